Background: an optimization exercise with open tools, aiming at small area. Do not read the settings as production practice.
Only simulation tests tie the RTL to the original design; equivalence was not proved.
Order is by start time. A run may have started before the one above it ended, and the first run may already hold edits.
Not every run is shown, and edits may drop behaviour that the tests do not exercise.
Power and IR drop assume default switching activity. The clock port is modelled as an ideal driver; clocking choices that lean on that would not hold on a real chip.

File: flow/config.mk
export PLATFORM = sky130hd
export DESIGN_NAME = ram
export DESIGN_NICKNAME = ram
export VERILOG_FILES = /design/flow/design.v
export SDC_FILE = /design/flow/constraint.sdc
export NUM_CORES = 4
export LEC_CHECK = 0
export CAP_MARGIN = 20
export CORE_MARGIN = 2
export CORE_UTILIZATION = 50
export SLEW_MARGIN = 20
File: flow/constraint.sdc
create_clock -name core_clock -period 10.0 [get_ports {clock}]
set_input_delay 2.0000 -clock core_clock [delete_from_list [all_inputs] [get_ports {clock}]]
set_output_delay 2.0000 -clock core_clock [all_outputs]
set_load 0.01 [all_outputs]
File: flow/design.v
module ram
#(parameter logHeight = 5)  
(bytein, byteout, adr, rwn, clock);
    input logic [7:0] bytein;
    input logic [logHeight+1:0] adr;
    input logic rwn, clock;
    output logic [7:0] byteout;
    localparam N = 2**(logHeight+2);
    logic [7:0] mem [N-1:0];
    logic                 pend_we;
    logic [logHeight+1:0] pend_adr;
    logic [7:0]           pend_data;
    always_ff @(posedge clock) begin
        pend_we   <= ~rwn;
        pend_adr  <= adr;
        pend_data <= bytein;
        if (pend_we)
            mem[pend_adr] <= pend_data;
        if (rwn)
            byteout <= mem[adr];
    end
endmodule
File: flow/run.sh
#!/bin/bash
# synth_recipe.tcl (not shown) runs the flow's synth.tcl, then flattens the netlist and writes it again
# the make line also repeats each setting of config.mk as NAME=value (left out here)
make -C /OpenROAD-flow-scripts/flow DESIGN_CONFIG=/design/flow/config.mk WORK_HOME=/design/flow/orfs CLKGATE_MAP_FILE= SYNTH_SCRIPT=/design/flow/synth_recipe.tcl finish
==> impl_metrics.ini, run 1 <==
[worst_setup_path]
slowest_delay_ns = 0.60
endpoint_kind = flip-flop
worstPathRequired_ns = 10.40
crit_fanout = 71
cp-start-kind = primary input
cp.arrival_ns = 5.63
cp_common_cell = mux4_2
path_class = primary input to flip-flop
cp_slowest_cell = mux4_2
path_cells = buf_8 -> buf_12 -> buf_16 -> mux4_2 -> mux4_2 -> mux4_2 -> mux2_2

[timing]
setup_viol = 0
period_needed_ns = 5.23
tns_ns = 0
slew_headroom_pct = 22.7
skew_ns = 0.0239
maxSlewViolCount = 0
tightest_slew_ns = 1.16
fmax_mhz = 191
rsz0062_at_grt = false
setup_ws_ns = 4.77
hold_violations = 0
fin_crit_sh_pct = 52.3

[synth]
synthFlopType = edfxtp_1
yosys_warnings = 1
synth_cell_types = 18
syn_inst = 1652
synthesis.area_um2 = 40100
synth.avg_cell_area_um2 = 24.3
yosys.area.top_type = edfxtp_1
ys_seq_area_share_pct = 78.1
synth_fp_nets = 1669
ys_ff_latch = 1048
netlist.area_leader.share_pct = 77.3
synth_commonest_cells = edfxtp_1, mux4_2, nor2_1
ys_async_sr_fraction_pct = 0
synth_area_leaders = edfxtp_1, mux4_2, nor2_1, dfxtp_1, clkbuf_1
synth_most_common_cell = edfxtp_1
synth_edf_count = 1032

[route]
via_per_inst = 6.11
firstDrtPassIters = 5
drtIter0Drc = 2050
drc = 0
antenna_left = 0
wire_per_inst_um = 31.2
routed_wl_mm = 89.2
vias = 17400

[floorplanning]
dieArea_um2 = 82400
rows = 103
die_y_um = 287
chipWidth_um = 287
design.core.area_um2 = 79100
io_pins = 25
initial_core_util_pct = 50.6

[place]
dp_hpwl_mm = 51.7
io_buffers = 24
post-place-ws_ns = 4.04
gp_congestion = 0.760

[outcome]
status = no timing/DRC/antenna violations

[global_routing]
overflow = 0
grt_max_degree = 112
antenna_found_initial = 10
grt_pass1_vias = 17800
grt_pass1_wl_mm = 129
track_usage_pct = 22.3

[power_and_ir_drop]
vdd_drop_max_uv = 205
p_leak_nw = 13.6
power_density_nw_per_um2 = 203

[clock_network]
cts.clk_slew.worst_paths_ns = 0.06
ctsHoldBuffers = 0
cts_sinks = 1048
cts_buffers = 104
cts_resized = 0
cts_tree = yes
h-tree-depth = 3
clock_latency_ns = 0.66
root_buffer = clkbuf_16
cts_setup_buffers = 0
clock_path_buffers = 3

[layout]
drive_gt1_share_pct = 29.8
final_nets = 1737
syn_to_final_growth_pct = 12.1
post-route-util_pct = 56.8
diodes = 0

[worst_hold_path]
hold_class = flip-flop to flip-flop

[job]
maxCapViolCount = 0
## registers in the layout (all words and copies together), names as in the netlist
name       flops
byteout        8
pend_we        1
mem         1024
pend_adr       7
pend_data      8
## power breakdown
part / switching [mW] / internal, mW / total, mW
Clock: 1.60 / 2.25 / 3.84
Combinational: 0.232 / 0.177 / 0.408
Sequential: 0.0380 / 4.85 / 4.89
## layout by cell type, fill, tap and decap left out, types with 10 or more instances in the layout
cell and instances:
edfxtp_1 1032, mux4_2 336, nor2_1 120, clkbuf_16 109, clkbuf_1 26, buf_4 24, clkinv_1 20, clkinv_2 19
clkdlybuf4s50_1 19, nand2_1 14, nand3_1 10, bufinv_16 10
## worst max-delay path: cells and delay by family
| family | cells | cell delay, ns |
|---|---|---|
| buffers and inverters | 3 | 1.43 |
| multiplexers | 4 | 1.90 |
## layout make-up
class	instances	area, um2
well taps	1050	1310
fillers	5803	34200
multi-input cells	514	8390
clock inverters	57	544
clock buffers	135	2830
inverters	1	3.75
flip-flops and latches	1048	31300
repair buffers	51	504
## layer usage
| layer | share of wire [%] | wire length [um] | up-vias | GRT usage, % |
|---|---|---|---|---|
| met4 | 2.0 | 1750 | 6 | 5.25 |
| met2 | 49 | 44000 | 576 | 35.5 |
| li1 | - | - | 7228 | - |
| met5 | 0.052 | 46 | - | 0 |
| met3 | 6.1 | 5460 | 121 | 3.92 |
| met1 | 43 | 37900 | 9517 | 32.7 |
## metrics by stage
step | hold WS (ns) | area (um2) | power [mW] | instances
final | 0.654 | 44900 | 9.14 | 2856
after global routing | 0.689 | 44900 | 9.39 | 2856
after CTS | 0.662 | 44900 | 9.21 | 2855
after detailed placement | 0.655 | 41500 | 5.40 | 2663
after global placement | 0.637 | 41500 | 5.39 | 2663
after floorplan | 0.874 | 40100 | 5.23 | 1652
## path summary, 6_finish.rpt
kind                     start     endpoint  slack [ns]  depth (start not counted)
setup / recovery        adr[0]   byteout[7]        4.77                          7
hold / removal    pend_data[6]  mem[103][6]        0.65                          0
setup reg to reg   pend_adr[0]    mem[9][0]        6.95                          2
hold reg to reg   pend_data[6]  mem[103][6]        0.65                          0
## cell families (layout without fill, tap and decap cells)
| group | count (synthesis) | count (layout) | share of synthesized area, % |
|---|---|---|---|
| buffers and inverters | 90 | 244 | 1.00 |
| flip-flops | 1048 | 1048 | 78.1 |
| multiplexers | 344 | 344 | 19.1 |
| AND/OR/NAND/NOR | 170 | 170 | 1.74 |
==> inputs of run 2 (changes only) <==
==> flow/design.v (replaced) <==
module rd_aoi3 (a, s, y);
    input  logic [2:0] a, s;
    output logic y;
    assign y = ~((a[0] & s[0]) | (a[1] & s[1]) | (a[2] & s[2]));
endmodule
module rd_aoi2 (a, s, y);
    input  logic [1:0] a, s;
    output logic y;
    assign y = ~((a[0] & s[0]) | (a[1] & s[1]));
endmodule
module ram
#(parameter logHeight = 5)  
(bytein, byteout, adr, rwn, clock);
    input logic [7:0] bytein;
    input logic [logHeight+1:0] adr;
    input logic rwn, clock;
    output logic [7:0] byteout;
    localparam N  = 2**(logHeight+2);
    localparam NG = (N + 2) / 3;    
    logic [7:0] mem [N-1:0];
    logic                 pend_we;
    logic [logHeight+1:0] pend_adr;
    logic [7:0]           pend_data;
    logic [3*NG-1:0] rsel;
    always_comb begin
        rsel = '0;
        for (int i = 0; i < N; i++)
            rsel[i] = (adr == i);
    end
    logic [7:0] rdata;
    genvar b, g;
    generate
        for (b = 0; b < 8; b++) begin : bit_g
            logic [NG-1:0] leaf_n;
            for (g = 0; g < NG; g++) begin : grp_g
                if (3*g + 2 < N) begin : full_g
                    rd_aoi3 u (
                        .a({mem[3*g+2][b], mem[3*g+1][b], mem[3*g][b]}),
                        .s(rsel[3*g+2:3*g]),
                        .y(leaf_n[g]));
                end else begin : part_g
                    rd_aoi2 u (
                        .a({mem[3*g+1][b], mem[3*g][b]}),
                        .s(rsel[3*g+1:3*g]),
                        .y(leaf_n[g]));
                end
            end
            assign rdata[b] = ~&leaf_n;
        end
    endgenerate
    always_ff @(posedge clock) begin
        pend_we   <= ~rwn;
        pend_adr  <= adr;
        pend_data <= bytein;
        if (pend_we)
            mem[pend_adr] <= pend_data;
        if (rwn)
            byteout <= rdata;
    end
endmodule
--- a/flow/config.mk
+++ b/flow/config.mk
@@ -7,5 +7,7 @@
 export LEC_CHECK = 0
 export CAP_MARGIN = 20
 export CORE_MARGIN = 2
-export CORE_UTILIZATION = 50
+export CORE_UTILIZATION = 35
 export SLEW_MARGIN = 20
+export SYNTH_HIERARCHICAL = 1
+export SYNTH_MINIMUM_KEEP_SIZE = 0
==> run 2 against run 1 <==
  * Non-clock buffer count fell by 9
  * Sequential share of layout area increased by 4.1 points
  * Sequential power barely moved
  * Cell count grew 21%
  * Critical path type unchanged
  * Critical endpoint is now byteout[1]
==> impl_metrics.ini, run 2 <==
[outcome]
status = no timing/DRC/antenna violations

[floorplanning]
dieArea_um2 = 108000
design.core.area_um2 = 105000
io_pins = 25
initial_core_util_pct = 35.2
rows = 119
die_y_um = 329
chipWidth_um = 329

[clock_network]
h-tree-depth = 3
clock_path_buffers = 3
cts_resized = 0
root_buffer = clkbuf_16
cts_tree = yes
cts_buffers = 100
ctsHoldBuffers = 0
cts_setup_buffers = 0
clock_latency_ns = 0.68
cts.clk_slew.worst_paths_ns = 0.06
cts_sinks = 1048

[worst_setup_path]
endpoint_kind = flip-flop
worstPathRequired_ns = 10.36
cp.arrival_ns = 6.24
cp-start-kind = primary input
reg2reg_slack_ns = 7.07
reg2reg_depth = 4
crit_fanout = 8
path_class = primary input to flip-flop

[layout]
syn_to_final_growth_pct = 14.7
final_cell_mix = edfxtp_1, a222oi_1, nor2_1
largest_reg_flops = 1024
drive_gt1_share_pct = 9.54
n_fill_cell = 9225
diodes = 0
final_common_cell = edfxtp_1
final_nets = 2001
top_regs = mem (1024), byteout (8), pend_data (8)
top_register = mem
postLayoutCellArea_um2 = 42400

[route]
vias = 20900
firstDrtPassIters = 15
wire_per_inst_um = 28.9
via_per_inst = 6.03
drtIter0Drc = 4209
routed_wl_mm = 99.9
drc = 0
antenna_left = 0

[place]
io_buffers = 24
dp_hpwl_mm = 63.3
gp_congestion = 0.902
place_area_um2 = 39000

[global_routing]
grt_pass1_wl_mm = 143
grt_max_degree = 90
track_usage_pct = 18.0
grt_pass1_vias = 20100
overflow = 0
antenna_found_initial = 4

[synth]
yosys.area.top_type = edfxtp_1
yosys_warnings = 7
ys_ff_latch = 1048
synth.avg_cell_area_um2 = 19.8
syn_inst = 1865
ys_async_sr_fraction_pct = 0
synth_fp_nets = 1882
synth_most_common_cell = edfxtp_1
synth_cell_types = 22
synth_edf_count = 1032
synth_commonest_cells = edfxtp_1, a222oi_1, nor2_1
ys_seq_area_share_pct = 84.6
synthFlopType = edfxtp_1
synthesis.area_um2 = 37000
synth_area_leaders = edfxtp_1, a222oi_1, nor2_1, nand4_1, dfxtp_1
netlist.area_leader.share_pct = 83.8

[timing]
tightest_slew_ns = 1.24
skew_ns = 0.0424
setup_viol = 0
tns_ns = 0
maxSlewViolCount = 0
slew_headroom_pct = 16.4
rsz0062_at_grt = false
fin_crit_sh_pct = 58.8
period_needed_ns = 5.88
fmax_mhz = 170
hold_violations = 0

[worst_hold_path]
min_path_cells = 0
hold_class = flip-flop to flip-flop

[power_and_ir_drop]
p_leak_nw = 12.7
vdd_drop_max_uv = 166
power_density_nw_per_um2 = 211

[job]
maxCapViolCount = 0
-- run 2: path summary, 6_finish.rpt --
check,start,to
worst max-delay path,adr[2],byteout[1]
worst min-delay path,pend_data[1],mem[42][1]
worst max register to register,pend_adr[0],mem[41][5]
worst min register to register,pend_data[1],mem[42][1]
-- run 2: area by class of cell --
class | instances | area, um2 | area share, %
Inverter | 1 | 3.75 | 0.00885
Timing Repair Buffer | 42 | 377 | 0.888
Clock buffer | 122 | 2660 | 6.26
Sequential cell | 1048 | 31300 | 73.9
Clock inverter | 62 | 748 | 1.76
Tap cell | 1391 | 1740 | 4.10
Multi-Input combinational cell | 791 | 5560 | 13.1
-- run 2: stage by stage --
stage	util [%]	power, mW	setup WS (ns)	cells	hold WS [ns]
6_report	40.4	8.97	4.12	3457	0.701
5_1_grt	40.4	9.19	4.27	3457	0.737
4_1_cts	40.3	9.01	4.41	3456	0.700
3_5_place_dp	37.1	5.16	3.74	3272	0.683
3_3_place_gp	37.1	5.16	3.71	3271	0.673
2_1_floorplan	-	5.05	6.17	1865	0.613
-- run 2: logic make-up (layout without fill, tap and decap cells) --
| family | Yosys count | count (layout) | synth area share [%] |
|---|---|---|---|
| AOI/OAI and AO/OA | 344 | 344 | 9.36 |
| buffers and inverters | 26 | 227 | 0.433 |
| DFF | 1048 | 1048 | 84.6 |
| and+or+nand+nor | 447 | 447 | 5.59 |
-- run 2: where the power goes --
part / leakage (nW) / internal, mW / switching (mW)
Combinational: 1.58 / 0.0375 / 0.142
Clock: 1.66 / 2.31 / 1.59
Sequential: 9.42 / 4.85 / 0.0452
Total: 12.7 / 7.19 / 1.78
-- run 2: critical path, stage by stage --
cell	delay (ns)
clkdlybuf4s50_1	0.73
and2b_1	0.28
nand3_1	0.73
nor2_1	0.37
a222oi_1	0.61
nand4_1	0.23
nor4_1	1.08
nand3_1	0.20
-- run 2: Yosys stat by module, one instance, submodules excluded --
module | cells inside | flip-flops and latches | area (um2) | times used
rd_aoi3 | 1 | 0 | 10.0 | 336
ram | 1521 | 1048 | 33500 | 1
rd_aoi2 | 1 | 0 | 12.5 | 8
-- run 2: routing by layer --
| metal | part of all wire, % | GRT usage [%] | vias up | wire length (um) |
|---|---|---|---|---|
| met2 | 47 | 28.4 | 1399 | 46600 |
| met3 | 11 | 4.27 | 184 | 11200 |
| met4 | 3.1 | 6.02 | 8 | 3080 |
| li1 | - | - | 8618 | - |
| met5 | 0.046 | 0 | - | 46 |
| met1 | 39 | 24.7 | 10700 | 38900 |
==> inputs of run 3 (changes only) <==
==> flow/flow/run.sh (new file) <==
#!/bin/bash
# Standard layout, but clock tree synthesis without dummy loads.
set -euo pipefail
export CTS_ARGS="-sink_clustering_enable -repair_clock_nets -dont_use_dummy_load"
bash standard.sh finish > standard_flow.log 2>&1
==> flow/standard.sh (new file) <==
#!/bin/bash
# synth_recipe.tcl (not shown) runs the flow's synth.tcl, then flattens the netlist and writes it again
# the make line also repeats each setting of config.mk as NAME=value (left out here)
make -C /OpenROAD-flow-scripts/flow DESIGN_CONFIG=/design/flow/config.mk WORK_HOME=/design/flow/orfs CLKGATE_MAP_FILE= SYNTH_SCRIPT=/design/flow/synth_recipe.tcl "${@:-finish}"
removed: flow/run.sh
==> run 3 against run 2 <==
  * Still clean on timing, DRC and antenna
  * Routed wire length down 0.99%
  * Sequential share of layout area up 1.6 points
  * Non-clock buffer count down 1
  * Register-to-register slack worse by 0.10 ns
  * Critical path depth unchanged
  * Maximum frequency up 3.2%
  * Sequential power about the same
  * Area after synthesis unchanged
  * Total power down 8.3%
  * Clock skew up 0.023 ns
  * Cell count down 2.5%
  * Largest power group unchanged
  * Highest routed layer unchanged
==> impl_metrics.ini, run 3 <==
[place]
post-place-ws_ns = 3.74
gp_congestion = 0.902
dp_hpwl_mm = 63.3
io_buffers = 24

[synth]
synthFlopType = edfxtp_1
synth_area_leaders = edfxtp_1, a222oi_1, nor2_1, nand4_1, dfxtp_1
synth_cell_types = 22
syn_inst = 1865
ys_seq_area_share_pct = 84.6
synth_commonest_cells = edfxtp_1, a222oi_1, nor2_1
synth.avg_cell_area_um2 = 19.8
ys_ff_latch = 1048
ys_async_sr_fraction_pct = 0
synth_fp_nets = 1882
synthesis.area_um2 = 37000
synth_edf_count = 1032
yosys.area.top_type = edfxtp_1
yosys_warnings = 7
synth_most_common_cell = edfxtp_1
netlist.area_leader.share_pct = 83.8

[worst_setup_path]
cpLargestDelayFamily = simple AND/OR/NAND/NOR gates
slowest_delay_ns = 0.98
path_class = primary input to flip-flop
reg2reg_slack_ns = 6.97
worstPathRequired_ns = 10.37
cp-start-kind = primary input
crit_fanout = 8
reg2reg_depth = 3
worst-path-buf-inv = 1
cp_slowest_cell = nor4_1
cp.arrival_ns = 6.07
endpoint_kind = flip-flop
path_cells = clkdlybuf4s50_1 -> and2b_1 -> nand3_1 -> nor2_1 -> a222oi_1 -> nand4_1 -> nor4_1 -> nand3_1
cp_common_cell = nand3_1
r2r-start = pend_adr[0]
r2r-end = mem[61][2]

[route]
vias = 20600
via_per_inst = 6.10
antenna_left = 0
drc = 0
wire_per_inst_um = 29.3
firstDrtPassIters = 17
drtIter0Drc = 4061
routed_wl_mm = 98.9

[layout]
syn_to_final_growth_pct = 12.2
regArea_um2 = 31300
multi_input_area_um2 = 5560
final_common_cell = edfxtp_1
final_cell_mix = edfxtp_1, a222oi_1, nor2_1
largest_reg_flops = 1024
top_regs = mem (1024), byteout (8), pend_data (8)
final_nets = 2000
n_fill_cell = 9296
diodes = 0
top_register = mem
drive_gt1_share_pct = 7.32

[floorplanning]
die_y_um = 329
dieArea_um2 = 108000
initial_core_util_pct = 35.2
io_pins = 25
chipWidth_um = 329
rows = 119
design.core.area_um2 = 105000

[clock_network]
h-tree-depth = 3
cts_tree = yes
cts_buffers = 100
cts_resized = 0
cts.clk_slew.worst_paths_ns = 0.06
clock_latency_ns = 0.67
cts_sinks = 1048
root_buffer = clkbuf_16
cts_setup_buffers = 0
clock_path_buffers = 3
ctsHoldBuffers = 0

[timing]
maxSlewViolCount = 0
setup_viol = 0
period_needed_ns = 5.70
tightest_slew_ns = 1.23
fin_crit_sh_pct = 57.0
fmax_mhz = 175
slew_headroom_pct = 17.9
rsz0062_at_grt = false
hold_violations = 0
skew_ns = 0.0650
tns_ns = 0
setup_ws_ns = 4.30

[power_and_ir_drop]
vdd_drop_max_uv = 153
p_leak_nw = 12.2
power_density_nw_per_um2 = 198

[global_routing]
grt_max_degree = 90
grt_pass1_vias = 20000
grt_pass1_wl_mm = 141
antenna_found_initial = 4
track_usage_pct = 17.9
overflow = 0

[worst_hold_path]
holdCritStartpoint = pend_data[1]
min_path_cells = 0
hold_class = flip-flop to flip-flop
whs_endpoint = mem[36][1]

[job]
maxCapViolCount = 0

[outcome]
status = no timing/DRC/antenna violations
-- run 3: cell counts after synthesis --
Identical to the previous run, type by type.
-- run 3: how the worst max path moves through the flow --
stage                 from          to  slack (ns)  depth (start not counted)
floorplan           adr[4]  byteout[0]        6.17                          8
global placement    adr[2]  byteout[0]        3.71                          8
detailed placement  adr[2]  byteout[0]        3.74                          8
CTS                 adr[2]  byteout[0]        4.40                          8
global route        adr[2]  byteout[2]        4.35                          8
finish              adr[2]  byteout[4]        4.30                          8
-- run 3: power breakdown --
| group | internal (mW) | total, mW | switching (mW) | leakage, nW |
|---|---|---|---|---|
| combinational | 0.0373 | 0.179 | 0.141 | 1.57 |
| clock | 1.74 | 3.15 | 1.41 | 1.23 |
| sequential | 4.85 | 4.90 | 0.0450 | 9.42 |
-- run 3: per-stage QoR --
step	utilization (%)	power, mW	instance area (um2)	instances	hold slack (ns)
finish	39.5	8.23	41500	3372	0.680
global route	39.5	8.44	41500	3372	0.717
CTS	39.5	8.27	41500	3372	0.692
detailed placement	37.1	5.16	39000	3272	0.683
global placement	37.1	5.16	39000	3271	0.673
floorplan	-	5.05	37000	1865	0.613
-- run 3: area by class of cell --
type	instances	share of cell area, %
Inverter	1	0.00904
Clock buffer	100	6.03
Sequential cell	1048	75.5
Tap cell	1391	4.19
Multi-Input combinational cell	791	13.4
Timing Repair Buffer	41	0.880
-- run 3: worst register-to-register path, stage by stage, from the launching register on --
cell	delay [ns]
dfxtp_1	0.70
nor2b_1	0.24
nand2_1	0.75
nor2_1	0.92
-- run 3: kinds of logic (layout without fill, tap and decap cells) --
group | count (synthesis) | in the layout | synth area share [%]
buf+inv | 26 | 142 | 0.433
flops | 1048 | 1048 | 84.6
compound gates | 344 | 344 | 9.36
simple gates | 447 | 447 | 5.59
-- run 3: per-layer routing --
| metal | routed length, um | track usage (%) | part of all wire (%) | vias to the layer above |
|---|---|---|---|---|
| li1 | - | - | - | 8509 |
| met1 | 38300 | 24.4 | 39 | 10400 |
| met2 | 45900 | 28.2 | 46 | 1410 |
| met3 | 11400 | 4.52 | 12 | 192 |
| met4 | 3250 | 6.23 | 3.3 | 8 |
| met5 | 50 | 0 | 0.051 | - |
-- run 3: per-module statistics from Yosys (local to each module, per instance) --
module,area [um2],flip-flops and latches
rd_aoi2,12.5,0
ram,33500,1048
rd_aoi3,10.0,0
==> inputs of run 4 (changes only) <==
==> flow/flow/run.sh (replaced) <==
#!/bin/bash
# Standard layout, but a leaner clock tree: no dummy loads, and larger sink
# clusters driven by clkbuf_16 (the flip-flop clock slew stays near 100 ps).
set -euo pipefail
export CTS_ARGS="-sink_clustering_enable -repair_clock_nets -dont_use_dummy_load -buf_list sky130_fd_sc_hd__clkbuf_16 -sink_clustering_size 30 -sink_clustering_max_diameter 100"
bash standard.sh finish > standard_flow.log 2>&1
==> run 4 against run 3 <==
  * Global-route usage decreased by 0.32 points
  * Maximum frequency shrank 0.88%
  * Clock-buffer cell count down 60
  * Synthesized cell count unchanged
  * Sequential share of layout area is 2.8 points higher
  * Area after synthesis is the same
  * Clock power shrank 39%
  * Cell area fell by 3.6%
  * Via count decreased by 1.5%
  * Sequential power about the same
  * Still clean on timing, DRC and antenna
  * Worst setup slack got worse by 0.051 ns
  * Combinational power about the same
==> impl_metrics.ini, run 4 <==
[outcome]
status = no timing/DRC/antenna violations

[route]
via_per_inst = 6.11
vias = 20200
wire_per_inst_um = 29.6
drc = 0
drtIter0Drc = 4041
antenna_left = 0
routed_wl_mm = 97.9
firstDrtPassIters = 14

[place]
gp_congestion = 0.902
place_area_um2 = 39000
post-place-ws_ns = 3.74
dp_hpwl_mm = 63.3
io_buffers = 24

[synth]
synth_edf_count = 1032
netlist.area_leader.share_pct = 83.8
synth_most_common_cell = edfxtp_1
yosys.area.top_type = edfxtp_1
synth.avg_cell_area_um2 = 19.8
synth_commonest_cells = edfxtp_1, a222oi_1, nor2_1
synth_area_leaders = edfxtp_1, a222oi_1, nor2_1, nand4_1, dfxtp_1
ys_seq_area_share_pct = 84.6
synthesis.area_um2 = 37000
syn_inst = 1865
synth_fp_nets = 1882
yosys_warnings = 7
synthFlopType = edfxtp_1
ys_async_sr_fraction_pct = 0
ys_ff_latch = 1048
synth_cell_types = 22

[power_and_ir_drop]
p_leak_nw = 11.5
p_total_mw = 6.98
vdd_drop_max_uv = 114
power_density_nw_per_um2 = 175

[clock_network]
cts_buffers = 40
h-tree-depth = 2
cts_tree = yes
ctsHoldBuffers = 0
root_buffer = clkbuf_16
cts_setup_buffers = 0
cts_resized = 0
clock_path_buffers = 3
clock_latency_ns = 0.62
cts.clk_slew.worst_paths_ns = 0.11
cts_sinks = 1048

[layout]
final_nets = 1940
diodes = 0
post-route-util_pct = 38.1
drive_gt1_share_pct = 4.42
largest_reg_flops = 1024
top_register = mem
top_regs = mem (1024), byteout (8), pend_data (8)
n_fill_cell = 9440
syn_to_final_growth_pct = 8.13
postLayoutCellArea_um2 = 40000
final_common_cell = edfxtp_1
final_cell_mix = edfxtp_1, a222oi_1, nor2_1

[floorplanning]
design.core.area_um2 = 105000
die_y_um = 329
initial_core_util_pct = 35.2
dieArea_um2 = 108000
io_pins = 25
chipWidth_um = 329
rows = 119

[job]
maxCapViolCount = 0

[timing]
fmax_mhz = 174
rsz0062_at_grt = false
slew_headroom_pct = 21.3
skew_ns = 0.0339
hold_violations = 0
tns_ns = 0
fin_crit_sh_pct = 57.5
setup_viol = 0
setup_ws_ns = 4.25
maxSlewViolCount = 0
tightest_slew_ns = 1.17
period_needed_ns = 5.75

[global_routing]
overflow = 0
grt_pass1_wl_mm = 139
grt_pass1_vias = 19500
grt_max_degree = 90
track_usage_pct = 17.6
antenna_found_initial = 3

[worst_setup_path]
crit_fanout = 8
cp-start-kind = primary input
worstPathRequired_ns = 10.32
cp.arrival_ns = 6.07
endpoint_kind = flip-flop
path_class = primary input to flip-flop

[worst_hold_path]
hold_class = flip-flop to flip-flop
-- run 4: changes by cell type in the layout (fill, tap and decap cells not counted) --
| cell | previous run | this run |
|---|---|---|
| clkbuf_16 | 100 | 40 |
-- run 4: worst max-delay path, stage by stage --
cell and delay [ns]:
clkdlybuf4s50_1 0.71, and2b_1 0.28, nand3_1 0.73, nor2_1 0.37, a222oi_1 0.57, nand4_1 0.23
nor4_1 1.03, nand3_1 0.14
-- run 4: power breakdown --
group	switching, mW	internal (mW)
clock network	1.19	0.726
logic	0.141	0.0373
registers	0.0453	4.84
-- run 4: kinds of logic (layout without fill, tap and decap cells) --
family                 after synthesis  in the layout  share of synthesized area, %
DFF                               1048           1048                          84.6
buffers and inverters               26             82                         0.433
AOI/OAI and AO/OA                  344            344                          9.36
and+or+nand+nor                    447            447                          5.59
-- run 4: final cells by class --
class                           count  area [um2]  share of cell area (%)
Clock buffer                       40        1000                    2.50
Inverter                            1        3.75                 0.00938
Multi-Input combinational cell    791        5560                    13.9
Sequential cell                  1048       31300                    78.3
Tap cell                         1391        1740                    4.35
Timing Repair Buffer               41         365                   0.913
-- run 4: stage by stage --
| stage | hold slack, ns | std cells |
|---|---|---|
| 2_1_floorplan | 0.613 | 1865 |
| 3_3_place_gp | 0.673 | 3271 |
| 3_5_place_dp | 0.683 | 3272 |
| 4_1_cts | 0.712 | 3312 |
| 5_1_grt | 0.758 | 3312 |
| 6_report | 0.712 | 3312 |
-- run 4: routing by layer --
| layer | global-route usage (%) | vias to the layer above | share of wire [%] |
|---|---|---|---|
| met5 | 0 | - | 0.038 |
| met4 | 5.60 | 6 | 3.2 |
| met3 | 3.78 | 170 | 11 |
| met2 | 28.1 | 1289 | 47 |
| met1 | 24.2 | 10400 | 39 |
| li1 | - | 8382 | - |
-- run 4: Yosys stat by module, one instance, submodules excluded --
| module | area [um2] | flops+latches | cells | copies in the design |
|---|---|---|---|---|
| ram | 33500 | 1048 | 1521 | 1 |
| rd_aoi3 | 10.0 | 0 | 1 | 336 |
| rd_aoi2 | 12.5 | 0 | 1 | 8 |
-- run 4: path summary, 6_finish.rpt --
kind	cells past startpoint	endpoint	slack (ns)	startpoint
max	8	byteout[2]	4.25	adr[2]
min	4	byteout[7]	0.71	mem[109][7]
max reg2reg	3	mem[109][5]	7.00	pend_adr[0]
min reg2reg	4	byteout[7]	0.71	mem[109][7]
==> inputs of run 5 (changes only) <==
==> flow/flow/run.sh (replaced) <==
#!/bin/bash
# Standard layout, but a leaner clock tree: no dummy loads, and larger sink
# clusters driven by clkbuf_16 (the flip-flop clock slew stays near 100 ps).
# Ports are buffered with the smallest buffer.
set -euo pipefail
export CTS_ARGS="-sink_clustering_enable -repair_clock_nets -dont_use_dummy_load -buf_list sky130_fd_sc_hd__clkbuf_16 -sink_clustering_size 30 -sink_clustering_max_diameter 100"
export BUFFER_PORTS_ARGS="-buffer_cell sky130_fd_sc_hd__buf_1"
bash standard.sh finish > standard_flow.log 2>&1
==> run 5 against run 4 <==
  * Core utilization fell by 0.089 points
  * Cell count up 0.18%
  * Flip-flop and latch count is the same
  * Critical endpoint is now byteout[1]
  * Largest power group unchanged
==> impl_metrics.ini, run 5 <==
[worst_setup_path]
path_cells = buf_1 -> and2b_1 -> nand2_1 -> nor2_1 -> a222oi_1 -> nand4_1 -> nor4_1 -> nand3_1
cp.arrival_ns = 5.61
path_class = primary input to flip-flop
cp_slowest_cell = nor4_1
r2r-end = mem[127][4]
endpoint_kind = flip-flop
r2r-start = pend_adr[1]
reg2reg_depth = 2
worstPathRequired_ns = 10.32
slowest_delay_ns = 0.85
crit_fanout = 8
reg2reg_slack_ns = 7.07
cp-start-kind = primary input

[timing]
period_needed_ns = 5.28
hold_ws_ns = 0.682
slew_headroom_pct = 21.2
fin_crit_sh_pct = 52.8
maxSlewViolCount = 0
skew_ns = 0.0295
hold_violations = 0
tightest_slew_ns = 1.18
setup_viol = 0
fmax_mhz = 189
rsz0062_at_grt = false
tns_ns = 0

[layout]
final_common_cell = edfxtp_1
n_fill_cell = 9526
regArea_um2 = 31300
final_nets = 1945
multi_input_area_um2 = 5550
top_register = mem
drive_gt1_share_pct = 4.67
largest_reg_flops = 1024
final_cell_mix = edfxtp_1, a222oi_1, nor2_1
syn_to_final_growth_pct = 7.88
top_regs = mem (1024), byteout (8), pend_data (8)

[clock_network]
cts_buffers = 40
cts_tree = yes
clock_latency_ns = 0.62
cts.clk_slew.worst_paths_ns = 0.12
cts_sinks = 1048
ctsHoldBuffers = 0
cts_setup_buffers = 0
h-tree-depth = 2
clock_path_buffers = 3
root_buffer = clkbuf_16
cts_resized = 0

[synth]
yosys.area.top_type = edfxtp_1
synth_mux_area_share_pct = 0
synth_top_family_by_area = compound AO/OA/AOI/OAI gates
yosys_warnings = 7
synth_fp_nets = 1882
synth.avg_cell_area_um2 = 19.8
synth_most_common_cell = edfxtp_1
syn_inst = 1865
synth_xor_area_share_pct = 0
synthAdderAreaFrac_pct = 0
netlist.area_leader.share_pct = 83.8
synthesis.area_um2 = 37000
ys_ff_latch = 1048
synth_area_leaders = edfxtp_1, a222oi_1, nor2_1, nand4_1, dfxtp_1
synth_edf_count = 1032
synth_cell_types = 22
ys_seq_area_share_pct = 84.6
yosys.area_share.simple_pct = 5.59
synth-compound-area-share_pct = 9.36
synth_commonest_cells = edfxtp_1, a222oi_1, nor2_1
ys_async_sr_fraction_pct = 0
synthFlopType = edfxtp_1

[floorplanning]
design.core.area_um2 = 105000
rows = 119
die_y_um = 329
io_pins = 25
dieArea_um2 = 108000
chipWidth_um = 329
initial_core_util_pct = 35.2

[power_and_ir_drop]
swShare_pct = 20.1
power_frac_comb_pct = 2.5
p_leak_nw = 11.5
internal-power_mw = 5.60
vdd_drop_max_uv = 129
seqPwrFrac_pct = 69.7
p_total_mw = 7.01
power_density_nw_per_um2 = 176
p_switching_mw = 1.41
clkPwrFrac_pct = 27.7

[global_routing]
overflow = 0
grt_pass1_wl_mm = 142
track_usage_pct = 17.9
antenna_found_initial = 4
grt_max_degree = 99
grt_pass1_vias = 19800

[job]
maxCapViolCount = 0

[route]
drc = 0
wire_per_inst_um = 29.9
vias = 20500
firstDrtPassIters = 14
via_per_inst = 6.17
antenna_left = 0
routed_wl_mm = 99.3
drtIter0Drc = 4203

[place]
io_buffers = 24
gp_congestion = 0.919
dp_hpwl_mm = 63.2

[worst_hold_path]
min_path_cells = 0
holdCritStartpoint = pend_data[0]
whs_endpoint = mem[43][0]
hold_class = flip-flop to flip-flop

[outcome]
status = no timing/DRC/antenna violations
run 5: cell counts after synthesis:
No cell type changed its count.
run 5: critical path: cells and delay by family:
kind | cells | cell delay [ns]
buffers and inverters | 1 | 0.25
AO/OA/AOI/OAI | 1 | 0.62
AND/OR/NAND/NOR | 6 | 2.72
run 5: how the worst max path moves through the flow:
stage                     startpoint          to  slack, ns  cells past startpoint
after global placement        adr[5]  byteout[2]       4.31                      7
after CTS                     adr[5]  byteout[2]       4.91                      7
after floorplan               adr[4]  byteout[0]       6.17                      8
final                         adr[2]  byteout[1]       4.72                      8
after detailed placement      adr[5]  byteout[2]       4.27                      7
after global routing          adr[3]  byteout[7]       4.73                      8
run 5: cells by family after synthesis:
group,after synthesis
AOI/OAI and AO/OA,344
buffers and inverters,26
DFF,1048
and+or+nand+nor,447
run 5: power groups by stage:
stage / clock (mW) / combinational [mW] / sequential, mW
after floorplan: 0 / 0.0571 / 4.99
after global placement: 0 / 0.169 / 4.98
after detailed placement: 0 / 0.173 / 4.99
after CTS: 1.97 / 0.173 / 4.89
after global routing: 2.12 / 0.183 / 4.89
final: 1.94 / 0.177 / 4.89
run 5: through the flow:
step	std cells	instance area, um2	setup slack [ns]	utilization, %
floorplan	1865	37000	6.17	-
global placement	3275	38900	4.31	37.0
detailed placement	3275	38900	4.27	37.0
CTS	3315	39900	4.91	37.9
global route	3317	39900	4.73	38.0
finish	3318	39900	4.72	38.0
run 5: area by class of cell:
cell class | instances | share of cell area, %
well taps | 1391 | 4.36
diodes | 1 | 0.00627
flip-flops and latches | 1048 | 78.5
inverters | 1 | 0.00940
repair buffers | 46 | 0.686
clock buffers | 40 | 2.51
multi-input cells | 791 | 13.9
run 5: modules after synthesis (local to each module, per instance):
module,cell area [um2],cells
ram,33500,1521
rd_aoi3,10.0,1
rd_aoi2,12.5,1
run 5: metal layers:
layer	track usage [%]	wire length, um
met1	24.7	38800
met5	0	20
met3	3.60	10700
met4	5.76	3350
met2	28.6	46400
==> inputs of run 6 (changes only) <==
==> flow/design.v (replaced) <==
module rd_aoi3 (a, s, y);
    input  logic [2:0] a, s;
    output logic y;
    assign y = ~((a[0] & s[0]) | (a[1] & s[1]) | (a[2] & s[2]));
endmodule
module ram
#(parameter logHeight = 5)  
(bytein, byteout, adr, rwn, clock);
    input logic [7:0] bytein;
    input logic [logHeight+1:0] adr;
    input logic rwn, clock;
    output logic [7:0] byteout;
    localparam N  = 2**(logHeight+2);
    localparam NS = N + 1;           
    localparam NG = NS / 3;          
    logic [7:0] mem [N-1:0];
    logic                 pend_we;
    logic [logHeight+1:0] pend_adr;
    logic [7:0]           pend_data;
    logic [3*NG-1:0] rsel;
    always_comb begin
        rsel = '0;
        for (int i = 0; i < N; i++)
            rsel[i] = rwn & (adr == i);
        rsel[N] = ~rwn;
    end
    logic [7:0] nextout;
    genvar b, g;
    generate
        for (b = 0; b < 8; b++) begin : bit_g
            logic [3*NG-1:0] src;
            logic [NG-1:0]   leaf_n;
            for (g = 0; g < N; g++) begin : src_g
                assign src[g] = mem[g][b];
            end
            assign src[N] = byteout[b];    
            for (g = 0; g < NG; g++) begin : grp_g
                rd_aoi3 u (
                    .a(src[3*g+2:3*g]),
                    .s(rsel[3*g+2:3*g]),
                    .y(leaf_n[g]));
            end
            assign nextout[b] = ~&leaf_n;
        end
    endgenerate
    always_ff @(posedge clock) begin
        pend_we   <= ~rwn;
        pend_adr  <= adr;
        pend_data <= bytein;
        if (pend_we)
            mem[pend_adr] <= pend_data;
        byteout <= nextout;
    end
endmodule
==> run 6 against run 5 <==
  * Area after synthesis grew 0.21%
  * Global-route usage increased by 0.21 points
  * Cell count grew 0.27%
  * Core utilization is essentially flat
  * Sequential power about the same
  * Clock skew grew 0.016 ns
  * Critical path type unchanged
  * Largest cell class unchanged
==> impl_metrics.ini, run 6 <==
[layout]
syn_to_final_growth_pct = 7.65
final_common_cell = edfxtp_1
regArea_um2 = 31300
final_cell_mix = edfxtp_1, a222oi_1, nor2_1
final_nets = 1955
multi_input_area_um2 = 5660
top_register = mem
stdcell_count = 3327
top_regs = mem (1024), byteout (8), pend_data (8)
largest_reg_flops = 1024
diodes = 0
drive_gt1_share_pct = 4.39
n_fill_cell = 9518

[timing]
setup_viol = 0
slew_headroom_pct = 21.7
fmax_mhz = 189
tightest_slew_ns = 1.16
setup_ws_ns = 4.72
skew_ns = 0.0456
rsz0062_at_grt = false
period_needed_ns = 5.28
maxSlewViolCount = 0
hold_violations = 0
tns_ns = 0
fin_crit_sh_pct = 52.8

[route]
firstDrtPassIters = 17
via_per_inst = 6.15
wire_per_inst_um = 30.2
antenna_left = 0
vias = 20500
drc = 0
drtIter0Drc = 4742
routed_wl_mm = 100

[power_and_ir_drop]
power_frac_comb_pct = 2.2
internal-power_mw = 5.63
swShare_pct = 20.0
p_leak_nw = 11.5
power_density_nw_per_um2 = 176
vdd_drop_max_uv = 123
clkPwrFrac_pct = 28.1
seqPwrFrac_pct = 69.6
p_switching_mw = 1.41

[global_routing]
antenna_found_initial = 5
grt_util_met3_pct = 3.56
grt_pass1_vias = 19600
grt_pass1_wl_mm = 143
grt_max_degree = 81
grt.met2_usage_pct = 28.1
overflow = 0
track_usage_pct = 18.1
use_met1_pct = 25.7
gr-max-usage-layer = met2

[synth]
synth.avg_cell_area_um2 = 19.6
synth_most_common_cell = edfxtp_1
yosys_warnings = 7
synthesis.area_um2 = 37100
synth_cell_types = 28
synth_edf_count = 1024
netlist.area_leader.share_pct = 82.9
synthFlopType = edfxtp_1
synth_fp_nets = 1907
ys_seq_area_share_pct = 84.2
syn_inst = 1890
synth_area_leaders = edfxtp_1, a222oi_1, nor2_1, nand4_1, dfxtp_1
synth_commonest_cells = edfxtp_1, a222oi_1, nor2_1
ys_async_sr_fraction_pct = 0
ys_ff_latch = 1048
yosys.area.top_type = edfxtp_1

[place]
io_buffers = 24
post-place-ws_ns = 4.37
dp.cells = 3285
dp_hpwl_mm = 65.6
gp_congestion = 0.959

[clock_network]
clock_latency_ns = 0.61
h-tree-depth = 2
ctsHoldBuffers = 0
cts_buffers = 42
cts_resized = 0
root_buffer = clkbuf_16
cts_tree = yes
cts_sinks = 1048
clock_path_buffers = 3
cts.clk_slew.worst_paths_ns = 0.12
cts_setup_buffers = 0

[floorplanning]
initial_core_util_pct = 35.3
io_pins = 25
die_y_um = 329
dieArea_um2 = 109000
rows = 119
design.core.area_um2 = 105000
chipWidth_um = 329

[worst_setup_path]
endpoint_kind = flip-flop
cp-start-kind = primary input
cp.arrival_ns = 5.72
worstPathRequired_ns = 10.44
path_class = primary input to flip-flop
crit_fanout = 16

[worst_hold_path]
hold_class = flip-flop to flip-flop

[job]
maxCapViolCount = 0

[outcome]
status = no timing/DRC/antenna violations
-- run 6: changes by cell type after synthesis, sizes merged, moves of 5 or more --
cell | previous run | this run
edfxtp | 1032 | 1024
dfxtp | 16 | 24
a222oi | 336 | 344
nand2 | 25 | 34
clkbuf | 5 | 10
a22oi | 8 | 0
buf | 20 | 25
-- run 6: worst paths after layout --
| path | endpoint | depth (start not counted) | from | slack [ns] |
|---|---|---|---|---|
| worst min-delay path | byteout[1] | 4 | mem[103][1] | 0.66 |
| worst max register to register | mem[91][7] | 2 | pend_adr[1] | 7.02 |
| worst min register to register | byteout[1] | 4 | mem[103][1] | 0.66 |
| worst max-delay path | byteout[2] | 7 | adr[6] | 4.72 |
-- run 6: critical path, stage by stage --
cell	delay (ns)
buf_1	0.31
nand3b_1	0.71
nor2_1	0.43
a222oi_1	0.86
nand4_1	0.31
nor4_1	0.90
nand3_1	0.18
-- run 6: Yosys stat by module (local to each module, per instance) --
| module | area (um2) | cells | flip-flops and latches | copies in the design |
|---|---|---|---|---|
| rd_aoi3 | 10.0 | 1 | 0 | 344 |
| ram | 33600 | 1546 | 1048 | 1 |
-- run 6: per-stage QoR --
stage | hold WS [ns] | cell area (um2) | util (%) | total power, mW
after global routing | 0.684 | 39900 | 38.0 | 7.22
after floorplan | 0.537 | 37100 | - | 5.06
after global placement | 0.617 | 38800 | 36.9 | 5.15
final | 0.657 | 39900 | 38.0 | 7.04
after CTS | 0.649 | 39900 | 37.9 | 7.07
after detailed placement | 0.614 | 38800 | 36.9 | 5.16
-- run 6: metal layers --
metal  vias to the layer above  wire (um)
li1                       8441          -
met1                     10500      39200
met2                      1369      46100
met3                       186      11500
met4                        10       3440
met5                         -         63
-- run 6: power groups by stage --
stage	registers (mW)	logic, mW	clock network [mW]
floorplan	4.98	0.0717	0
global placement	5.00	0.149	0
detailed placement	5.00	0.155	0
CTS	4.90	0.155	2.01
global route	4.91	0.165	2.15
finish	4.90	0.157	1.98
-- run 6: final cells by class --
type,count,area share [%]
Inverter,1,0.00940
Tap cell,1391,4.36
Timing Repair Buffer,39,0.508
Clock buffer,42,2.63
Sequential cell,1048,78.3
Multi-Input combinational cell,806,14.2
-- run 6: cell families (layout without fill, tap and decap cells) --
| family | after synthesis | after routing | share of synthesized area, % |
|---|---|---|---|
| AOI/OAI and AO/OA | 344 | 344 | 9.29 |
| buffers and inverters | 36 | 82 | 0.618 |
| DFF | 1048 | 1048 | 84.2 |
| and+or+nand+nor | 462 | 462 | 5.87 |
==> inputs of run 7 (changes only) <==
--- a/flow/config.mk
+++ b/flow/config.mk
@@ -7,7 +7,7 @@
 export LEC_CHECK = 0
 export CAP_MARGIN = 20
 export CORE_MARGIN = 2
-export CORE_UTILIZATION = 35
+export CORE_UTILIZATION = 42
 export SLEW_MARGIN = 20
 export SYNTH_HIERARCHICAL = 1
 export SYNTH_MINIMUM_KEEP_SIZE = 0
==> run 7 against run 6 <==
  * Cell area decreased by 0.72%
  * Clock skew decreased by 0.00096 ns
  * Register-to-register slack got worse by 0.07 ns
  * Combinational power about the same
  * Core utilization increased by 7.5 points
  * Maximum frequency increased by 4.6%
  * Total power decreased by 0.15%
  * Critical path depth unchanged
  * Largest cell class unchanged
==> impl_metrics.ini, run 7 <==
[worst_setup_path]
cp-start-kind = primary input
path_cells = buf_1 -> or3b_1 -> nor2_1 -> a222oi_1 -> nand4_1 -> nor4_1 -> nand3_1
crit_start = adr[6]
crit_end = byteout[1]
reg2reg_slack_ns = 6.95
crit_fanout = 16
endpoint_kind = flip-flop
r2r-end = mem[43][1]
slowest_delay_ns = 0.87
reg2reg_depth = 3
cp_slowest_cell = nor4_1
cp.arrival_ns = 5.53
path_class = primary input to flip-flop
worstPathRequired_ns = 10.48
r2r-start = pend_we

[global_routing]
grt_pass1_wl_mm = 141
antenna_found_initial = 2
grt_max_degree = 90
track_usage_pct = 21.5
grt_pass1_vias = 19600
overflow = 0

[floorplanning]
die_y_um = 301
dieArea_um2 = 90700
initial_core_util_pct = 42.5
rows = 108
io_pins = 25
chipWidth_um = 301
design.core.area_um2 = 87200

[route]
drtIter0Drc = 5167
vias = 20400
wire_per_inst_um = 31.8
via_per_inst = 6.60
firstDrtPassIters = 13
routed_wl_mm = 98.4
drc = 0
antenna_left = 0

[outcome]
status = no timing/DRC/antenna violations

[power_and_ir_drop]
seqPwrFrac_pct = 69.7
p_leak_nw = 11.5
clkPwrFrac_pct = 28.0
swShare_pct = 20.1
power_frac_comb_pct = 2.3
vdd_drop_max_uv = 163
p_total_mw = 7.03
power_density_nw_per_um2 = 177
internal-power_mw = 5.61
p_switching_mw = 1.41

[clock_network]
cts_sinks = 1048
cts_resized = 0
clock_path_buffers = 3
root_buffer = clkbuf_16
clock_latency_ns = 0.64
cts_setup_buffers = 0
h-tree-depth = 2
ctsHoldBuffers = 0
cts_buffers = 41
cts.clk_slew.worst_paths_ns = 0.12
cts_tree = yes

[synth]
synth_top_family_by_area = compound AO/OA/AOI/OAI gates
synthAdderAreaFrac_pct = 0
synth_most_common_cell = edfxtp_1
synth_commonest_cells = edfxtp_1, a222oi_1, nor2_1
ys_ff_latch = 1048
yosys.area_share.simple_pct = 5.87
yosys.area.top_type = edfxtp_1
syn_inst = 1890
synth_fp_nets = 1907
synth.avg_cell_area_um2 = 19.6
synth_mux_area_share_pct = 0
ys_seq_area_share_pct = 84.2
synthesis.area_um2 = 37100
synth-compound-area-share_pct = 9.29
synth_cell_types = 28
yosys_warnings = 7
synth_xor_area_share_pct = 0
synth_area_leaders = edfxtp_1, a222oi_1, nor2_1, nand4_1, dfxtp_1
synthFlopType = edfxtp_1
ys_async_sr_fraction_pct = 0
synth_edf_count = 1024
netlist.area_leader.share_pct = 82.9

[timing]
hold_violations = 0
slew_headroom_pct = 30.0
hold_ws_ns = 0.665
fin_crit_sh_pct = 50.5
skew_ns = 0.0447
tns_ns = 0
setup_viol = 0
rsz0062_at_grt = false
fmax_mhz = 198
maxSlewViolCount = 0
period_needed_ns = 5.05
tightest_slew_ns = 1.04

[layout]
syn_to_final_growth_pct = 6.87
top_register = mem
regArea_um2 = 31300
final_common_cell = edfxtp_1
multi_input_area_um2 = 5650
top_regs = mem (1024), byteout (8), pend_data (8)
largest_reg_flops = 1024
final_cell_mix = edfxtp_1, a222oi_1, nor2_1
drive_gt1_share_pct = 4.39
diodes = 0
n_fill_cell = 7325
final_nets = 1956

[place]
dp_hpwl_mm = 64.8
io_buffers = 24
gp_congestion = 0.949

[worst_hold_path]
hold_class = flip-flop to flip-flop
holdCritStartpoint = mem[106][1]

[job]
maxCapViolCount = 0
[run 7: kinds of logic (layout without fill, tap and decap cells)]
family                 count (synthesis)  in the layout
DFF                                 1048           1048
AOI/OAI and AO/OA                    344            344
buffers and inverters                 36             83
and+or+nand+nor                      462            462
[run 7: per-stage QoR]
step,cell area [um2],setup WS (ns),cells,utilization [%]
after floorplan,37100,6.33,1890,-
after global placement,38500,4.18,3050,44.2
after detailed placement,38600,4.37,3051,44.3
after CTS,39600,5.04,3092,45.5
after global routing,39600,4.90,3092,45.5
final,39600,4.95,3092,45.5
[run 7: critical path: cells and delay by family]
kind | cells | cell delay, ns
and+or+nand+nor | 5 | 2.44
AOI/OAI and AO/OA | 1 | 0.75
buffers and inverters | 1 | 0.34
[run 7: final cells by class]
class	instances	share of cell area [%]
sequential	1048	78.9
inverter	1	0.00947
clock buffer	41	2.59
timing repair buffer	41	0.600
tap	1155	3.65
multi-input combinational	806	14.3
[run 7: layer usage]
layer	GRT usage, %	vias up	routed length (um)
li1	-	8443	-
met1	31.0	10500	38300
met2	33.8	1355	45800
met3	3.96	153	11400
met4	5.79	2	2830
met5	0	-	13
[run 7: how the worst min path moves through the flow]
stage | endpoint | slack (ns) | depth (start not counted)
after floorplan | byteout[0] | 0.54 | 4
after global placement | byteout[7] | 0.62 | 4
after detailed placement | byteout[1] | 0.63 | 4
after CTS | byteout[1] | 0.66 | 4
after global routing | byteout[5] | 0.71 | 4
final | byteout[1] | 0.66 | 4
[run 7: power groups by stage]
| stage | combinational (mW) | clock (mW) | sequential, mW |
|---|---|---|---|
| 2_1_floorplan | 0.0717 | 0 | 4.98 |
| 3_5_place_dp | 0.157 | 0 | 5.00 |
| 6_report | 0.159 | 1.97 | 4.90 |
| 4_1_cts | 0.157 | 1.99 | 4.90 |
| 5_1_grt | 0.168 | 2.13 | 4.90 |
| 3_3_place_gp | 0.153 | 0 | 5.00 |
[run 7: per-module statistics from Yosys, one instance, submodules excluded]
module | cells | times used | area [um2]
ram | 1546 | 1 | 33600
rd_aoi3 | 1 | 344 | 10.0
==> inputs of run 8 (changes only) <==
--- a/flow/design.v
+++ b/flow/design.v
@@ -2,6 +2,55 @@
     input  logic [2:0] a, s;
     output logic y;
     assign y = ~((a[0] & s[0]) | (a[1] & s[1]) | (a[2] & s[2]));
+endmodule
+module g_inv (a, y);
+    input  logic a;
+    output logic y;
+    assign y = ~a;
+endmodule
+module g_nand4 (a, y);
+    input  logic [3:0] a;
+    output logic y;
+    assign y = ~&a;
+endmodule
+module g_nor2 (a, y);
+    input  logic [1:0] a;
+    output logic y;
+    assign y = ~|a;
+endmodule
+module dec7 (en, a, y);
+    input  logic       en;
+    input  logic [6:0] a;
+    output logic [127:0] y;
+    logic [6:0] an;
+    logic [7:0]  lo_n;
+    logic [15:0] hi_n;
+    genvar i;
+    generate
+        for (i = 0; i < 7; i++) begin : inv_g
+            g_inv u (.a(a[i]), .y(an[i]));
+        end
+        for (i = 0; i < 8; i++) begin : lo_g
+            g_nand4 u (.a({en,
+                           i[2] ? a[2] : an[2],
+                           i[1] ? a[1] : an[1],
+                           i[0] ? a[0] : an[0]}), .y(lo_n[i]));
+        end
+        for (i = 0; i < 16; i++) begin : hi_g
+            g_nand4 u (.a({i[3] ? a[6] : an[6],
+                           i[2] ? a[5] : an[5],
+                           i[1] ? a[4] : an[4],
+                           i[0] ? a[3] : an[3]}), .y(hi_n[i]));
+        end
+        for (i = 0; i < 128; i++) begin : out_g
+            g_nor2 u (.a({hi_n[i / 8], lo_n[i % 8]}), .y(y[i]));
+        end
+    endgenerate
+endmodule
+module or43n (a, y);
+    input  logic [42:0] a;
+    output logic y;
+    assign y = ~&a;
 endmodule
 module ram
 #(parameter logHeight = 5)  
@@ -13,17 +62,15 @@
     localparam N  = 2**(logHeight+2);
     localparam NS = N + 1;           
     localparam NG = NS / 3;          
-    logic [7:0] mem [N-1:0];
+    logic [N-1:0][7:0] mem;
     logic                 pend_we;
     logic [logHeight+1:0] pend_adr;
     logic [7:0]           pend_data;
     logic [3*NG-1:0] rsel;
-    always_comb begin
-        rsel = '0;
-        for (int i = 0; i < N; i++)
-            rsel[i] = rwn & (adr == i);
-        rsel[N] = ~rwn;
-    end
+    dec7 u_rdec (.en(rwn), .a(adr), .y(rsel[N-1:0]));
+    g_inv u_hold (.a(rwn), .y(rsel[N]));
+    logic [N-1:0] wen;
+    dec7 u_wdec (.en(pend_we), .a(pend_adr), .y(wen));
     logic [7:0] nextout;
     genvar b, g;
     generate
@@ -40,15 +87,21 @@
                     .s(rsel[3*g+2:3*g]),
                     .y(leaf_n[g]));
             end
-            assign nextout[b] = ~&leaf_n;
+            or43n u_or (.a(leaf_n), .y(nextout[b]));
         end
     endgenerate
     always_ff @(posedge clock) begin
         pend_we   <= ~rwn;
         pend_adr  <= adr;
         pend_data <= bytein;
-        if (pend_we)
-            mem[pend_adr] <= pend_data;
-        byteout <= nextout;
+        byteout   <= nextout;
     end
+    genvar i;
+    generate
+        for (i = 0; i < N; i++) begin : mem_g
+            always_ff @(posedge clock)
+                if (wen[i])
+                    mem[i] <= pend_data;
+        end
+    endgenerate
 endmodule
--- a/flow/config.mk
+++ b/flow/config.mk
@@ -7,7 +7,7 @@
 export LEC_CHECK = 0
 export CAP_MARGIN = 20
 export CORE_MARGIN = 2
-export CORE_UTILIZATION = 42
+export CORE_UTILIZATION = 35
 export SLEW_MARGIN = 20
 export SYNTH_HIERARCHICAL = 1
 export SYNTH_MINIMUM_KEEP_SIZE = 0
==> run 8 against run 7 <==
  * Critical path type unchanged
  * Still clean
  * Die area grew 19%
  * Largest cell class unchanged
  * Total power shrank 0.59%
  * Via count grew 1.1%
  * Core utilization shrank 7.2 points
  * Sequential share of layout area shrank 0.27 points
  * Critical path depth grew 1
  * Sequential power is essentially flat
  * Area after synthesis shrank 0.81%
  * Combinational power grew 4%
  * Clock power shrank 3%
  * Cell area grew 0.35%
  * Routed wire length shrank 0.83%
==> impl_metrics.ini, run 8 <==
[outcome]
status = no timing/DRC/antenna violations

[worst_setup_path]
path_class = primary input to flip-flop
endpoint_kind = flip-flop
r2r-end = mem[690]
reg2reg_depth = 3
reg2reg_slack_ns = 7.32
cp.arrival_ns = 5.65
cp-start-kind = primary input
crit_fanout = 10
worstPathRequired_ns = 10.46
r2r-start = pend_we

[power_and_ir_drop]
vdd_drop_max_uv = 105
power_density_nw_per_um2 = 176
power_frac_comb_pct = 2.4
clkPwrFrac_pct = 27.5
p_leak_nw = 11.4
p_total_mw = 6.98
p_switching_mw = 1.39
internal-power_mw = 5.59
seqPwrFrac_pct = 70.1
swShare_pct = 19.9

[worst_hold_path]
min_path_cells = 4
holdCritStartpoint = mem[996]
whs_endpoint = byteout[4]
hold_class = flip-flop to flip-flop

[timing]
maxSlewViolCount = 0
hold_violations = 0
skew_ns = 0.0497
tns_ns = 0
setup_ws_ns = 4.81
slew_headroom_pct = 23.3
rsz0062_at_grt = false
tightest_slew_ns = 1.14
period_needed_ns = 5.19
setup_viol = 0
fin_crit_sh_pct = 51.9
fmax_mhz = 193

[synth]
synth_cell_types = 10
synthFlopType = edfxtp_1
synth_area_leaders = edfxtp_1, a222oi_1, nor2_1, nand4_1, dfxtp_1
yosys.area.top_type = edfxtp_1
synthesis.area_um2 = 36800
ys_ff_latch = 1048
synth_most_common_cell = edfxtp_1
synth_fp_nets = 1857
synthAdderAreaFrac_pct = 0
netlist.area_leader.share_pct = 83.6
yosys_warnings = 7
synth_xor_area_share_pct = 0
yosys.area_share.simple_pct = 5.39
synth_mux_area_share_pct = 0
synth.avg_cell_area_um2 = 20.0
synth_commonest_cells = edfxtp_1, a222oi_1, nor2_1
synth_edf_count = 1024
synth_top_family_by_area = compound AO/OA/AOI/OAI gates
ys_async_sr_fraction_pct = 0
ys_seq_area_share_pct = 84.9
synth-compound-area-share_pct = 9.36
syn_inst = 1840

[route]
drtIter0Drc = 4684
drc = 0
antenna_left = 0
via_per_inst = 6.25
vias = 20600
firstDrtPassIters = 15
wire_per_inst_um = 29.6
routed_wl_mm = 97.5

[job]
maxCapViolCount = 0

[floorplanning]
rows = 118
die_y_um = 328
chipWidth_um = 328
initial_core_util_pct = 35.4
io_pins = 25
dieArea_um2 = 108000
design.core.area_um2 = 104000

[layout]
diodes = 0
top_regs = mem (1024), byteout (8), pend_data (8)
largest_reg_flops = 1024
syn_to_final_growth_pct = 8.12
final_nets = 1939
drive_gt1_share_pct = 3.91
final_cell_mix = edfxtp_1, a222oi_1, nor2_1
top_register = mem
postLayoutCellArea_um2 = 39800
final_common_cell = edfxtp_1

[global_routing]
grt_pass1_wl_mm = 140
antenna_found_initial = 2
grt_max_degree = 93
overflow = 0
track_usage_pct = 17.6
grt_pass1_vias = 19600

[place]
place_area_um2 = 38800
gp_congestion = 0.942
io_buffers = 24
post-place-ws_ns = 4.26
dp_hpwl_mm = 61.4

[clock_network]
clock_latency_ns = 0.62
cts_buffers = 40
cts_sinks = 1048
root_buffer = clkbuf_16
cts_tree = yes
cts_setup_buffers = 0
clock_path_buffers = 3
ctsHoldBuffers = 0
cts.clk_slew.worst_paths_ns = 0.11
cts_resized = 0
h-tree-depth = 2
[run 8: cell families (layout without fill, tap and decap cells)]
| group | after synthesis | in the layout |
|---|---|---|
| and+or+nand+nor | 424 | 424 |
| AOI/OAI and AO/OA | 344 | 344 |
| DFF | 1048 | 1048 |
| buffers and inverters | 24 | 104 |
[run 8: area by class of cell]
type                       count  area, um2
fill                        9344      64200
multi-input combinational    768       5440
timing repair buffer          48        270
inverter                      16       60.1
clock buffer                  40       1000
sequential                  1048      31300
tap                         1380       1730
[run 8: per-layer routing]
layer  up-vias  track usage, %  share of wire [%]
met5         -               0              0.027
met4         4            4.65                2.6
met3       145            2.58                 11
met2      1427            27.8                 46
met1     10600            25.7                 40
li1       8425               -                  -
[run 8: power groups by stage]
stage               clock [mW]  combinational [mW]  sequential, mW
finish                    1.92               0.165            4.90
global route              2.10               0.174            4.90
CTS                       1.96               0.164            4.90
detailed placement           0               0.164            5.00
global placement             0               0.160            4.99
floorplan                    0              0.0626            4.98
[run 8: how the worst max path moves through the flow]
stage,from,depth (start not counted),endpoint,slack [ns]
2_1_floorplan,adr[0],7,byteout[0],6.48
3_3_place_gp,adr[6],8,byteout[5],4.30
3_5_place_dp,adr[6],8,byteout[1],4.26
4_1_cts,adr[6],8,byteout[1],4.90
5_1_grt,adr[6],8,byteout[4],4.80
6_report,adr[6],8,byteout[4],4.81
[run 8: critical path, stage by stage]
cell	delay, ns
buf_1	0.31
inv_1	0.23
nand4_1	0.67
nor2_1	0.32
a222oi_1	0.62
nand4_1	0.30
nor4_1	1.02
nand3_1	0.15
[run 8: stage by stage]
| step | hold slack [ns] | util (%) | cells |
|---|---|---|---|
| after floorplan | 0.537 | - | 1840 |
| after global placement | 0.612 | 37.3 | 3260 |
| after detailed placement | 0.601 | 37.3 | 3260 |
| after CTS | 0.621 | 38.2 | 3300 |
| after global routing | 0.660 | 38.3 | 3300 |
| final | 0.626 | 38.3 | 3300 |
[run 8: Yosys stat by module (local to each module, per instance), a selection]
module   times used  cells  area (um2)  flops+latches
ram               1   1057       31300           1048
or43n             8     15        90.1              0
rd_aoi3         344      1        10.0              0
g_nand4          48      1        6.26              0
g_inv            15      1        3.75              0
g_nor2          256      1        3.75              0
==> inputs of run 9 (changes only) <==
--- a/flow/config.mk
+++ b/flow/config.mk
@@ -7,7 +7,7 @@
 export LEC_CHECK = 0
 export CAP_MARGIN = 20
 export CORE_MARGIN = 2
-export CORE_UTILIZATION = 35
+export CORE_UTILIZATION = 42
 export SLEW_MARGIN = 20
 export SYNTH_HIERARCHICAL = 1
 export SYNTH_MINIMUM_KEEP_SIZE = 0
==> run 9 against run 8 <==
  * Area after synthesis unchanged
  * Routed wire length down 0.54%
  * Worst hold slack better by 0.016 ns
  * Sequential share of layout area up 0.51 points
  * Die area down 16%
  * Largest cell class unchanged
  * Worst setup slack worse by 0.027 ns
==> impl_metrics.ini, run 9 <==
[timing]
slew_headroom_pct = 28.6
tightest_slew_ns = 1.06
setup_viol = 0
maxSlewViolCount = 0
hold_violations = 0
rsz0062_at_grt = false
period_needed_ns = 5.21
fin_crit_sh_pct = 52.1
skew_ns = 0.0768
fmax_mhz = 192
tns_ns = 0

[layout]
n_fill_cell = 7348
final_common_cell = edfxtp_1
top_register = mem
final_cell_mix = edfxtp_1, a222oi_1, nor2_1
postLayoutCellArea_um2 = 39500
top_regs = mem (1024), byteout (8), pend_data (8)
syn_to_final_growth_pct = 7.43
drive_gt1_share_pct = 3.85
largest_reg_flops = 1024
final_nets = 1940

[synth]
synth_commonest_cells = edfxtp_1, a222oi_1, nor2_1
syn_inst = 1840
synth_fp_nets = 1857
synthFlopType = edfxtp_1
ys_async_sr_fraction_pct = 0
netlist.area_leader.share_pct = 83.6
synth_edf_count = 1024
synth_most_common_cell = edfxtp_1
ys_ff_latch = 1048
ys_seq_area_share_pct = 84.9
synth_cell_types = 10
yosys.area.top_type = edfxtp_1
yosys_warnings = 7
synthesis.area_um2 = 36800
synth.avg_cell_area_um2 = 20.0
synth_area_leaders = edfxtp_1, a222oi_1, nor2_1, nand4_1, dfxtp_1

[clock_network]
root_buffer = clkbuf_16
cts.clk_slew.worst_paths_ns = 0.11
cts_buffers = 41
cts_tree = yes
clock_latency_ns = 0.64
clock_path_buffers = 3
cts_resized = 0
h-tree-depth = 2
cts_sinks = 1048
ctsHoldBuffers = 0
cts_setup_buffers = 0

[place]
gp_congestion = 0.888
io_buffers = 24
place_area_um2 = 38500
dp_hpwl_mm = 62.9

[global_routing]
grt_max_degree = 102
grt_pass1_vias = 19500
track_usage_pct = 21.1
overflow = 0
antenna_found_initial = 6
grt_pass1_wl_mm = 138

[worst_setup_path]
cp-start-kind = primary input
cp.arrival_ns = 5.69
path_class = primary input to flip-flop
worstPathRequired_ns = 10.48
endpoint_kind = flip-flop
crit_fanout = 9

[power_and_ir_drop]
internal-power_mw = 5.61
power_frac_comb_pct = 2.3
power_density_nw_per_um2 = 177
p_leak_nw = 11.4
p_switching_mw = 1.40
seqPwrFrac_pct = 69.8
vdd_drop_max_uv = 197
swShare_pct = 20.0
clkPwrFrac_pct = 27.9

[route]
drtIter0Drc = 4348
firstDrtPassIters = 14
wire_per_inst_um = 31.5
vias = 20300
drc = 0
via_per_inst = 6.59
antenna_left = 0
routed_wl_mm = 97.0

[floorplanning]
chipWidth_um = 300
die_y_um = 300
design.core.area_um2 = 86800
dieArea_um2 = 89900
rows = 108
io_pins = 25
initial_core_util_pct = 42.4

[worst_hold_path]
hold_class = flip-flop to flip-flop

[outcome]
status = no timing/DRC/antenna violations

[job]
maxCapViolCount = 0
[run 9: cells by family after synthesis]
family	Yosys count	synth area share, %
flops	1048	84.9
simple gates	424	5.39
compound gates	344	9.36
buf+inv	24	0.327
[run 9: per-module statistics from Yosys, one instance, submodules excluded, excerpt]
module | cells | flip-flops and latches | area [um2]
g_inv | 1 | 0 | 3.75
g_nand4 | 1 | 0 | 6.26
g_nor2 | 1 | 0 | 3.75
or43n | 15 | 0 | 90.1
ram | 1057 | 1048 | 31300
rd_aoi3 | 1 | 0 | 10.0
[run 9: area by class of cell]
cell class / instances / area (um2) / area share [%]
repair buffers: 48 / 278 / 0.703
multi-input cells: 768 / 5430 / 13.7
well taps: 1155 / 1450 / 3.66
clock buffers: 41 / 1030 / 2.60
inverters: 16 / 60.1 / 0.152
diodes: 3 / 7.51 / 0.0190
flip-flops and latches: 1048 / 31300 / 79.1
[run 9: final timing paths]
kind / startpoint / end / slack [ns] / cells after the start
setup / recovery: adr[1] / byteout[1] / 4.79 / 9
hold / removal: mem[537] / byteout[1] / 0.64 / 4
setup reg to reg: pend_adr[2] / mem[986] / 7.14 / 4
hold reg to reg: mem[537] / byteout[1] / 0.64 / 4
[run 9: power by group through the flow]
stage	combinational (mW)	sequential [mW]	clock, mW
finish	0.165	4.89	1.95
CTS	0.164	4.89	1.99
detailed placement	0.164	4.99	0
global placement	0.160	4.99	0
global route	0.174	4.90	2.12
floorplan	0.0626	4.98	0
[run 9: through the flow]
step	instances	util (%)	hold WS (ns)	worst slack (ns)	power, mW
final	3079	45.5	0.642	4.79	7.01
after global routing	3078	45.5	0.675	4.90	7.19
after CTS	3076	45.5	0.638	5.02	7.04
after detailed placement	3035	44.3	0.617	4.34	5.16
after global placement	3035	44.3	0.645	4.14	5.15
after floorplan	1840	-	0.537	6.48	5.05
[run 9: layer usage]
| metal | GRT usage, % | part of all wire [%] |
|---|---|---|
| met2 | 32.6 | 46 |
| met1 | 30.3 | 39 |
| met4 | 5.39 | 2.4 |
| met5 | 1.32 | 0.19 |
| met3 | 4.99 | 12 |
[run 9: critical path, stage by stage]
cell and delay (ns):
buf_1 0.30, inv_1 0.16, nand4_1 0.70, buf_4 0.39, nor2_1 0.20, a222oi_1 0.55, nand4_1 0.27, nor4_1 0.95
nand3_1 0.16
==> inputs of run 10 (changes only) <==
==> flow/flow/run.sh (replaced) <==
#!/bin/bash
# Standard layout, but a leaner clock tree: no dummy loads, sink clusters of
# up to 30 flip-flops driven by clkbuf_16 (flip-flop clock slew near 120 ps),
# and clkbuf_8 above them. Ports are buffered with the smallest buffer.
set -euo pipefail
export CTS_ARGS="-sink_clustering_enable -repair_clock_nets -dont_use_dummy_load -sink_clustering_size 30 -sink_clustering_max_diameter 100 -sink_clustering_buffer sky130_fd_sc_hd__clkbuf_16 -buf_list sky130_fd_sc_hd__clkbuf_8 -root_buf sky130_fd_sc_hd__clkbuf_8"
export BUFFER_PORTS_ARGS="-buffer_cell sky130_fd_sc_hd__buf_1"
bash standard.sh finish > standard_flow.log 2>&1
--- a/flow/config.mk
+++ b/flow/config.mk
@@ -7,7 +7,7 @@
 export LEC_CHECK = 0
 export CAP_MARGIN = 20
 export CORE_MARGIN = 2
-export CORE_UTILIZATION = 42
+export CORE_UTILIZATION = 35
 export SLEW_MARGIN = 20
 export SYNTH_HIERARCHICAL = 1
 export SYNTH_MINIMUM_KEEP_SIZE = 0
==> run 10 against run 9 <==
  * Routed wire length is 0.63% higher
  * Critical path depth is 1 lower
  * Cell count is 7.2% higher
  * Total power is 1.2% lower
  * Non-clock buffer count stayed put
  * Combinational power hardly changed
  * Core utilization is 7.3 points lower
  * Clock skew is 0.0062 ns lower
  * Synthesized cell count stayed put
  * Cell area is 0.49% higher
  * Clock power is 4% lower
  * Critical endpoint unchanged
==> impl_metrics.ini, run 10 <==
[synth]
netlist.area_leader.share_pct = 83.6
synth_commonest_cells = edfxtp_1, a222oi_1, nor2_1
synth_cell_types = 10
synth_fp_nets = 1857
synth_edf_count = 1024
synth_area_leaders = edfxtp_1, a222oi_1, nor2_1, nand4_1, dfxtp_1
synthesis.area_um2 = 36800
ys_seq_area_share_pct = 84.9
ys_async_sr_fraction_pct = 0
synth_most_common_cell = edfxtp_1
synth.avg_cell_area_um2 = 20.0
yosys_warnings = 7
yosys.area.top_type = edfxtp_1
syn_inst = 1840
synthFlopType = edfxtp_1
ys_ff_latch = 1048

[worst_setup_path]
cp_common_cell = nand4_1
crit_fanout = 10
path_class = primary input to flip-flop
cp-start-kind = primary input
endpoint_kind = flip-flop
r2r-start = pend_we
path_cells = buf_1 -> inv_1 -> nand4_1 -> nor2_1 -> a222oi_1 -> nand4_1 -> nor4_1 -> nand3_1
reg2reg_slack_ns = 7.30
r2r-end = mem[690]
worstPathRequired_ns = 10.53
slowest_delay_ns = 1.11
cp.arrival_ns = 5.65
cp_slowest_cell = nor4_1
reg2reg_depth = 3

[timing]
fin_crit_sh_pct = 51.2
setup_viol = 0
tns_ns = 0
rsz0062_at_grt = false
hold_violations = 0
fmax_mhz = 195
tightest_slew_ns = 1.28
skew_ns = 0.0706
hold_ws_ns = 0.603
period_needed_ns = 5.12
maxSlewViolCount = 0
slew_headroom_pct = 14.1

[power_and_ir_drop]
p_total_mw = 6.93
clkPwrFrac_pct = 27.0
power_frac_comb_pct = 2.4
swShare_pct = 20.0
vdd_drop_max_uv = 119
p_leak_nw = 11.4
power_density_nw_per_um2 = 175
p_switching_mw = 1.39
internal-power_mw = 5.54
seqPwrFrac_pct = 70.7

[global_routing]
grt_max_degree = 93
overflow = 0
track_usage_pct = 17.6
antenna_found_initial = 2
grt_pass1_wl_mm = 140
grt_pass1_vias = 19500

[clock_network]
clock_latency_ns = 0.74
ctsHoldBuffers = 0
cts_sinks = 1048
root_buffer = clkbuf_8
cts_setup_buffers = 0
cts.clk_slew.worst_paths_ns = 0.12
cts_tree = yes
cts_resized = 0
h-tree-depth = 2
cts_buffers = 40
clock_path_buffers = 3

[layout]
final_common_cell = edfxtp_1
post-route-util_pct = 38.2
final_cell_mix = edfxtp_1, a222oi_1, nor2_1
largest_reg_flops = 1024
syn_to_final_growth_pct = 7.96
final_nets = 1939
drive_gt1_share_pct = 3.85
postLayoutCellArea_um2 = 39700
top_register = mem
top_regs = mem (1024), byteout (8), pend_data (8)

[route]
drc = 0
wire_per_inst_um = 29.6
vias = 20700
firstDrtPassIters = 14
drtIter0Drc = 4629
via_per_inst = 6.26
routed_wl_mm = 97.6
antenna_left = 0

[place]
io_buffers = 24
dp_hpwl_mm = 61.4
place_area_um2 = 38800
gp_congestion = 0.942

[floorplanning]
design.core.area_um2 = 104000
die_y_um = 328
chipWidth_um = 328
dieArea_um2 = 108000
rows = 118
initial_core_util_pct = 35.4
io_pins = 25

[worst_hold_path]
min_path_cells = 4
holdCritStartpoint = mem[132]
whs_endpoint = byteout[4]
hold_class = flip-flop to flip-flop

[outcome]
status = no timing/DRC/antenna violations

[job]
maxCapViolCount = 0
run 10: kinds of logic (layout without fill, tap and decap cells):
family	Yosys count	in the layout	synth area share, %
AND/OR/NAND/NOR	424	424	5.39
flip-flops	1048	1048	84.9
other	0	1	0
buffers and inverters	24	104	0.327
AO/OA/AOI/OAI	344	344	9.36
run 10: layout make-up:
type                            instances  area (um2)
Tap cell                             1380        1730
Clock buffer                           40         945
Fill cell                            9353       64200
Timing Repair Buffer                   48         270
Inverter                               16        60.1
Multi-Input combinational cell        768        5440
Sequential cell                      1048       31300
Antenna cell                            1        2.50
run 10: how the worst max path moves through the flow:
stage               startpoint         end  slack, ns  depth (start not counted)
finish                  adr[6]  byteout[1]       4.88                          8
global route            adr[3]  byteout[1]       4.86                          8
CTS                     adr[6]  byteout[1]       5.01                          8
detailed placement      adr[6]  byteout[1]       4.26                          8
global placement        adr[6]  byteout[5]       4.30                          8
floorplan               adr[0]  byteout[0]       6.48                          7
run 10: per-module statistics from Yosys, one instance, submodules excluded, excerpt:
module   cells inside  flip-flops and latches  cell area [um2]  times used
rd_aoi3             1                       0             10.0         344
ram              1057                    1048            31300           1
g_nand4             1                       0             6.26          48
or43n              15                       0             90.1           8
g_inv               1                       0             3.75          15
g_nor2              1                       0             3.75         256
run 10: layer usage:
metal	global-route usage (%)	share of wire (%)	vias up
li1	-	-	8433
met1	25.8	40	10700
met2	27.8	47	1415
met3	2.49	11	144
met4	4.54	2.6	4
met5	0	0.027	-
run 10: per-stage QoR:
stage          worst slack [ns]  std cells
3_5_place_dp               4.26       3260
6_report                   4.88       3301
2_1_floorplan              6.48       1840
4_1_cts                    5.01       3300
3_3_place_gp               4.30       3260
5_1_grt                    4.86       3300
run 10: power groups by stage:
stage          registers, mW  clock network (mW)  logic [mW]
6_report                4.90                1.87       0.165
5_1_grt                 4.90                2.04       0.173
4_1_cts                 4.90                1.90       0.164
3_5_place_dp            5.00                   0       0.164
3_3_place_gp            4.99                   0       0.160
2_1_floorplan           4.98                   0      0.0626
run 10: critical path, delay by kind of cell:
family          cells  cell delay [ns]
compound gates      1             0.60
buf+inv             2             0.54
simple gates        5             2.48
==> inputs of run 11 (changes only) <==
==> flow/flow/run.sh (replaced) <==
#!/bin/bash
# Standard layout, but a leaner clock tree: no dummy loads, sink clusters of
# up to 30 flip-flops driven by clkbuf_16 (flip-flop clock slew near 120 ps),
# and clkbuf_4 above them. Ports are buffered with the smallest buffer.
set -euo pipefail
export CTS_ARGS="-sink_clustering_enable -repair_clock_nets -dont_use_dummy_load -sink_clustering_size 30 -sink_clustering_max_diameter 100 -sink_clustering_buffer sky130_fd_sc_hd__clkbuf_16 -buf_list sky130_fd_sc_hd__clkbuf_4 -root_buf sky130_fd_sc_hd__clkbuf_4"
export BUFFER_PORTS_ARGS="-buffer_cell sky130_fd_sc_hd__buf_1"
bash standard.sh finish > standard_flow.log 2>&1
==> run 11 against run 10 <==
  * Critical endpoint is now byteout[4]
  * Clock skew increased by 0.028 ns
  * Non-clock buffer count increased by 1
  * Highest routed layer unchanged
  * Largest power group unchanged
  * Via count about the same
==> impl_metrics.ini, run 11 <==
[timing]
skew_ns = 0.0991
setup_ws_ns = 5.10
fin_crit_sh_pct = 49.0
slew_headroom_pct = 23.9
maxSlewViolCount = 0
hold_violations = 0
rsz0062_at_grt = false
fmax_mhz = 204
period_needed_ns = 4.90
tightest_slew_ns = 1.13
setup_viol = 0
tns_ns = 0

[clock_network]
cts_setup_buffers = 0
cts_sinks = 1048
cts_tree = yes
cts_resized = 0
clock_latency_ns = 0.97
h-tree-depth = 2
clock_path_buffers = 3
cts_buffers = 40
ctsHoldBuffers = 0
root_buffer = clkbuf_4
cts.clk_slew.worst_paths_ns = 0.11

[synth]
synth_area_leaders = edfxtp_1, a222oi_1, nor2_1, nand4_1, dfxtp_1
ys_ff_latch = 1048
yosys.area.top_type = edfxtp_1
synthFlopType = edfxtp_1
netlist.area_leader.share_pct = 83.6
synth_fp_nets = 1857
synthesis.area_um2 = 36800
yosys_warnings = 7
ys_async_sr_fraction_pct = 0
synth.avg_cell_area_um2 = 20.0
synth_cell_types = 10
ys_seq_area_share_pct = 84.9
syn_inst = 1840
synth_edf_count = 1024
synth_commonest_cells = edfxtp_1, a222oi_1, nor2_1
synth_most_common_cell = edfxtp_1

[floorplanning]
initial_core_util_pct = 35.4
rows = 118
chipWidth_um = 328
dieArea_um2 = 108000
io_pins = 25
die_y_um = 328
design.core.area_um2 = 104000

[place]
gp_congestion = 0.942
post-place-ws_ns = 4.26
io_buffers = 24
dp_hpwl_mm = 61.4

[worst_setup_path]
crit_fanout = 10
worstPathRequired_ns = 10.81
r2r-start = pend_we
reg2reg_slack_ns = 7.23
path_class = primary input to flip-flop
cp-start-kind = primary input
cp.arrival_ns = 5.71
endpoint_kind = flip-flop
r2r-end = mem[690]
reg2reg_depth = 3

[layout]
final_nets = 1940
top_register = mem
n_fill_cell = 9357
final_common_cell = edfxtp_1
drive_gt1_share_pct = 3.90
multi_input_area_um2 = 5440
syn_to_final_growth_pct = 7.89
regArea_um2 = 31300
largest_reg_flops = 1024
top_regs = mem (1024), byteout (8), pend_data (8)
final_cell_mix = edfxtp_1, a222oi_1, nor2_1

[global_routing]
track_usage_pct = 17.6
antenna_found_initial = 3
overflow = 0
grt_max_degree = 93
grt_pass1_wl_mm = 140
grt_pass1_vias = 19500

[route]
via_per_inst = 6.25
antenna_left = 0
routed_wl_mm = 97.4
firstDrtPassIters = 14
vias = 20600
drc = 0
drtIter0Drc = 4704
wire_per_inst_um = 29.5

[power_and_ir_drop]
vdd_drop_max_uv = 105
p_leak_nw = 11.4
power_density_nw_per_um2 = 174

[job]
maxCapViolCount = 0

[worst_hold_path]
whs_endpoint = byteout[4]
holdCritStartpoint = mem[132]
hold_class = flip-flop to flip-flop
min_path_cells = 4

[outcome]
status = no timing/DRC/antenna violations
run 11: cell counts after synthesis:
No cell type changed its count.
run 11: cell type report:
class | count | share of cell area, %
Antenna cell | 2 | 0.0126
Clock buffer | 40 | 2.30
Inverter | 16 | 0.151
Multi-Input combinational cell | 768 | 13.7
Sequential cell | 1048 | 78.8
Tap cell | 1380 | 4.35
Timing Repair Buffer | 49 | 0.694
run 11: per-stage QoR:
step	instances	instance area (um2)	hold WS, ns	util [%]	total power, mW
2_1_floorplan	1840	36800	0.537	-	5.05
6_report	3303	39700	0.576	38.2	6.89
3_3_place_gp	3260	38700	0.612	37.3	5.15
4_1_cts	3300	39700	0.561	38.2	6.92
3_5_place_dp	3260	38800	0.601	37.3	5.16
5_1_grt	3302	39700	0.613	38.2	7.08
run 11: worst max-delay path by stage:
stage	startpoint	end	depth (start not counted)
2_1_floorplan	adr[0]	byteout[0]	7
3_3_place_gp	adr[6]	byteout[5]	8
3_5_place_dp	adr[6]	byteout[1]	8
4_1_cts	adr[6]	byteout[1]	8
5_1_grt	adr[6]	byteout[4]	8
6_report	adr[6]	byteout[4]	8
run 11: Yosys stat by module, one instance, submodules excluded, a selection:
module	times used	flops+latches	cells inside
or43n	8	0	15
ram	1	1048	1057
g_nand4	48	0	1
g_inv	15	0	1
rd_aoi3	344	0	1
g_nor2	256	0	1
run 11: layer usage:
layer	vias to the layer above	global-route usage, %	part of all wire, %
li1	8434	-	-
met1	10600	25.9	40
met2	1451	27.9	47
met3	151	2.29	11
met4	2	4.35	2.5
met5	-	0	0.012
run 11: worst max-delay path: stages:
cell and delay (ns):
buf_1 0.32, inv_1 0.24, nand4_1 0.65, nor2_1 0.33, a222oi_1 0.64, nand4_1 0.32
nor4_1 1.02, nand3_1 0.15
run 11: where the power goes:
part | switching [mW] | total (mW) | internal (mW)
logic | 0.136 | 0.165 | 0.0287
registers | 0.0557 | 4.89 | 4.84
clock network | 1.18 | 1.83 | 0.643
run 11: cells by family after synthesis:
group,share of synthesized area (%)
compound gates,9.36
flops,84.9
buf+inv,0.327
simple gates,5.39

[afterwards: timing with drivers on the ports]
How much do the figures lean on ideal ports? The routed layouts below were timed once more, with nothing changed but the port constraints. Step 1 assumes that a clkbuf_16 drives the clock port and a buf_2 every other input. Step 2, shift: input delay + t, output delay - t, t = (earliest + latest rising clock arrival at the registers) / 2. This alone moves slack from input paths to output paths. Slacks: ideal ports / drivers / drivers and shift; pairs: ideal ports / drivers.
run	shift t [ns]	setup slack, ns	hold slack, ns	latest minus earliest clock arrival (ns)	slew at the worst register clock pin (ns)
run 1	0.715	4.768 / 4.789 / 4.074	0.654 / 0.654 / 0.654	0.028 / 0.028	0.06 / 0.06
run 2	0.721	4.121 / 4.145 / 3.424	0.701 / 0.701 / 0.701	0.047 / 0.046	0.07 / 0.07
run 3	0.709	4.301 / 4.330 / 3.621	0.680 / 0.680 / 0.680	0.069 / 0.069	0.07 / 0.07
run 4	0.669	4.251 / 4.278 / 3.609	0.712 / 0.712 / 0.712	0.036 / 0.035	0.12 / 0.12
run 5	0.676	4.717 / 4.687 / 4.011	0.682 / 0.682 / 0.682	0.034 / 0.034	0.12 / 0.12
run 6	0.657	4.716 / 4.603 / 3.946	0.657 / 0.657 / 0.657	0.052 / 0.051	0.12 / 0.12
run 7	0.684	4.950 / 4.914 / 4.229	0.665 / 0.665 / 0.665	0.051 / 0.051	0.12 / 0.12
run 8	0.662	4.814 / 4.796 / 4.133	0.626 / 0.626 / 0.626	0.051 / 0.051	0.12 / 0.12
run 9	0.670	4.787 / 4.832 / 4.161	0.642 / 0.642 / 0.642	0.077 / 0.077	0.12 / 0.12
run 10	0.766	4.881 / 4.854 / 4.088	0.603 / 0.603 / 0.603	0.070 / 0.071	0.12 / 0.12
run 11	0.974	5.096 / 5.073 / 4.098	0.576 / 0.576 / 0.576	0.101 / 0.101	0.12 / 0.12
After both steps setup and hold are still met in every run listed. The setup slack of run 11, which loses most, moves by -0.023 ns with the drivers and by -0.998 ns with both steps.
